What follows belongs to an exercise in optimizing a design on an open flow for small area; a production flow would make more cautious choices.
RTL that was checked went through simulation tests only; none was proved equivalent to the original.
The runs stand in the order in which they began. Some may have run side by side, so a run need not build on the results above it, and the first need not be the original design.
Some runs may be left out. An edit can pass the tests and still lose a function that they never use.
For runs 2 to 5, only the layout was checked, not whether the RTL still works.
The clock cells of runs 7, 8 and 10 to 12 come from the design's own scripts or RTL, not from TritonCTS.
No driver is modelled on the clock port, so clock power and skew are understated where the tree is cut down; a real chip needs a root buffer or a tree.
Power and IR drop assume default switching activity.

`flow/design.v`:
```
module cycle # (
    parameter                   COUNT_WIDTH = 32,
    parameter                   MAX_COUNT = 25_000_000,
    parameter                   OUTPUT_WIDTH = 4       
)(
    input clk,
    input rst,
    output     [OUTPUT_WIDTH-1:0] out
);
    reg [COUNT_WIDTH-1:0] counter;  
    reg [2:0] cycle_index;  
    reg direction;
    reg [3:0] seq;
    assign out = seq;
    always @(posedge clk) begin
        if (rst) begin
            counter <= 0;
            cycle_index <= 3'b000;
            direction <= 0;
            seq <= 4'b0000;
        end
        else
            if (counter < MAX_COUNT)
                counter <= counter + 1;
            else begin
                counter <= 0;
                if (direction)
                    case (cycle_index)
                        3'b000: seq <= 4'b0000;
                        3'b001: seq <= 4'b0001;
                        3'b010: seq <= 4'b0011;
                        3'b011: seq <= 4'b0111;
                        3'b100: seq <= 4'b1111;
                    endcase
                else
                    case (cycle_index)
                        3'b000: seq <= 4'b1111;
                        3'b001: seq <= 4'b0111;
                        3'b010: seq <= 4'b0011;
                        3'b011: seq <= 4'b0001;
                        3'b100: seq <= 4'b0000;
                    endcase
                if (cycle_index == 3'b100) begin
                    cycle_index <= 3'b000;
                    direction <= ~direction;
                end
                else
                    cycle_index <= cycle_index + 1;     
            end
    end
endmodule
module lfsr # (
    parameter                       COUNT_WIDTH = 32,
    parameter   [COUNT_WIDTH-1:0]   MAX_COUNT = 25_000_000,
    parameter                       OUTPUT_WIDTH = 4
)(
    input                           clk,
    input                           rst,
    output    [OUTPUT_WIDTH-1:0]  out 
);
    wire feedback;
    reg [COUNT_WIDTH-1:0] counter;
    reg [OUTPUT_WIDTH-1:0] shift_register;
    assign feedback = ~(shift_register[3] ^ shift_register[2]);
    assign out = shift_register;
    always @(posedge clk) begin
        if (rst) begin
            counter <= 0;
            shift_register <= 0;
        end
        else
            if (counter < MAX_COUNT)  
                counter <= counter + 1;
            else begin
                counter <= 0;
                shift_register <= {shift_register[2:0], feedback};
            end
    end       
endmodule
module blinker # (
    parameter                       COUNT_WIDTH = 32,
    parameter   [COUNT_WIDTH-1:0]   MAX_COUNT = 25_000_000,
    parameter                       OUTPUT_WIDTH = 4
)(
    input                           clk,
    input                           rst,
    output    [OUTPUT_WIDTH-1:0]    out 
);
    reg [COUNT_WIDTH-1:0] counter;
    reg [OUTPUT_WIDTH-1:0] seed;
    assign out = seed;
    always @(posedge clk) begin
        if (rst) begin
            counter <= 0;
            seed <= 0;
        end
        else
            if (counter < MAX_COUNT)  
                counter <= counter + 1;
            else begin
                counter <= 0;
                seed <= ~seed;
            end
    end       
endmodule
module looper # (
    parameter                       COUNT_WIDTH = 32,
    parameter   [COUNT_WIDTH-1:0]   MAX_COUNT = 25_000_000,
    parameter                       OUTPUT_WIDTH = 4
)(
    input                           clk,
    input                           rst,
    output     [OUTPUT_WIDTH-1:0]  out 
);
    integer i;
    reg[OUTPUT_WIDTH-1:0] seed;
    reg [COUNT_WIDTH-1:0] counter;
    assign out = seed;
    always @(posedge clk) begin
        if (rst) begin
            counter <= 0;
            seed <= 4'b0011;
        end
        else
            if (counter < MAX_COUNT)  
                counter <= counter + 1;
            else begin
                counter <= 0;
                for (i=0; i<OUTPUT_WIDTH; i=i+1) begin
                    seed[i+1] <= seed[i];
                end
                seed[0] <= seed[OUTPUT_WIDTH-1];
            end
    end       
endmodule
module cycle_v2 # (
    parameter COUNT_WIDTH = 32,
    parameter MAX_COUNT = 50_000_000,
    parameter OUTPUT_WIDTH = 4       
) (
    input clk,
    input rst,
    output  [OUTPUT_WIDTH-1:0] out
);
    reg [COUNT_WIDTH-1:0] counter;  
    reg [2:0] cycle_index;  
    reg direction;
    reg [3:0] seq;
    assign out = seq;
    always @(posedge clk) begin
        if (rst) begin
            counter <= 0;
            cycle_index <= 3'b000;
            direction <= 1;
            seq <= 4'b0000;
        end
        else
            if (counter < MAX_COUNT)
                counter <= counter + 1;
            else begin
                counter <= 0;
                if (direction)
                    seq <= (seq << 1) + 1;
                else
                    seq <= seq >> 1;
                if (cycle_index == 2'b11) begin
                    cycle_index <= 2'b00;
                    direction <= ~direction;
                end
                else
                    cycle_index <= cycle_index + 1;     
            end
    end
endmodule
module top (
    input               clk,  
    input               rst,  
    input       [3:0]   sw,
    output      [3:0]   led
);
    wire[3:0]   sequence_0, 
                sequence_1, 
                sequence_2, 
                sequence_3, 
                sequence_4;
    reg [3:0]   seq;
    assign led = seq;
    cycle #(.COUNT_WIDTH(15), .MAX_COUNT(25_000)) mode_0 (
        .clk(clk),
        .rst(rst),
        .out(sequence_0)
    );
    lfsr #(.COUNT_WIDTH(15), .MAX_COUNT(25_000)) mode_1 (
        .clk(clk),
        .rst(rst),
        .out(sequence_1)
    );
    blinker #(.COUNT_WIDTH(15), .MAX_COUNT(25_000)) mode_2 (
        .clk(clk),
        .rst(rst),
        .out(sequence_2)
    );
    looper #(.COUNT_WIDTH(15), .MAX_COUNT(25_000)) mode_3 (
        .clk(clk),
        .rst(rst),
        .out(sequence_3)
    );
    cycle_v2 #(.COUNT_WIDTH(16), .MAX_COUNT(50_000)) mode_4 (
        .clk(clk),
        .rst(rst),
        .out(sequence_4)
    );
    always @(*) begin
        case (sw[2:0])
            3'b000: seq = sequence_0;
            3'b001: seq = sequence_1;
            3'b010: seq = sequence_2;
            3'b011: seq = sequence_3;
            3'b100: seq = sequence_4;
            3'b101: seq = sw;
            3'b110: seq = sw;
            3'b111: seq = sw;
        endcase
    end
endmodule
```
`flow/run.sh`:
```
#!/bin/bash
# synth_recipe.tcl (not shown) runs the flow's synth.tcl, then flattens the netlist and writes it again
# the make line also repeats each setting of config.mk as NAME=value (left out here)
make -C /OpenROAD-flow-scripts/flow DESIGN_CONFIG=/design/flow/config.mk WORK_HOME=/design/flow/orfs CLKGATE_MAP_FILE= SYNTH_SCRIPT=/design/flow/synth_recipe.tcl finish
```
`flow/config.mk`:
```
export PLATFORM = sky130hd
export DESIGN_NAME = top
export DESIGN_NICKNAME = top
export VERILOG_FILES = /design/flow/design.v
export SDC_FILE = /design/flow/constraint.sdc
export NUM_CORES = 4
export LEC_CHECK = 0
export CAP_MARGIN = 20
export CORE_MARGIN = 2
export CORE_UTILIZATION = 40
export SLEW_MARGIN = 20
```
`flow/constraint.sdc`:
```
create_clock -name core_clock -period 10.0 [get_ports {clk}]
set_input_delay 2.0000 -clock core_clock [delete_from_list [all_inputs] [get_ports {clk}]]
set_output_delay 2.0000 -clock core_clock [all_outputs]
set_load 0.01 [all_outputs]
```
==> results of run 1 <==
## cell families after synthesis
| family | share of synthesized area, % |
|---|---|
| flip-flops | 39.9 |
| adder cells (fa/ha/maj) | 2.64 |
| multiplexers | 3.86 |
| buffers and inverters | 3.98 |
| AND/OR/NAND/NOR | 27.5 |
| AO/OA/AOI/OAI | 12.1 |
| XOR/XNOR | 9.91 |
## power by group through the flow
stage / Clock, W / Sequential, W / Combinational, W
floorplan: 0 / 0.000470 / 0.0000577
global placement: 0 / 0.000475 / 0.0000696
detailed placement: 0 / 0.000476 / 0.0000721
CTS: 0.000382 / 0.000467 / 0.0000728
global route: 0.000399 / 0.000472 / 0.0000833
finish: 0.000369 / 0.000467 / 0.0000720
## critical path: cells and delay by family
kind,cells,cell delay [ps]
buf+inv,2,1270
compound gates,3,820
## worst min-delay path by stage
stage                                            start                                  to  slack, ps  depth (start not counted)
floorplan           mode_4.cycle_index[2]$_SDFFE_PP0P_  mode_4.cycle_index[2]$_SDFFE_PP0P_        410                          2
global placement    mode_4.cycle_index[2]$_SDFFE_PP0P_  mode_4.cycle_index[2]$_SDFFE_PP0P_        420                          2
detailed placement  mode_4.cycle_index[2]$_SDFFE_PP0P_  mode_4.cycle_index[2]$_SDFFE_PP0P_        430                          2
CTS                 mode_4.cycle_index[2]$_SDFFE_PP0P_  mode_4.cycle_index[2]$_SDFFE_PP0P_        440                          2
global route        mode_4.cycle_index[2]$_SDFFE_PP0P_  mode_4.cycle_index[2]$_SDFFE_PP0P_        470                          2
finish              mode_4.cycle_index[2]$_SDFFE_PP0P_  mode_4.cycle_index[2]$_SDFFE_PP0P_        440                          2
## per-layer routing
metal | wire length, um | vias up
met5 | 0 | -
met4 | 228 | 0
met3 | 347 | 15
met2 | 4340 | 45
met1 | 5200 | 1927
li1 | - | 2184
## sequential cells by signal, summed over array words and instances, names as in the netlist
name,cells
mode_4.counter,16
mode_2.counter,15
mode_2.seed,4
mode_0.counter,15
mode_1.shift_register,4
mode_4.direction,1
mode_0.seq,4
mode_4.cycle_index,3
mode_1.counter,15
mode_4.seq,4
mode_0.direction,1
mode_0.cycle_index,3
mode_3.seed,4
mode_3.counter,15
## layout by cell type (no fill, tap or decap), types with 3 or more instances in the layout
cell type / Yosys / final
a211oi_1: 6 / 6
a21o_1: 5 / 5
a21oi_1: 17 / 17
a22oi_1: 6 / 6
and3_1: 11 / 11
and4_1: 4 / 4
buf_4: 0 / 4
clkbuf_16: 0 / 9
clkbuf_8: 0 / 4
clkdlybuf4s50_1: 0 / 8
dfxtp_1: 104 / 104
ha_1: 11 / 11
inv_1: 24 / 24
mux2i_1: 19 / 19
nand2_1: 49 / 49
nand2b_1: 4 / 4
nand3_1: 31 / 31
nand4_1: 17 / 17
nor2_1: 63 / 63
nor2b_1: 14 / 14
nor3_1: 48 / 48
nor4_1: 17 / 17
o211ai_1: 4 / 4
o21a_1: 4 / 4
o21ai_0: 14 / 14
o21bai_1: 3 / 3
o22a_1: 3 / 3
or3_1: 3 / 3
or4_1: 5 / 5
xnor2_1: 38 / 38
xor2_1: 21 / 21
## cell usage after synthesis (15+ instances only)
master / number / share of area (%)
a21oi_1: 17 / 1.6
clkbuf_1: 15 / 1.1
dfxtp_1: 104 / 40
inv_1: 24 / 1.7
mux2i_1: 19 / 3.6
nand2_1: 49 / 3.5
nand3_1: 31 / 3.0
nand4_1: 17 / 2.0
nor2_1: 63 / 4.5
nor3_1: 48 / 4.6
nor4_1: 17 / 2.0
xnor2_1: 38 / 6.4
xor2_1: 21 / 3.5
## cell type report
cell class / instances / area [um^2] / area share (%)
clock buffers: 14 / 284 / 4.94
well taps: 172 / 215 / 3.74
diodes: 1 / 2.50 / 0.0435
flip-flops and latches: 104 / 2080 / 36.2
clock inverters: 2 / 35.0 / 0.609
repair buffers: 13 / 115 / 2.00
multi-input cells: 460 / 2930 / 50.9
inverters: 24 / 90.1 / 1.57
## through the flow
| step | setup WS [ps] | cells |
|---|---|---|
| 2_1_floorplan | 5040 | 613 |
| 3_3_place_gp | 3950 | 772 |
| 3_5_place_dp | 3890 | 772 |
| 4_1_cts | 3870 | 788 |
| 5_1_grt | 3750 | 789 |
| 6_report | 3900 | 790 |
==> impl_metrics.env, run 1 <==
export IMPL_use_met2_pct=22.8
export IMPL_wl_per_cell_um=12.8
export IMPL_cts_made_buffers=9
export IMPL_power_density_nw_per_um2=158
export IMPL_comb_power_share_pct=7.9
export IMPL_crit_required_ps=8000
export IMPL_ant_nets=0
export IMPL_reg2reg_to="mode_4.seq[3]$_SDFFE_PP0P_"
export IMPL_drc=0
export IMPL_power_switching_w=0.000214
export IMPL_clkLatencyLatePin_ps=350
export IMPL_worst_pin_slew_ps=868
export IMPL_io_buffer_count=9
export IMPL_cp_max_fo=17
export IMPL_drive_gt1_share_pct=5.67
export IMPL_rsz0062_at_grt="no"
export IMPL_vias=4171
export IMPL_period_needed_ps=6100
export IMPL_p_total_w=0.000908
export IMPL_antenna_found_initial=1
export IMPL_clk_pin_slew_ps=70
export IMPL_dieWidth_um=118
export IMPL_drt_total_wl_mm=10.1
export IMPL_grtUsageMet3_pct=3.33
export IMPL_cpPeakStageDelay_ps=680
export IMPL_synth_edf_count=0
export IMPL_hold_viol=0
export IMPL_synth_ff_type="dfxtp_1"
export IMPL_fin_crit_sh_pct=61.0
export IMPL_hold_path_class="reg2reg"
export IMPL_hold_ws_ps=438
export IMPL_design_area_um2=5750
export IMPL_yosysWarnings=8
export IMPL_nFillCells=1233
export IMPL_htree_levels=3
export IMPL_crit_path_end_kind="primary output"
export IMPL_drt_iter0_markers=278
export IMPL_initial_core_util_pct=41.2
export IMPL_grt_max_degree=59
export IMPL_root_buffer="clkbuf_16"
export IMPL_cp_slowest_cell="clkdlybuf4s50_1"
export IMPL_clkSinkCount=104
export IMPL_top_usage_layer="met2"
export IMPL_synth_cell_types=62
export IMPL_clk_path_buf_depth=2
export IMPL_synth_cells=613
export IMPL_r2r_slack_ps=8090
export IMPL_fin_nets=629
export IMPL_timing_fmax_mhz=164
export IMPL_worstPathCellList="clkdlybuf4s50_1 > a211oi_1 > o22ai_1 > a21oi_1 > clkdlybuf4s50_1"
export IMPL_pin_count=10
export IMPL_cp_startpoint="sw[2]"
export IMPL_grt_usage_pct=15.2
export IMPL_reg2reg_depth=4
export IMPL_post_cts_buffers=0
export IMPL_synth_fp_nets=630
export IMPL_ir_drop_v=0.0000893
export IMPL_setup_tns_ps=0
export IMPL_ys_seq_area_share_pct=39.9
export IMPL_use_met1_pct=20.5
export IMPL_relSlewSlack_pct=41.6
export IMPL_drt_vias_per_instance=5.28
export IMPL_drt_pass1_iter_count=4
export IMPL_sw_frac_of_total_pct=23.5
export IMPL_avgSynthCellArea_um2=8.51
export IMPL_fin_worst_skew_ps=5.55
export IMPL_cp_arrival_ps=4100
export IMPL_grt_pass1_wl_mm=17.6
export IMPL_die_h_um=118
export IMPL_crit_path_frequent_cell="clkdlybuf4s50_1"
export IMPL_die_area_um2=14000
export IMPL_core_um2=12700
export IMPL_place_congestion=0.861
export IMPL_p_seq_share_pct=51.4
export IMPL_synth_seq_cells=104
export IMPL_start_kind="input pin"
export IMPL_grt_pass1_vias=3801
export IMPL_dp_hpwl_mm=7.01
export IMPL_cts_hold_buf=0
export IMPL_synth_async_sr_flop_share_pct=0
export IMPL_drv_cap=0
export IMPL_finalSetupViolations=0
export IMPL_syn2layout_area_growth_pct=10.2
export IMPL_crit_end="led[1]"
export IMPL_crit_type="in2out"
export IMPL_leakagePower_nw=2.11
export IMPL_cts_tree="built"
export IMPL_reg2reg_from="mode_4.counter[4]$_SDFF_PP0_"
export IMPL_placementRows=41
export IMPL_syn_area_um2=5220
export IMPL_cts_resized=0
export IMPL_grt_ovfl_total=0
export IMPL_p_int_w=0.000695
export IMPL_slew_violations=0
export IMPL_placed_cell_area_um2=5420
export IMPL_outcome="finished clean"
export IMPL_clkPwrFrac_pct=40.6
export IMPL_final_util_pct=45.4
==> run 2, diff against run 1 <==
==> flow/design.v (replaced) <==
module top (
    input               clk,  
    input               rst,  
    input       [3:0]   sw,
    output      [3:0]   led
);
    localparam [14:0] A_MASK = 15'h2AAA;    
    localparam [14:0] A_INIT = 15'h7BA4;    
    localparam [14:0] A_K    = 15'h2AFF;    
    localparam [14:0] A_LAST = 15'h0000;    
    reg  [14:0] a_q;
    wire [14:0] a_t = a_q ^ A_MASK;
    wire        a_tc = (a_t & A_K) == A_LAST;
    wire        a_ld = rst | a_tc;
    always @(posedge clk)
        a_q <= (a_ld ? A_INIT : {a_t[13:0], a_t[14] ^ a_t[0]}) ^ A_MASK;
    localparam [15:0] B_MASK = 16'hAAAA;
    localparam [15:0] B_INIT = 16'hB312;
    localparam [15:0] B_K    = 16'h5EBF;
    localparam [15:0] B_LAST = 16'h0000;
    reg  [15:0] b_q;
    wire [15:0] b_t = b_q ^ B_MASK;
    wire        b_tc = (b_t & B_K) == B_LAST;
    wire        b_ld = rst | b_tc;
    always @(posedge clk)
        b_q <= (b_ld ? B_INIT : {b_t[14:0], b_t[15] ^ b_t[6]}) ^ B_MASK;
    reg  [3:0] lf;       
    reg  [1:0] g;        
    reg        fresh;    
    always @(posedge clk) begin
        if (rst) begin
            lf    <= 4'b0000;
            g     <= 2'b00;
            fresh <= 1'b1;
        end else if (a_tc) begin
            lf    <= {lf[2:0], ~(lf[3] ^ lf[2])};
            g     <= {g[0], ~g[1]};
            fresh <= 1'b0;
        end
    end
    reg [3:0] cyc;
    always @(*) begin
        case ({lf, g})
            6'b000101: cyc = 4'b1111;  
            6'b001111: cyc = 4'b0111;  
            6'b011110: cyc = 4'b0011;  
            6'b111000: cyc = 4'b0001;  
            6'b110101: cyc = 4'b0000;  
            6'b101111: cyc = 4'b0000;  
            6'b011010: cyc = 4'b0001;  
            6'b110000: cyc = 4'b0011;  
            6'b100101: cyc = 4'b0111;  
            6'b001011: cyc = 4'b1111;  
            6'b010110: cyc = 4'b1111;  
            6'b101000: cyc = 4'b0111;  
            6'b010001: cyc = 4'b0011;  
            6'b100011: cyc = 4'b0001;  
            6'b000010: cyc = 4'b0000;  
            6'b000100: cyc = 4'b0000;  
            6'b001101: cyc = 4'b0001;  
            6'b011111: cyc = 4'b0011;  
            6'b111010: cyc = 4'b0111;  
            6'b110100: cyc = 4'b1111;  
            6'b101101: cyc = 4'b1111;  
            6'b011011: cyc = 4'b0111;  
            6'b110010: cyc = 4'b0011;  
            6'b100100: cyc = 4'b0001;  
            6'b001001: cyc = 4'b0000;  
            6'b010111: cyc = 4'b0000;  
            6'b101010: cyc = 4'b0001;  
            6'b010000: cyc = 4'b0011;  
            6'b100001: cyc = 4'b0111;  
            6'b000011: cyc = 4'b1111;  
            6'b000110: cyc = 4'b1111;  
            6'b001100: cyc = 4'b0111;  
            6'b011101: cyc = 4'b0011;  
            6'b111011: cyc = 4'b0001;  
            6'b110110: cyc = 4'b0000;  
            6'b101100: cyc = 4'b0000;  
            6'b011001: cyc = 4'b0001;  
            6'b110011: cyc = 4'b0011;  
            6'b100110: cyc = 4'b0111;  
            6'b001000: cyc = 4'b1111;  
            6'b010101: cyc = 4'b1111;  
            6'b101011: cyc = 4'b0111;  
            6'b010010: cyc = 4'b0011;  
            6'b100000: cyc = 4'b0001;  
            6'b000001: cyc = 4'b0000;  
            6'b000111: cyc = 4'b0000;  
            6'b001110: cyc = 4'b0001;  
            6'b011100: cyc = 4'b0011;  
            6'b111001: cyc = 4'b0111;  
            6'b110111: cyc = 4'b1111;  
            6'b101110: cyc = 4'b1111;  
            6'b011000: cyc = 4'b0111;  
            6'b110001: cyc = 4'b0011;  
            6'b100111: cyc = 4'b0001;  
            6'b001010: cyc = 4'b0000;  
            6'b010100: cyc = 4'b0000;  
            6'b101001: cyc = 4'b0001;  
            6'b010011: cyc = 4'b0011;  
            6'b100010: cyc = 4'b0111;  
            6'b000000: cyc = 4'b1111;  
            default: cyc = 4'bxxxx;
        endcase
    end
    wire [3:0] seq0 = fresh ? 4'b0000 : cyc;
    wire [3:0] seq3 = {g[1], g[0], ~g[1], ~g[0]};
    wire       blink = g[1] ^ g[0];
    reg  [3:0] j;
    always @(posedge clk) begin
        if (rst)
            j <= 4'b0000;
        else if (b_tc)
            j <= {j[2:0], ~j[3]};
    end
    wire [3:0] seq4 = {j[3] & j[0], j[2] & j[1], j[2] | j[1], j[3] | j[0]};
    reg [3:0] seq;
    assign led = seq;
    always @(*) begin
        case (sw[2:0])
            3'b000: seq = seq0;
            3'b001: seq = lf;
            3'b010: seq = {4{blink}};
            3'b011: seq = seq3;
            3'b100: seq = seq4;
            default: seq = sw;
        endcase
    end
endmodule
==> run 2 against run 1 <==
Net effect: critical endpoint is now led[2]; via count fell by 63%; synthesized area decreased by 63%; sequential share of layout area increased by 7.2 points; first-iteration DRC count fell by 41%; synthesized cell count decreased by 63%; critical path type unchanged; still clean.
==> impl_metrics.env, run 2 <==
export IMPL_yosysWarnings=1
export IMPL_synth_ff_type="dfxtp_1"
export IMPL_hold_viol=0
export IMPL_synth_cell_types=46
export IMPL_synth_top_area_share_pct=48.3
export IMPL_root_buffer="clkbuf_8"
export IMPL_reg2reg_depth=5
export IMPL_ant_nets=0
export IMPL_setup_tns_ps=0
export IMPL_rsz0062_at_grt="no"
export IMPL_start_kind="input pin"
export IMPL_slew_violations=0
export IMPL_hold_path_class="reg2reg"
export IMPL_worstPathCellList="clkdlybuf4s50_1 > nor2b_1 > xnor2_1 > a21oi_1 > nor2_1 > a31oi_1 > clkdlybuf4s50_1"
export IMPL_avgSynthCellArea_um2=8.40
export IMPL_largest_register_ffs=16
export IMPL_clkSinkCount=46
export IMPL_hold_end="b_q[8]$_SDFF_PP1_"
export IMPL_fin_worst_skew_ps=4.72
export IMPL_clk_path_buf_depth=2
export IMPL_cts_made_buffers=5
export IMPL_drt_vias_per_instance=5.41
export IMPL_cp_startpoint="sw[0]"
export IMPL_antenna_cells=0
export IMPL_synth_fp_nets=233
export IMPL_drc=0
export IMPL_synth_async_sr_flop_share_pct=0
export IMPL_drive_gt1_share_pct=5.19
export IMPL_post_cts_buffers=0
export IMPL_crit_required_ps=8000
export IMPL_die_area_um2=5340
export IMPL_wl_per_cell_um=12.9
export IMPL_die_h_um=73.0
export IMPL_cp_max_fo=14
export IMPL_worst_pin_slew_ps=759
export IMPL_worstHoldPathCells=1
export IMPL_crit_type="in2out"
export IMPL_crit_path_end_kind="primary output"
export IMPL_synth_most_common_cell="dfxtp_1"
export IMPL_outcome="finished clean"
export IMPL_syn_area_um2=1910
export IMPL_synth_seq_cells=46
export IMPL_reg2reg_from="a_q[2]$_SDFF_PP1_"
export IMPL_grt_pass1_wl_mm=6.29
export IMPL_cpPeakStageDelay_ps=710
export IMPL_cts_hold_buf=0
export IMPL_period_needed_ps=5830
export IMPL_antenna_found_initial=0
export IMPL_timing_fmax_mhz=171
export IMPL_placementRows=25
export IMPL_drv_cap=0
export IMPL_initial_core_util_pct=40.9
export IMPL_grt_max_degree=23
export IMPL_ys_seq_area_share_pct=48.3
export IMPL_relSlewSlack_pct=49.1
export IMPL_dp_hpwl_mm=2.52
export IMPL_cp_arrival_ps=3830
export IMPL_fin_crit_sh_pct=58.3
export IMPL_clkLatencyLatePin_ps=300
export IMPL_hold_start="b_q[7]$_DFF_P_"
export IMPL_core_um2=4660
export IMPL_vias=1542
export IMPL_synth_cells=227
export IMPL_synthTopCellsByCount="46 x dfxtp_1, 40 x nor2_1, 35 x nand2_1"
export IMPL_cp_slowest_cell="clkdlybuf4s50_1"
export IMPL_largestRegisters="b_q (16), a_q (15)"
export IMPL_io_buffer_count=9
export IMPL_power_density_nw_per_um2=160
export IMPL_placed_cell_area_um2=2020
export IMPL_grt_pass1_vias=1386
export IMPL_reg2reg_to="cyc[1]$_DFF_P_"
export IMPL_cts_resized=0
export IMPL_drt_pass1_iter_count=5
export IMPL_pin_count=10
export IMPL_final_common_cell="dfxtp_1"
export IMPL_drt_total_wl_mm=3.67
export IMPL_ir_drop_v=0.0000517
export IMPL_cts_tree="built"
export IMPL_grt_ovfl_total=0
export IMPL_regMostFlops="b_q"
export IMPL_r2r_slack_ps=7480
export IMPL_layout_common_cells="46 x dfxtp_1, 40 x nor2_1, 35 x nand2_1"
export IMPL_clk_pin_slew_ps=80
export IMPL_leakagePower_nw=0.831
export IMPL_syn2layout_area_growth_pct=11.3
export IMPL_fin_nets=236
export IMPL_drt_iter0_markers=163
export IMPL_design_area_um2=2120
export IMPL_dieWidth_um=73.0
export IMPL_finalSetupViolations=0
export IMPL_grt_usage_pct=15.3
export IMPL_crit_path_frequent_cell="clkdlybuf4s50_1"
export IMPL_synth_edf_count=0
export IMPL_netlist_top_cells_area="dfxtp_1 48%, nor2_1 7.9%, nand2_1 6.9%"
export IMPL_htree_levels=2
export IMPL_synth_top_area_cell="dfxtp_1"
export IMPL_place_congestion=0.822
run 2: cell types whose count changed after synthesis, moves of 15 or more:
cell     change
inv_1       -20
xnor2_1     -32
dfxtp_1     -58
nand4_1     -17
nand3_1     -25
xor2_1      -20
nor4_1      -15
nor2_1      -23
nor3_1      -46
run 2: worst max-delay path, delay by kind of cell:
kind	cells	cell delay, ps
simple gates	2	160
buf+inv	2	1260
xor+xnor	1	140
compound gates	2	280
run 2: through the flow:
step           setup slack [ps]  hold slack [ps]  total power (W)  cells  utilization [%]
2_1_floorplan              5130              353         0.000211    227                -
3_3_place_gp               4150              361         0.000220    277             43.3
3_5_place_dp               4160              368         0.000220    277             43.3
4_1_cts                    4160              386         0.000343    285             45.5
5_1_grt                    3950              391         0.000353    285             45.5
6_report                   4170              382         0.000339    285             45.5
run 2: power breakdown:
part / internal [W] / leakage [nW] / switching [W]
Combinational: 0.00000938 / 0.397 / 0.0000109
Sequential: 0.000191 / 0.379 / 0.00000403
Clock: 0.0000633 / 0.0544 / 0.0000603
run 2: cell families after synthesis:
group / Yosys count / synth area share, %
AO/OA/AOI/OAI: 43 / 15.3
XOR/XNOR: 7 / 3.22
buffers and inverters: 18 / 3.67
flip-flops: 46 / 48.3
multiplexers: 6 / 3.22
AND/OR/NAND/NOR: 107 / 26.3
run 2: layout make-up:
class / count / area, um^2
Clock buffer: 7 / 96.3
Clock inverter: 1 / 8.76
Fill cell: 463 / 2540
Inverter: 4 / 15.0
Multi-Input combinational cell: 163 / 916
Sequential cell: 46 / 921
Tap cell: 54 / 67.6
Timing Repair Buffer: 10 / 97.6
run 2: per-layer routing:
layer / routed length [um] / track usage (%)
met5: 0 / 0
met4: 46 / 6.17
met3: 134 / 3.73
met2: 1680 / 24.1
met1: 1810 / 19.9
run 2: worst max-delay path by stage:
| stage | end | slack (ps) | cells after the start |
|---|---|---|---|
| global route | led[3] | 3950 | 7 |
| global placement | led[2] | 4150 | 7 |
| floorplan | led[0] | 5130 | 3 |
| detailed placement | led[2] | 4160 | 7 |
| CTS | led[2] | 4160 | 7 |
| finish | led[2] | 4170 | 7 |
==> run 3, diff against run 2 <==
==> flow/design.v (replaced) <==
module top (
    input               clk,  
    input               rst,  
    input       [3:0]   sw,
    output      [3:0]   led
);
    localparam [14:0] A_MASK = 15'h2AAA;    
    localparam [14:0] A_INIT = 15'h7BA4;    
    localparam [14:0] A_K    = 15'h2AFF;    
    localparam [14:0] A_LAST = 15'h0000;    
    reg  [14:0] a_q;
    wire [14:0] a_t = a_q ^ A_MASK;
    wire        a_tc = (a_t & A_K) == A_LAST;
    wire        a_ld = rst | a_tc;
    always @(posedge clk)
        a_q <= (a_ld ? A_INIT : {a_t[13:0], a_t[14] ^ a_t[0]}) ^ A_MASK;
    localparam [15:0] B_MASK = 16'hAAAA;
    localparam [15:0] B_INIT = 16'hB312;
    localparam [15:0] B_K    = 16'h5EBF;
    localparam [15:0] B_LAST = 16'h0000;
    reg  [15:0] b_q;
    wire [15:0] b_t = b_q ^ B_MASK;
    wire        b_tc = (b_t & B_K) == B_LAST;
    wire        b_ld = rst | b_tc;
    always @(posedge clk)
        b_q <= (b_ld ? B_INIT : {b_t[14:0], b_t[15] ^ b_t[6]}) ^ B_MASK;
    reg  [3:0] lf;       
    reg  [1:0] g;        
    reg        fresh;    
    always @(posedge clk) begin
        if (rst) begin
            lf    <= 4'b0000;
            g     <= 2'b00;
            fresh <= 1'b1;
        end else if (a_tc) begin
            lf    <= {lf[2:0], ~(lf[3] ^ lf[2])};
            g     <= {g[0], ~g[1]};
            fresh <= 1'b0;
        end
    end
    reg [4:0] j0;
    always @(posedge clk) begin
        if (rst)
            j0 <= 5'b01111;
        else if (a_tc)
            j0 <= {j0[3:0], ~j0[4]};
    end
    wire [3:0] cyc = {j0[3] & j0[0], j0[2] & j0[1], j0[2] | j0[1], j0[3] | j0[0]};
    wire [3:0] seq0 = fresh ? 4'b0000 : cyc;
    wire [3:0] seq3 = {g[1], g[0], ~g[1], ~g[0]};
    wire       blink = g[1] ^ g[0];
    reg  [3:0] j;
    always @(posedge clk) begin
        if (rst)
            j <= 4'b0000;
        else if (b_tc)
            j <= {j[2:0], ~j[3]};
    end
    wire [3:0] seq4 = {j[3] & j[0], j[2] & j[1], j[2] | j[1], j[3] | j[0]};
    reg [3:0] seq;
    assign led = seq;
    always @(*) begin
        case (sw[2:0])
            3'b000: seq = seq0;
            3'b001: seq = lf;
            3'b010: seq = {4{blink}};
            3'b011: seq = seq3;
            3'b100: seq = seq4;
            default: seq = sw;
        endcase
    end
endmodule
--- a/flow/config.mk
+++ b/flow/config.mk
@@ -9,3 +9,5 @@
 export CORE_MARGIN = 2
-export CORE_UTILIZATION = 40
+export CORE_UTILIZATION = 60
+export CTS_CLUSTER_DIAMETER = 500
+export CTS_CLUSTER_SIZE = 60
 export SLEW_MARGIN = 20
==> run 3 against run 2 <==
Net effect: global-route usage grew 4.1 points; first-iteration DRC count shrank 60%; critical path type unchanged; routed wire length shrank 28%; critical endpoint is now led[0]; worst hold slack gained 6.4 ps; total power shrank 11%; highest routed layer unchanged.
==> impl_metrics.env, run 3 <==
export IMPL_dp_hpwl_mm=1.89
export IMPL_timing_fmax_mhz=163
export IMPL_placementRows=19
export IMPL_worst_pin_slew_ps=789
export IMPL_crit_type="in2out"
export IMPL_dieWidth_um=57.1
export IMPL_core_um2=2710
export IMPL_cpPeakStageDelay_ps=530
export IMPL_synth_ff_type="dfxtp_1"
export IMPL_cts_hold_buf=0
export IMPL_fin_nets=185
export IMPL_hold_path_class="reg2reg"
export IMPL_slew_violations=0
export IMPL_crit_path_frequent_cell="clkdlybuf4s50_1"
export IMPL_wl_per_cell_um=12.5
export IMPL_synth_cells=167
export IMPL_grt_max_degree=34
export IMPL_drt_iter0_markers=66
export IMPL_drv_cap=0
export IMPL_clk_path_buf_depth=2
export IMPL_rsz0062_at_grt="no"
export IMPL_fin_worst_skew_ps=5.66
export IMPL_netlist_top_cells_area="dfxtp_1 56%, nor2_1 6.9%, mux2i_1 5.9%"
export IMPL_die_h_um=57.1
export IMPL_period_needed_ps=6130
export IMPL_grt_usage_pct=19.4
export IMPL_post_cts_buffers=0
export IMPL_drive_gt1_share_pct=11.1
export IMPL_clkSinkCount=47
export IMPL_largest_register_ffs=16
export IMPL_synth_seq_cells=47
export IMPL_synth_top_area_cell="dfxtp_1"
export IMPL_cp_slowest_cell="clkdlybuf4s50_1"
export IMPL_clkLatencyLatePin_ps=330
export IMPL_power_density_nw_per_um2=162
export IMPL_clk_pin_slew_ps=120
export IMPL_design_area_um2=1850
export IMPL_fin_crit_sh_pct=61.3
export IMPL_synthTopCellsByCount="47 x dfxtp_1, 31 x nor2_1, 12 x nand2_1"
export IMPL_path_delay_family="buffers and inverters"
export IMPL_placed_cell_area_um2=1800
export IMPL_worstPathCellList="clkdlybuf4s50_1 > nor4_1 > o21ai_0 > o311ai_0 > a22o_1 > clkdlybuf4s50_1"
export IMPL_final_util_pct=68.3
export IMPL_synth_cell_types=36
export IMPL_synth_most_common_cell="dfxtp_1"
export IMPL_cts_made_buffers=5
export IMPL_antenna_cells=0
export IMPL_outcome="finished clean"
export IMPL_synth_top_area_share_pct=55.6
export IMPL_layout_common_cells="47 x dfxtp_1, 31 x nor2_1, 12 x nand2_1"
export IMPL_synth_fp_nets=173
export IMPL_final_common_cell="dfxtp_1"
export IMPL_crit_path_end_kind="primary output"
export IMPL_top_layer_used="met4"
export IMPL_seq_area_um2=941
export IMPL_antenna_found_initial=0
export IMPL_ys_seq_area_share_pct=55.6
export IMPL_cp_arrival_ps=4130
export IMPL_drt_vias_per_instance=5.57
export IMPL_setup_tns_ps=0
export IMPL_yosysWarnings=1
export IMPL_pre_cts_slack_ps=3880
export IMPL_drt_total_wl_mm=2.63
export IMPL_grt_ovfl_total=0
export IMPL_initial_core_util_pct=62.4
export IMPL_relSlewSlack_pct=47.2
export IMPL_hold_viol=0
export IMPL_place_congestion=0.969
export IMPL_avgSynthCellArea_um2=10.1
export IMPL_r2r_slack_ps=7860
export IMPL_ant_nets=0
export IMPL_grt_pass1_wl_mm=4.93
export IMPL_drt_pass1_iter_count=4
export IMPL_start_kind="input pin"
export IMPL_met3_length_um=90
export IMPL_grt_pass1_vias=1136
export IMPL_regMostFlops="b_q"
export IMPL_htree_levels=2
export IMPL_drc=0
export IMPL_leakagePower_nw=0.713
export IMPL_root_buffer="clkbuf_4"
export IMPL_syn2layout_area_growth_pct=9.47
export IMPL_die_area_um2=3260
export IMPL_largestRegisters="b_q (16), a_q (15), j0 (5)"
export IMPL_cp_max_fo=8
export IMPL_synth_edf_count=0
export IMPL_crit_required_ps=8000
export IMPL_ir_drop_v=0.000125
export IMPL_wl_met1_mm=1.32
export IMPL_finalWorstSetupSlack_ps=3870
export IMPL_syn_area_um2=1690
export IMPL_cts_resized=0
export IMPL_io_buffer_count=9
export IMPL_dr_wl_met2_mm=1.19
export IMPL_nFillCells=217
export IMPL_multi_input_area_um2=713
export IMPL_cts_tree="built"
export IMPL_pin_count=10
export IMPL_finalSetupViolations=0
export IMPL_worst_path_buf_inv=2
export IMPL_synth_async_sr_flop_share_pct=0
export IMPL_vias=1175
==> run 3: cell count changes after synthesis, moves of 3 or more <==
cell,delta
nand2b_1,+6
a211o_2,+3
clkbuf_1,-7
o211ai_1,-3
a22oi_1,-3
a31oi_1,-3
nor2_1,-9
xnor2_1,-4
nand2_1,-23
a21oi_1,-8
mux2i_1,+5
and4bb_2,+3
==> run 3: routing by layer <==
| layer | vias to the layer above | global-route usage, % |
|---|---|---|
| met3 | 2 | 7.26 |
| met2 | 22 | 28.7 |
| met1 | 546 | 26.3 |
| met5 | - | 0 |
| li1 | 605 | - |
| met4 | 0 | 6.64 |
==> run 3: cell type report <==
cell class / count / share of cell area (%)
inverters: 2 / 0.405
flip-flops and latches: 47 / 50.8
clock buffers: 6 / 2.23
multi-input cells: 113 / 38.5
repair buffers: 10 / 5.27
well taps: 31 / 2.09
clock inverters: 2 / 0.676
==> run 3: power by group <==
group / leakage [nW] / internal, W / switching (W) / total, W
Combinational: 0.297 / 0.0000106 / 0.00000985 / 0.0000205
Clock: 0.0282 / 0.0000272 / 0.0000537 / 0.0000809
Sequential: 0.387 / 0.000195 / 0.00000375 / 0.000199
==> run 3: path summary, 6_finish.rpt <==
check                                  startpoint  depth (start not counted)                 end
worst max-delay path                        sw[2]                          6              led[0]
worst min-delay path               a_q[1]$_DFF_P_                          1   a_q[2]$_SDFF_PP1_
worst max register to register  a_q[0]$_SDFF_PP0_                          4  j0[0]$_SDFFE_PP1N_
worst min register to register     a_q[1]$_DFF_P_                          1   a_q[2]$_SDFF_PP1_
==> run 3: per-stage QoR <==
step | total power (W) | cells | hold WS [ps]
after floorplan | 0.000215 | 167 | 353
after global placement | 0.000223 | 203 | 359
after detailed placement | 0.000224 | 203 | 362
after CTS | 0.000304 | 211 | 392
after global routing | 0.000315 | 211 | 403
final | 0.000300 | 211 | 389
==> run 3: cell families after synthesis <==
logic type,count (synthesis),synth area share [%]
AO/OA/AOI/OAI,22,10.1
XOR/XNOR,4,2.07
buffers and inverters,7,2.22
flip-flops,47,55.6
multiplexers,10,5.92
AND/OR/NAND/NOR,77,24.0
==> run 4, diff against run 3 <==
--- a/flow/design.v
+++ b/flow/design.v
@@ -26,34 +26,28 @@
         b_q <= (b_ld ? B_INIT : {b_t[14:0], b_t[15] ^ b_t[6]}) ^ B_MASK;
-    reg  [3:0] lf;       
-    reg  [1:0] g;        
-    reg        fresh;    
+    wire adv_a  = ~rst & a_tc;
+    wire hold_a = ~rst & ~a_tc;
+    wire adv_b  = ~rst & b_tc;
+    wire hold_b = ~rst & ~b_tc;
+    reg  [3:0] lf;
+    wire [3:0] lf_n = {lf[2:0], ~(lf[3] ^ lf[2])};
+    reg  [1:0] g;
+    wire [1:0] g_n = {g[0], ~g[1]};
+    reg  [4:0] jc;
+    wire [4:0] j0 = jc ^ 5'b01111;
+    wire [4:0] j0_n = {j0[3:0], ~j0[4]};
+    wire [4:0] jc_n = j0_n ^ 5'b01111;
+    reg        nfresh;
+    reg  [3:0] j;
+    wire [3:0] j_n = {j[2:0], ~j[3]};
     always @(posedge clk) begin
-        if (rst) begin
-            lf    <= 4'b0000;
-            g     <= 2'b00;
-            fresh <= 1'b1;
-        end else if (a_tc) begin
-            lf    <= {lf[2:0], ~(lf[3] ^ lf[2])};
-            g     <= {g[0], ~g[1]};
-            fresh <= 1'b0;
-        end
+        lf     <= ({4{adv_a}} & lf_n) | ({4{hold_a}} & lf);
+        g      <= ({2{adv_a}} & g_n)  | ({2{hold_a}} & g);
+        jc     <= ({5{adv_a}} & jc_n) | ({5{hold_a}} & jc);
+        nfresh <= adv_a | (hold_a & nfresh);
+        j      <= ({4{adv_b}} & j_n)  | ({4{hold_b}} & j);
     end
-    reg [4:0] j0;
-    always @(posedge clk) begin
-        if (rst)
-            j0 <= 5'b01111;
-        else if (a_tc)
-            j0 <= {j0[3:0], ~j0[4]};
-    end
-    wire [3:0] cyc = {j0[3] & j0[0], j0[2] & j0[1], j0[2] | j0[1], j0[3] | j0[0]};
-    wire [3:0] seq0 = fresh ? 4'b0000 : cyc;
+    wire [3:0] cyc  = {j0[3] & j0[0], j0[2] & j0[1], j0[2] | j0[1], j0[3] | j0[0]};
+    wire [3:0] seq0 = nfresh ? cyc : 4'b0000;
     wire [3:0] seq3 = {g[1], g[0], ~g[1], ~g[0]};
     wire       blink = g[1] ^ g[0];
-    reg  [3:0] j;
-    always @(posedge clk) begin
-        if (rst)
-            j <= 4'b0000;
-        else if (b_tc)
-            j <= {j[2:0], ~j[3]};
-    end
     wire [3:0] seq4 = {j[3] & j[0], j[2] & j[1], j[2] | j[1], j[3] | j[0]};
==> flow/flow/run.sh (new file) <==
#!/bin/bash
# Own layout flow: the standard synthesis, then the combinational logic
# re-mapped by ABC for area (registers untouched), then the standard ORFS
# layout with small port buffers and a one-level clock tree.
set -euo pipefail
W=$PWD
F=$W/flow
R=$W/orfs/results/$FLOW_PLATFORM/top/base
LIB=$FLOW_HOME/platforms/$FLOW_PLATFORM/lib/sky130_fd_sc_hd__tt_025C_1v80.lib
YOSYS=$(command -v yosys || echo $FLOW_HOME/../tools/install/yosys/bin/yosys)

# 1. standard synthesis
bash standard.sh synth > $W/synth.log 2>&1

# 2. re-map the combinational logic for area
cp $R/1_2_yosys.v $W/1_2_yosys_standard.v
DU=$(grep -o -- '-dont_use [^ ]*' $W/orfs/logs/$FLOW_PLATFORM/top/base/1_2_yosys.log | sort -u | tr '\n' ' ')
sed -e "s|@LIB@|$LIB|g" -e "s|@IN@|$W/1_2_yosys_standard.v|" -e "s|@OUT@|$R/1_2_yosys.v|" \
    -e "s|@SCRIPT@|$F/remap.abc|" -e "s|@DU@|$DU|" $F/remap.ys > $W/remap.ys
$YOSYS -s $W/remap.ys > $W/remap.log 2>&1

# 3. layout
bash standard.sh finish \
  "BUFFER_PORTS_ARGS=-buffer_cell sky130_fd_sc_hd__buf_1" \
  "CTS_ARGS=$(cat $F/cts_args)" > $W/layout.log 2>&1
==> flow/flow/cts_args (new file) <==
-sink_clustering_enable -repair_clock_nets -sink_clustering_size 60 -sink_clustering_max_diameter 500 -dont_use_dummy_load -buf_list sky130_fd_sc_hd__clkbuf_8 -root_buf sky130_fd_sc_hd__clkbuf_8
==> flow/flow/remap.abc (new file) <==
strash
dc2
dch -f
amap
strash
dc2
dch -f
amap
==> flow/flow/remap.ys (new file) <==
read_liberty -ignore_miss_func -ignore_miss_dir -ignore_miss_data_latch @LIB@
read_verilog @IN@
hierarchy -top top
blackbox sky130_fd_sc_hd__df* sky130_fd_sc_hd__edf* sky130_fd_sc_hd__sdf* sky130_fd_sc_hd__sedf* sky130_fd_sc_hd__dl* sky130_fd_sc_hd__conb_1
flatten
opt_clean -purge
abc -script @SCRIPT@ -liberty @LIB@ @DU@
opt_clean -purge
splitnets
opt_clean -purge
hilomap -singleton -hicell sky130_fd_sc_hd__conb_1 HI -locell sky130_fd_sc_hd__conb_1 LO
insbuf -buf sky130_fd_sc_hd__buf_4 A X
hierarchy -top top
stat -liberty @LIB@
write_verilog -noattr -nohex -nodec @OUT@
==> flow/standard.sh (new file) <==
#!/bin/bash
# synth_recipe.tcl (not shown) runs the flow's synth.tcl, then flattens the netlist and writes it again
# the make line also repeats each setting of config.mk as NAME=value (left out here)
make -C /OpenROAD-flow-scripts/flow DESIGN_CONFIG=/design/flow/config.mk WORK_HOME=/design/flow/orfs CLKGATE_MAP_FILE= SYNTH_SCRIPT=/design/flow/synth_recipe.tcl "${@:-finish}"
--- a/flow/config.mk
+++ b/flow/config.mk
@@ -9,5 +9,3 @@
 export CORE_MARGIN = 2
-export CORE_UTILIZATION = 60
-export CTS_CLUSTER_DIAMETER = 500
-export CTS_CLUSTER_SIZE = 60
+export CORE_UTILIZATION = 40
 export SLEW_MARGIN = 20
removed: flow/run.sh
==> run 4 against run 3 <==
Net effect: cell count is 8.5% higher; critical endpoint is now led[1]; critical path depth grew 2; combinational power down 24%.
==> impl_metrics.env, run 4 <==
export IMPL_clkLatencyLatePin_ps=290
export IMPL_dieWidth_um=66.0
export IMPL_htree_levels=2
export IMPL_drc=0
export IMPL_io_buffer_count=9
export IMPL_cts_made_buffers=5
export IMPL_fin_nets=189
export IMPL_crit_end="led[1]"
export IMPL_start_kind="input pin"
export IMPL_cp_arrival_ps=3440
export IMPL_timing_fmax_mhz=184
export IMPL_drt_vias_per_instance=5.12
export IMPL_grt_max_degree=17
export IMPL_synth_fp_nets=173
export IMPL_reg2reg_from="a_q[0]$_SDFF_PP0_"
export IMPL_clk_path_buf_depth=2
export IMPL_hold_ws_ps=366
export IMPL_cp_startpoint="sw[1]"
export IMPL_nFillCells=370
export IMPL_regMostFlops="b_q"
export IMPL_clk_pin_slew_ps=80
export IMPL_synth_cells=167
export IMPL_wl_per_cell_um=12.2
export IMPL_top_layer_used="met4"
export IMPL_syn_area_um2=1540
export IMPL_slew_violations=0
export IMPL_hold_path_class="reg2reg"
export IMPL_post_cts_buffers=0
export IMPL_finalSetupViolations=0
export IMPL_crit_path_end_kind="primary output"
export IMPL_met3_length_um=83
export IMPL_die_h_um=66.0
export IMPL_pin_count=10
export IMPL_initial_core_util_pct=41.6
export IMPL_drt_total_wl_mm=2.79
export IMPL_avgSynthCellArea_um2=9.19
export IMPL_reg2reg_to="lf[3]$_DFF_P_"
export IMPL_seq_area_um2=941
export IMPL_layout_common_cells="47 x dfxtp_1, 30 x nor2_1, 22 x clkinv_1"
export IMPL_relSlewSlack_pct=60.5
export IMPL_root_buffer="clkbuf_8"
export IMPL_cts_tree="built"
export IMPL_outcome="finished clean"
export IMPL_period_needed_ps=5440
export IMPL_ir_drop_v=0.000114
export IMPL_final_cells=229
export IMPL_finalWorstSetupSlack_ps=4560
export IMPL_crit_type="in2out"
export IMPL_antenna_cells=0
export IMPL_largestRegisters="b_q (16), a_q (15), jc (5)"
export IMPL_drt_iter0_markers=38
export IMPL_cts_hold_buf=0
export IMPL_syn2layout_area_growth_pct=10.6
export IMPL_ant_nets=0
export IMPL_grt_pass1_vias=1136
export IMPL_grt_ovfl_total=0
export IMPL_dr_wl_met2_mm=1.36
export IMPL_core_um2=3690
export IMPL_hold_viol=0
export IMPL_grt_pass1_wl_mm=4.87
export IMPL_placementRows=22
export IMPL_final_common_cell="dfxtp_1"
export IMPL_r2r_slack_ps=8210
export IMPL_vias=1172
export IMPL_wl_met1_mm=1.30
export IMPL_die_area_um2=4350
export IMPL_grt_usage_pct=15.1
export IMPL_antenna_found_initial=0
export IMPL_p_total_w=0.000312
export IMPL_crit_required_ps=8000
export IMPL_reg2reg_depth=6
export IMPL_fin_crit_sh_pct=54.4
export IMPL_place_congestion=0.844
export IMPL_dp_cells=224
export IMPL_rsz0062_at_grt="no"
export IMPL_leakagePower_nw=0.609
export IMPL_cts_resized=0
export IMPL_largest_register_ffs=16
export IMPL_drive_gt1_share_pct=2.76
export IMPL_cp_max_fo=8
export IMPL_power_density_nw_per_um2=184
export IMPL_fin_worst_skew_ps=14.5
export IMPL_clkSinkCount=47
export IMPL_multi_input_area_um2=512
export IMPL_drv_cap=0
export IMPL_drt_pass1_iter_count=4
export IMPL_pre_cts_slack_ps=4610
export IMPL_worst_pin_slew_ps=592
export IMPL_setup_tns_ps=0
export IMPL_yosysWarnings=1
export IMPL_dp_hpwl_mm=2.04
run 4: changes by cell type in the layout (fill, tap and decap cells not counted), sizes merged, moves of 3 or more:
cell	previous run	this run
a211o	4	0
buf	1	9
nor3	3	8
clkdlybuf4s50	9	0
mux2i	10	0
o22ai	0	15
clkinv	1	22
nor2b	4	0
and4bb	3	0
nand2b	9	6
run 4: how the worst min path moves through the flow:
stage	to	cells past startpoint	slack [ps]	from
2_1_floorplan	b_q[12]$_SDFF_PP1_	1	350	b_q[11]$_DFF_P_
3_3_place_gp	a_q[2]$_SDFF_PP1_	1	370	a_q[1]$_DFF_P_
3_5_place_dp	b_q[4]$_SDFF_PP1_	1	370	b_q[3]$_DFF_P_
4_1_cts	a_q[11]$_DFF_P_	1	370	a_q[10]$_SDFF_PP0_
5_1_grt	a_q[11]$_DFF_P_	1	380	a_q[10]$_SDFF_PP0_
6_report	a_q[11]$_DFF_P_	1	370	a_q[10]$_SDFF_PP0_
run 4: critical path: stages:
cell and delay [ps]:
buf_1 260, clkinv_1 240, nor2_1 140, o221ai_1 140, o21ai_0 150, clkinv_1 130, a31oi_1 200, buf_1 170
run 4: final cells by class:
cell class / count / area share, %
inverter: 22 / 4.86
clock buffer: 5 / 4.05
multi-input combinational: 98 / 30.1
timing repair buffer: 9 / 1.99
sequential: 47 / 55.4
tap: 48 / 3.54
run 4: where the power goes:
part            total, W  switching (W)  leakage [nW]  internal (W)
registers       0.000198     0.00000359         0.387      0.000195
clock network  0.0000982      0.0000532        0.0359     0.0000451
logic          0.0000156     0.00000995         0.186    0.00000561
total           0.000312      0.0000667         0.609      0.000245
run 4: through the flow:
| step | util, % | cell area, um^2 |
|---|---|---|
| floorplan | - | 1540 |
| detailed placement | 44.2 | 1630 |
| global placement | 44.2 | 1630 |
| finish | 46.0 | 1700 |
| CTS | 46.0 | 1700 |
| global route | 46.0 | 1700 |
run 4: metal layers:
| metal | vias to the layer above | GRT usage [%] |
|---|---|---|
| li1 | 609 | - |
| met1 | 536 | 17.5 |
| met2 | 20 | 25.3 |
| met3 | 7 | 5.11 |
| met4 | 0 | 6.89 |
| met5 | - | 0 |
==> run 5, diff against run 4 <==
==> flow/flow/cts_args (replaced) <==
-sink_clustering_enable -repair_clock_nets -dont_use_dummy_load -buf_list sky130_fd_sc_hd__clkbuf_4 -root_buf sky130_fd_sc_hd__clkbuf_4
--- a/flow/config.mk
+++ b/flow/config.mk
@@ -9,3 +9,3 @@
 export CORE_MARGIN = 2
-export CORE_UTILIZATION = 40
+export CORE_UTILIZATION = 70
 export SLEW_MARGIN = 20
==> run 5 against run 4 <==
Net effect: register-to-register slack got worse by 40 ps; flip-flop and latch count stayed put; sequential power about the same; utilization grew 35 points; synthesized area stayed put; still clean on timing, DRC and antenna; global-route usage increased by 9.8 points; maximum frequency fell by 0.47%; critical endpoint unchanged; highest routed layer unchanged; clock skew decreased by 2.7 ps; non-clock buffer count stayed put.
==> impl_metrics.env, run 5 <==
export IMPL_grt_pass1_wl_mm=4.64
export IMPL_syn2layout_area_growth_pct=6.85
export IMPL_root_buffer="clkbuf_4"
export IMPL_io_buffer_count=9
export IMPL_nFillCells=142
export IMPL_synth_fp_nets=173
export IMPL_fin_nets=189
export IMPL_syn_area_um2=1540
export IMPL_core_um2=2020
export IMPL_cp_max_fo=8
export IMPL_vias=1182
export IMPL_worst_pin_slew_ps=574
export IMPL_drt_iter0_markers=20
export IMPL_cts_made_buffers=5
export IMPL_cts_hold_buf=0
export IMPL_yosysWarnings=1
export IMPL_die_area_um2=2580
export IMPL_hold_path_class="reg2reg"
export IMPL_antenna_found_initial=0
export IMPL_clkSinkCount=47
export IMPL_antenna_cells=0
export IMPL_clk_pin_slew_ps=110
export IMPL_clk_path_buf_depth=2
export IMPL_placed_cell_area_um2=1600
export IMPL_design_area_um2=1640
export IMPL_place_congestion=0.876
export IMPL_relSlewSlack_pct=61.8
export IMPL_grt_usage_pct=24.9
export IMPL_crit_required_ps=8000
export IMPL_power_density_nw_per_um2=176
export IMPL_hold_viol=0
export IMPL_period_needed_ps=5460
export IMPL_final_common_cell="dfxtp_1"
export IMPL_die_h_um=50.8
export IMPL_largestRegisters="b_q (16), a_q (15), jc (5)"
export IMPL_drt_pass1_iter_count=4
export IMPL_crit_path_end_kind="primary output"
export IMPL_cts_tree="built"
export IMPL_drc=0
export IMPL_initial_core_util_pct=75.9
export IMPL_grt_ovfl_total=0
export IMPL_ant_nets=0
export IMPL_drive_gt1_share_pct=2.76
export IMPL_leakagePower_nw=0.596
export IMPL_drt_total_wl_mm=2.74
export IMPL_fin_crit_sh_pct=54.6
export IMPL_regMostFlops="b_q"
export IMPL_setup_tns_ps=0
export IMPL_p_total_w=0.000288
export IMPL_dieWidth_um=50.8
export IMPL_grt_max_degree=17
export IMPL_outcome="finished clean"
export IMPL_wl_per_cell_um=13.2
export IMPL_drv_cap=0
export IMPL_grt_pass1_vias=1106
export IMPL_pin_count=10
export IMPL_placementRows=16
export IMPL_cp_arrival_ps=3460
export IMPL_ir_drop_v=0.000158
export IMPL_rsz0062_at_grt="no"
export IMPL_finalSetupViolations=0
export IMPL_drt_vias_per_instance=5.68
export IMPL_htree_levels=2
export IMPL_avgSynthCellArea_um2=9.19
export IMPL_layout_common_cells="47 x dfxtp_1, 30 x nor2_1, 22 x clkinv_1"
export IMPL_post_cts_buffers=0
export IMPL_largest_register_ffs=16
export IMPL_fin_worst_skew_ps=11.8
export IMPL_slew_violations=0
export IMPL_timing_fmax_mhz=183
export IMPL_cts_resized=0
export IMPL_synth_cells=167
export IMPL_start_kind="input pin"
export IMPL_clkLatencyLatePin_ps=350
export IMPL_dp_hpwl_mm=1.97
export IMPL_crit_type="in2out"
==> run 5: layout make-up <==
cell class	instances	area [um^2]	share of cell area, %
repair buffers	9	33.8	2.06
flip-flops and latches	47	941	57.4
clock buffers	5	37.5	2.29
inverters	22	82.6	5.03
multi-input cells	98	512	31.2
well taps	27	33.8	2.06
==> run 5: path summary, 6_finish.rpt <==
check                           cells past startpoint         startpoint  slack, ps             end
worst max-delay path                                8              sw[1]       4540          led[1]
worst min-delay path                                1  a_q[8]$_SDFF_PP1_        390  a_q[9]$_DFF_P_
worst max register to register                      6  a_q[0]$_SDFF_PP0_       8170    g[0]$_DFF_P_
worst min register to register                      1  a_q[8]$_SDFF_PP1_        390  a_q[9]$_DFF_P_
==> run 5: critical path, stage by stage <==
cell and delay, ps:
buf_1 280, clkinv_1 250, nor2_1 150, o221ai_1 140
o21ai_0 130, clkinv_1 130, a31oi_1 210, buf_1 170
==> run 5: stage by stage <==
stage	worst slack [ps]	std cells	hold slack (ps)	util [%]
finish	4540	208	394	81.1
global route	4370	208	401	81.1
CTS	4610	208	398	81.1
detailed placement	4620	203	373	79.3
global placement	4710	203	365	79.3
floorplan	5060	167	353	-
==> run 5: per-layer routing <==
metal	wire, um	track usage (%)	vias up	part of all wire, %
met5	0	0	-	0
met4	74	12.2	0	2.7
met3	96	8.19	8	3.5
met2	1260	41.2	26	46
met1	1310	29.1	542	48
li1	-	-	606	-
==> run 5: power breakdown <==
part	switching [W]	leakage (nW)	total [W]	internal, W
registers	0.00000374	0.387	0.000198	0.000195
clock network	0.0000501	0.0230	0.0000737	0.0000236
logic	0.0000102	0.186	0.0000158	0.00000561
==> run 6, diff against run 5 <==
--- a/flow/design.v
+++ b/flow/design.v
@@ -34,9 +34,7 @@
     wire [1:0] g_n = {g[0], ~g[1]};
-    reg  [4:0] jc;
-    wire [4:0] j0 = jc ^ 5'b01111;
-    wire [4:0] j0_n = {j0[3:0], ~j0[4]};
-    wire [4:0] jc_n = j0_n ^ 5'b01111;
+    wire       blink = g[1] ^ g[0];
     reg        nfresh;
-    reg  [3:0] j;
-    wire [3:0] j_n = {j[2:0], ~j[3]};
+    reg  [2:0] c;
+    wire       c_f = (~c[2] & (~c[1] | c[0])) | (c[2] & c[1] & ~c[0]);
+    wire [2:0] c_n = {c[1:0], c_f};
     always @(posedge clk) begin
@@ -44,11 +42,14 @@
         g      <= ({2{adv_a}} & g_n)  | ({2{hold_a}} & g);
-        jc     <= ({5{adv_a}} & jc_n) | ({5{hold_a}} & jc);
         nfresh <= adv_a | (hold_a & nfresh);
-        j      <= ({4{adv_b}} & j_n)  | ({4{hold_b}} & j);
+        c      <= ({3{adv_b}} & c_n)  | ({3{hold_b}} & c);
     end
-    wire [3:0] cyc  = {j0[3] & j0[0], j0[2] & j0[1], j0[2] | j0[1], j0[3] | j0[0]};
+    wire l3 = lf[3], l2 = lf[2], l1 = lf[1], l0 = lf[0], p = blink;
+    wire [3:0] cyc;
+    assign cyc[0] = ~(l3&l1&l0&~p | l3&l2&l0&p | ~l3&~l2&~l0&p | ~l3&~l1&l0&~p);
+    assign cyc[1] = ~l3&l1&~p | ~l2&l1&~l0&~p | ~l3&~l1&l0&p | l3&~l2&l0&p | l2&~l1&~l0 | l2&l1&l0 | l3&l2&l0&~p | ~l3&~l0&~p | l3&~l2&~l1&p | l3&l2&l1&p;
+    assign cyc[2] = ~l2&l1&~l0&~p | ~l3&~l1&l0&p | ~l3&~l2&~l0&~p | l3&~l2&l0&p | l3&l2&l0&~p | ~l3&~l2&l1&~p | l3&~l2&~l1&p | ~l3&l1&~l0&~p | l3&l2&l1&p;
+    assign cyc[3] = ~l3&~l1&l0&p | ~l3&~l2&~l0&~p | l3&l2&l0&~p | l3&l1&l0&p;
     wire [3:0] seq0 = nfresh ? cyc : 4'b0000;
     wire [3:0] seq3 = {g[1], g[0], ~g[1], ~g[0]};
-    wire       blink = g[1] ^ g[0];
-    wire [3:0] seq4 = {j[3] & j[0], j[2] & j[1], j[2] | j[1], j[3] | j[0]};
+    wire [3:0] seq4 = {c[2] & c[1] & ~c[0], c[2] & (c[1] | c[0]), c[1] | (c[2] & c[0]), |c};
     reg [3:0] seq;
==> flow/flow/remap.abc (replaced) <==
strash
&get -n
&deepsyn -T 15
&put
dch -f
amap
mfs3 -a
--- a/flow/config.mk
+++ b/flow/config.mk
@@ -9,3 +9,3 @@
 export CORE_MARGIN = 2
-export CORE_UTILIZATION = 70
+export CORE_UTILIZATION = 40
 export SLEW_MARGIN = 20
==> run 6 against run 5 <==
Net effect: sequential power down 12%; clock power down about 10%; synthesized cell count down 5.4%; die area up 55%; via count down 6.7%; flip-flop and latch count down 6; sequential share of layout area down 3.9 points; global-route usage down 12 points; critical path type unchanged; largest cell class unchanged; largest power group unchanged.
==> impl_metrics.env, run 6 <==
export IMPL_outcome="finished clean"
export IMPL_ant_nets=0
export IMPL_synth_fp_nets=164
export IMPL_clkSinkCount=41
export IMPL_wl_per_cell_um=10.7
export IMPL_grt_ovfl_total=0
export IMPL_core_um2=3360
export IMPL_layout_common_cells="41 x dfxtp_1, 34 x nor2_1, 15 x nand2_1, 15 x clkinv_1, 11 x o22ai_1"
export IMPL_die_area_um2=4010
export IMPL_crit_required_ps=8000
export IMPL_finalSetupViolations=0
export IMPL_avgSynthCellArea_um2=8.90
export IMPL_cts_made_buffers=5
export IMPL_hold_viol=0
export IMPL_cp_arrival_ps=3310
export IMPL_crit_path_end_kind="primary output"
export IMPL_placementRows=21
export IMPL_vias=1103
export IMPL_syn2layout_area_growth_pct=9.16
export IMPL_io_buffer_count=9
export IMPL_grt_max_degree=17
export IMPL_drive_gt1_share_pct=2.91
export IMPL_timing_fmax_mhz=188
export IMPL_drv_cap=0
export IMPL_crit_type="in2out"
export IMPL_finalWorstSetupSlack_ps=4690
export IMPL_clk_path_buf_depth=2
export IMPL_dieWidth_um=63.3
export IMPL_yosysWarnings=1
export IMPL_drt_total_wl_mm=2.34
export IMPL_htree_levels=2
export IMPL_largestRegisters="b_q (16), a_q (15), lf (4)"
export IMPL_cp_max_fo=5
export IMPL_initial_core_util_pct=41.8
export IMPL_relSlewSlack_pct=62.9
export IMPL_grt_pass1_wl_mm=4.15
export IMPL_setup_tns_ps=0
export IMPL_regMostFlops="b_q"
export IMPL_drc=0
export IMPL_reg2reg_depth=6
export IMPL_die_h_um=63.3
export IMPL_ir_drop_v=0.0000925
export IMPL_period_needed_ps=5310
export IMPL_pre_cts_slack_ps=4730
export IMPL_fin_crit_sh_pct=53.1
export IMPL_drt_vias_per_instance=5.06
export IMPL_antenna_found_initial=0
export IMPL_start_kind="input pin"
export IMPL_fin_worst_skew_ps=11.1
export IMPL_dp_hpwl_mm=1.74
export IMPL_worstHoldPathCells=1
export IMPL_pin_count=10
export IMPL_grt_pass1_vias=1022
export IMPL_power_density_nw_per_um2=166
export IMPL_drt_pass1_iter_count=5
export IMPL_cts_tree="built"
export IMPL_hold_ws_ps=387
export IMPL_grt_usage_pct=13.4
export IMPL_root_buffer="clkbuf_4"
export IMPL_post_cts_buffers=0
export IMPL_clk_pin_slew_ps=100
export IMPL_syn_area_um2=1410
export IMPL_cts_hold_buf=0
export IMPL_antenna_cells=0
export IMPL_fin_nets=180
export IMPL_largest_register_ffs=16
export IMPL_clkLatencyLatePin_ps=330
export IMPL_rsz0062_at_grt="no"
export IMPL_final_common_cell="dfxtp_1"
export IMPL_slew_violations=0
export IMPL_drt_iter0_markers=120
export IMPL_worst_pin_slew_ps=556
export IMPL_hold_path_class="reg2reg"
export IMPL_cts_resized=0
export IMPL_place_congestion=0.800
export IMPL_leakagePower_nw=0.569
export IMPL_synth_cells=158
==> run 6: layout make-up <==
cell class | count | area, um^2
Fill cell | 354 | 1830
Sequential cell | 41 | 821
Multi-Input combinational cell | 102 | 529
Tap cell | 46 | 57.6
Inverter | 15 | 56.3
Clock buffer | 5 | 37.5
Timing Repair Buffer | 9 | 33.8
==> run 6: final timing paths <==
check / startpoint / end / slack [ps]
worst min register to register: a_q[11]$_DFF_P_ / a_q[12]$_SDFF_PP1_ / 390
worst max-delay path: sw[0] / led[1] / 4690
worst max register to register: a_q[0]$_SDFF_PP0_ / lf[2]$_DFF_P_ / 8470
worst min-delay path: a_q[11]$_DFF_P_ / a_q[12]$_SDFF_PP1_ / 390
==> run 6: worst max-delay path, cell delays in order <==
cell and delay (ps):
buf_1 140, clkinv_1 120, nor2_1 270, a22oi_1 140, a221oi_1 330, a31oi_1 70
nand2_1 80, buf_1 150
==> run 6: per-layer routing <==
metal	wire length (um)	GRT usage [%]	part of all wire [%]
met3	103	3.39	4.4
met4	63	9.51	2.7
met2	1050	21.7	45
met5	0	0	0
met1	1120	15.3	48
==> run 6: through the flow <==
stage / cell area, um^2 / power (W) / instances / util [%]
3_3_place_gp: 1500 / 0.000193 / 213 / 44.5
6_report: 1540 / 0.000255 / 218 / 45.6
4_1_cts: 1540 / 0.000260 / 218 / 45.6
3_5_place_dp: 1500 / 0.000193 / 213 / 44.5
2_1_floorplan: 1410 / 0.000187 / 158 / -
5_1_grt: 1540 / 0.000269 / 218 / 45.6
==> run 6: power breakdown <==
part | internal [W] | switching, W
Combinational | 0.00000581 | 0.00000879
Sequential | 0.000171 | 0.00000383
Clock | 0.0000235 | 0.0000425
==> run 7, diff against run 6 <==
==> flow/flow/run.sh (replaced) <==
#!/bin/bash
# Own layout flow:
#  1. the standard synthesis (standard.sh synth), unchanged;
#  2. the combinational logic between the registers re-mapped by ABC for
#     area (registers, their names and cells untouched): several ABC runs
#     with different random seeds, in two rounds, keeping the smallest;
#  3. the standard ORFS layout, with buf_1 port buffers and, after CTS, the
#     clock tree replaced by a few leaf buffers driven by the clock port
#     (flow/clock_tree.tcl).
# Each tool's output goes to its own log file in the work folder.
set -euo pipefail
W=$PWD
F=$W/flow
R=$W/orfs/results/$FLOW_PLATFORM/top/base
LIB=$FLOW_HOME/platforms/$FLOW_PLATFORM/lib/sky130_fd_sc_hd__tt_025C_1v80.lib
YOSYS=$(command -v yosys || echo $FLOW_HOME/../tools/install/yosys/bin/yosys)

# 1. standard synthesis
bash standard.sh synth > $W/synth.log 2>&1

# 2. area re-mapping
mkdir -p $W/remap
cp $R/1_2_yosys.v $W/remap/standard.v
DU=$(grep -o -- '-dont_use [^ ]*' $W/orfs/logs/$FLOW_PLATFORM/top/base/1_2_yosys.log | sort -u | tr '\n' ' ')
remap_one() {  # in.v seed tag
  local tag=$3
  sed -e "s|@SEED@|$2|" $F/remap.abc > $W/remap/$tag.abc
  sed -e "s|@LIB@|$LIB|g" -e "s|@IN@|$1|" -e "s|@OUT@|$W/remap/$tag.v|" \
      -e "s|@SCRIPT@|$W/remap/$tag.abc|" -e "s|@DU@|$DU|" $F/remap.ys > $W/remap/$tag.ys
  if timeout 600 $YOSYS -s $W/remap/$tag.ys > $W/remap/$tag.log 2>&1; then
    grep "Chip area for module" $W/remap/$tag.log | tail -1 | awk -v t=$tag '{print $NF, t}' >> $W/remap/areas.txt
  fi
}
: > $W/remap/areas.txt
for s in 1 2 3 4; do remap_one $W/remap/standard.v $s r1s$s & done; wait
for s in 5 6 7 8; do remap_one $W/remap/standard.v $s r1s$s & done; wait
if [[ -s $W/remap/areas.txt ]]; then
  best=$(sort -g $W/remap/areas.txt | head -1 | awk '{print $2}')
  for s in 11 12 13 14; do remap_one $W/remap/$best.v $s r2s$s & done; wait
  best=$(sort -g $W/remap/areas.txt | head -1 | awk '{print $2}')
  echo "using $best: $(sort -g $W/remap/areas.txt | head -1)" > $W/remap/chosen.txt
  cp $W/remap/$best.v $R/1_2_yosys.v
fi

# 3. layout
bash standard.sh finish \
  "BUFFER_PORTS_ARGS=-buffer_cell sky130_fd_sc_hd__buf_1" \
  "CTS_ARGS=-sink_clustering_enable -repair_clock_nets -dont_use_dummy_load -buf_list sky130_fd_sc_hd__clkbuf_4 -root_buf sky130_fd_sc_hd__clkbuf_4" \
  "POST_CTS_TCL=$F/clock_tree.tcl" > $W/layout.log 2>&1
==> flow/flow/clock_tree.tcl (new file) <==
# Runs after clock_tree_synthesis (POST_CTS_TCL). Replaces the tree it built
# with NLEAF leaf buffers driven straight from the clock port, each driving
# the register clock pins of one cluster (k-means on pin position, equal
# weights). Every register still gets the clock through exactly one buffer.
set leaf_cell sky130_fd_sc_hd__clkbuf_8
set nleaf 2
set block [ord::get_db_block]
set clknet [$block findNet clk]
set sinks {}
foreach inst [$block getInsts] {
  if { [[$inst getMaster] isSequential] } {
    set loc [$inst getLocation]
    lappend sinks [list [$inst findITerm CLK] [lindex $loc 0] [lindex $loc 1]]
  }
}
foreach inst [$block getInsts] {
  set name [$inst getName]
  if { [string match clkbuf_* $name] || [string match clkload* $name] } {
    puts "clock_tree.tcl: removing [$inst getName] ([[$inst getMaster] getName])"
    odb::dbInst_destroy $inst
  }
}
foreach net [$block getNets] {
  if { [string match clknet_* [$net getName]] } { odb::dbNet_destroy $net }
}
foreach s $sinks {
  set it [lindex $s 0]
  if { [$it getNet] ne "NULL" } { $it disconnect }
}
# k-means, seeded with sinks spread along x
set sorted [lsort -integer -index 1 $sinks]
set n [llength $sorted]
set cx {}; set cy {}
for { set g 0 } { $g < $nleaf } { incr g } {
  set s [lindex $sorted [expr {($g * $n + $n / 2) / $nleaf}]]
  lappend cx [lindex $s 1]; lappend cy [lindex $s 2]
}
for { set iter 0 } { $iter < 20 } { incr iter } {
  set assign {}
  foreach s $sinks {
    set bg 0; set bd -1
    for { set g 0 } { $g < $nleaf } { incr g } {
      set dx [expr {[lindex $s 1] - [lindex $cx $g]}]
      set dy [expr {[lindex $s 2] - [lindex $cy $g]}]
      set d [expr {double($dx) * $dx + double($dy) * $dy}]
      if { $bd < 0 || $d < $bd } { set bd $d; set bg $g }
    }
    lappend assign $bg
  }
  set ncx {}; set ncy {}
  for { set g 0 } { $g < $nleaf } { incr g } {
    set sx 0; set sy 0; set k 0
    foreach s $sinks a $assign {
      if { $a == $g } { set sx [expr {$sx + [lindex $s 1]}]; set sy [expr {$sy + [lindex $s 2]}]; incr k }
    }
    if { $k > 0 } { lappend ncx [expr {$sx / $k}]; lappend ncy [expr {$sy / $k}] } else { lappend ncx [lindex $cx $g]; lappend ncy [lindex $cy $g] }
  }
  set cx $ncx; set cy $ncy
}
set master [[ord::get_db] findMaster $leaf_cell]
for { set g 0 } { $g < $nleaf } { incr g } {
  set leaf [odb::dbInst_create $block $master clkbuf_leaf_$g]
  set lnet [odb::dbNet_create $block clknet_leaf_$g]
  $lnet setSigType CLOCK
  [$leaf findITerm A] connect $clknet
  [$leaf findITerm X] connect $lnet
  set k 0
  foreach s $sinks a $assign {
    if { $a == $g } { [lindex $s 0] connect $lnet; incr k }
  }
  $leaf setLocation [lindex $cx $g] [lindex $cy $g]
  $leaf setPlacementStatus PLACED
  puts "clock_tree.tcl: $leaf_cell clkbuf_leaf_$g drives $k clock pins"
}
detailed_placement
estimate_parasitics -placement
==> flow/flow/remap.abc (replaced) <==
strash
&get -n
&deepsyn -T 15 -S @SEED@
&put
dch -f
amap
mfs3 -a
removed: flow/flow/cts_args
==> run 7 against run 6 <==
Net effect: cell count up 0.92%; synthesized area down 0.36%; cell area is 0.98% lower; critical endpoint is now led[3]; largest power group unchanged; highest routed layer unchanged.
==> impl_metrics.env, run 7 <==
export IMPL_outcome="finished clean"
export IMPL_ir_drop_v=0.000102
export IMPL_drt_vias_per_instance=4.90
export IMPL_hold_path_class="reg2reg"
export IMPL_timing_fmax_mhz=173
export IMPL_slew_violations=0
export IMPL_power_density_nw_per_um2=161
export IMPL_sw_frac_of_total_pct=20.5
export IMPL_reg2reg_from="a_q[0]$_SDFF_PP0_"
export IMPL_fin_nets=182
export IMPL_clkPwrFrac_pct=22.9
export IMPL_grt_pass1_vias=1017
export IMPL_crit_required_ps=8000
export IMPL_syn2layout_area_growth_pct=8.48
export IMPL_cp_max_fo=8
export IMPL_initial_core_util_pct=41.7
export IMPL_layout_common_cells="41 x dfxtp_1, 36 x nor2_1, 16 x o22ai_1, 16 x nand2_1, 16 x clkinv_1"
export IMPL_grt_max_degree=23
export IMPL_die_area_um2=3990
export IMPL_synth_cells=163
export IMPL_dp_hpwl_mm=1.80
export IMPL_yosysWarnings=1
export IMPL_avgSynthCellArea_um2=8.60
export IMPL_hold_viol=0
export IMPL_relSlewSlack_pct=62.1
export IMPL_io_buffer_count=9
export IMPL_largest_register_ffs=16
export IMPL_die_h_um=63.2
export IMPL_drc=0
export IMPL_syn_area_um2=1400
export IMPL_synth_fp_nets=169
export IMPL_cp_startpoint="sw[1]"
export IMPL_drt_total_wl_mm=2.36
export IMPL_cp_arrival_ps=3790
export IMPL_dieWidth_um=63.2
export IMPL_dp_cells=218
export IMPL_antenna_found_initial=0
export IMPL_leakagePower_nw=0.552
export IMPL_vias=1077
export IMPL_placementRows=21
export IMPL_regMostFlops="b_q"
export IMPL_hold_start="a_q[12]$_SDFF_PP1_"
export IMPL_p_seq_share_pct=71.2
export IMPL_grt_pass1_wl_mm=4.20
export IMPL_drv_cap=0
export IMPL_drt_pass1_iter_count=4
export IMPL_grt_usage_pct=12.7
export IMPL_antenna_cells=0
export IMPL_p_int_w=0.000195
export IMPL_period_needed_ps=5790
export IMPL_crit_type="in2out"
export IMPL_drive_gt1_share_pct=1.15
export IMPL_crit_path_end_kind="primary output"
export IMPL_grt_ovfl_total=0
export IMPL_setup_tns_ps=0
export IMPL_final_cells=220
export IMPL_final_common_cell="dfxtp_1"
export IMPL_fin_worst_skew_ps=7.59
export IMPL_worst_pin_slew_ps=555
export IMPL_ant_nets=0
export IMPL_place_congestion=0.872
export IMPL_finalWorstSetupSlack_ps=4210
export IMPL_rsz0062_at_grt="no"
export IMPL_clk_pin_slew_ps=110
export IMPL_comb_power_share_pct=5.9
export IMPL_clkSinkCount=41
export IMPL_clkLatencyLatePin_ps=170
export IMPL_start_kind="input pin"
export IMPL_power_switching_w=0.0000502
export IMPL_fin_crit_sh_pct=57.9
export IMPL_pin_count=10
export IMPL_core_um2=3360
export IMPL_finalSetupViolations=0
export IMPL_largestRegisters="b_q (16), a_q (15), lf (4)"
export IMPL_drt_iter0_markers=79
export IMPL_wl_per_cell_um=10.7
export IMPL_pre_cts_slack_ps=4220
export IMPL_p_total_w=0.000245
[run 7: power groups by stage]
stage	sequential (W)	combinational [W]	clock [W]
final	0.000175	0.0000144	0.0000563
after detailed placement	0.000178	0.0000145	0
after floorplan	0.000177	0.00000968	0
after global routing	0.000176	0.0000166	0.0000653
after global placement	0.000178	0.0000140	0
[run 7: stage by stage]
stage	hold WS (ps)	cell area (um^2)	util, %
finish	392	1520	45.2
global placement	368	1490	44.4
detailed placement	368	1490	44.4
floorplan	358	1400	-
global route	402	1520	45.2
[run 7: routing by layer]
| metal | vias to the layer above | wire, um | track usage (%) |
|---|---|---|---|
| met3 | 3 | 83 | 2.32 |
| met5 | - | 0 | 0 |
| met4 | 0 | 25 | 2.45 |
| li1 | 576 | - | - |
| met1 | 485 | 1110 | 15.4 |
| met2 | 13 | 1140 | 23.4 |
[run 7: worst paths after layout]
path / end / slack (ps) / cells after the start
min reg2reg: a_q[13]$_DFF_P_ / 390 / 1
max reg2reg: lf[0]$_DFF_P_ / 8350 / 6
min: a_q[13]$_DFF_P_ / 390 / 1
max: led[3] / 4210 / 10
[run 7: cell type report]
type / instances / area, um^2
plain buffers: 2 / 27.5
flip-flops and latches: 41 / 821
inverters: 16 / 60.1
multi-input cells: 106 / 520
repair buffers: 9 / 33.8
well taps: 46 / 57.6
fillers: 369 / 1840
[run 7: worst max-delay path: stages]
cell and delay, ps:
buf_1 150, nor2_1 130, nand2_1 80, a2111oi_0 440, nor2_1 130, nor2_1 120, a21oi_1 40, or3_1 350
o21ai_0 170, buf_1 160
==> run 8, diff against run 7 <==
--- a/flow/flow/run.sh
+++ b/flow/flow/run.sh
@@ -37,6 +37,6 @@
 if [[ -s $W/remap/areas.txt ]]; then
-  best=$(sort -g $W/remap/areas.txt | head -1 | awk '{print $2}')
+  best=$(sort -g $W/remap/areas.txt | awk 'NR==1 {print $2}')
   for s in 11 12 13 14; do remap_one $W/remap/$best.v $s r2s$s & done; wait
-  best=$(sort -g $W/remap/areas.txt | head -1 | awk '{print $2}')
-  echo "using $best: $(sort -g $W/remap/areas.txt | head -1)" > $W/remap/chosen.txt
+  best=$(sort -g $W/remap/areas.txt | awk 'NR==1 {print $2}')
+  sort -g $W/remap/areas.txt > $W/remap/chosen.txt
   cp $W/remap/$best.v $R/1_2_yosys.v
==> run 8 against run 7 <==
Net effect: flip-flop and latch count is the same; clock power about the same; cell area did not move; synthesized area unchanged; largest cell class unchanged; largest power group unchanged.
==> impl_metrics.env, run 8 <==
export IMPL_clkLatencyLatePin_ps=170
export IMPL_cp_arrival_ps=3790
export IMPL_place_congestion=0.872
export IMPL_design_area_um2=1520
export IMPL_slew_violations=0
export IMPL_pre_cts_slack_ps=4220
export IMPL_wl_per_cell_um=10.7
export IMPL_hold_path_class="reg2reg"
export IMPL_grt_pass1_wl_mm=4.20
export IMPL_outcome="finished clean"
export IMPL_drc=0
export IMPL_final_common_cell="dfxtp_1"
export IMPL_avgSynthCellArea_um2=8.60
export IMPL_ant_nets=0
export IMPL_drt_pass1_iter_count=4
export IMPL_die_h_um=63.2
export IMPL_synth_cells=163
export IMPL_worstHoldPathCells=1
export IMPL_reg2reg_depth=6
export IMPL_largest_register_ffs=16
export IMPL_pin_count=10
export IMPL_start_kind="input pin"
export IMPL_placed_cell_area_um2=1490
export IMPL_grt_max_degree=23
export IMPL_initial_core_util_pct=41.7
export IMPL_hold_viol=0
export IMPL_rsz0062_at_grt="no"
export IMPL_relSlewSlack_pct=62.1
export IMPL_fin_crit_sh_pct=57.9
export IMPL_syn2layout_area_growth_pct=8.48
export IMPL_grt_usage_pct=12.7
export IMPL_clkSinkCount=41
export IMPL_drive_gt1_share_pct=1.15
export IMPL_fin_worst_skew_ps=7.59
export IMPL_drt_total_wl_mm=2.36
export IMPL_reg2reg_to="lf[0]$_DFF_P_"
export IMPL_regMostFlops="b_q"
export IMPL_grt_pass1_vias=1017
export IMPL_core_um2=3360
export IMPL_vias=1077
export IMPL_largestRegisters="b_q (16), a_q (15), lf (4)"
export IMPL_placementRows=21
export IMPL_antenna_cells=0
export IMPL_crit_end="led[3]"
export IMPL_setup_tns_ps=0
export IMPL_io_buffer_count=9
export IMPL_crit_required_ps=8000
export IMPL_nFillCells=369
export IMPL_hold_ws_ps=392
export IMPL_yosysWarnings=1
export IMPL_crit_type="in2out"
export IMPL_finalWorstSetupSlack_ps=4210
export IMPL_cp_max_fo=8
export IMPL_syn_area_um2=1400
export IMPL_crit_path_end_kind="primary output"
export IMPL_layout_common_cells="41 x dfxtp_1, 36 x nor2_1, 16 x o22ai_1, 16 x nand2_1, 16 x clkinv_1"
export IMPL_drt_vias_per_instance=4.90
export IMPL_worst_pin_slew_ps=555
export IMPL_reg2reg_from="a_q[0]$_SDFF_PP0_"
export IMPL_dp_hpwl_mm=1.80
export IMPL_die_area_um2=3990
export IMPL_r2r_slack_ps=8350
export IMPL_finalSetupViolations=0
export IMPL_grt_ovfl_total=0
export IMPL_dieWidth_um=63.2
export IMPL_clk_pin_slew_ps=110
export IMPL_synth_fp_nets=169
export IMPL_power_density_nw_per_um2=161
export IMPL_timing_fmax_mhz=173
export IMPL_leakagePower_nw=0.552
export IMPL_period_needed_ps=5790
export IMPL_antenna_found_initial=0
export IMPL_drv_cap=0
export IMPL_cp_startpoint="sw[1]"
export IMPL_drt_iter0_markers=79
export IMPL_fin_nets=182
export IMPL_ir_drop_v=0.000102
## run 8: worst min-delay path by stage
| stage | startpoint | end | slack [ps] |
|---|---|---|---|
| finish | a_q[12]$_SDFF_PP1_ | a_q[13]$_DFF_P_ | 390 |
| floorplan | a_q[7]$_DFF_P_ | a_q[8]$_SDFF_PP1_ | 360 |
| global route | a_q[10]$_SDFF_PP0_ | a_q[11]$_DFF_P_ | 400 |
| detailed placement | a_q[11]$_DFF_P_ | a_q[12]$_SDFF_PP1_ | 370 |
| global placement | a_q[13]$_DFF_P_ | a_q[14]$_SDFF_PP1_ | 370 |
## run 8: area by class of cell
type	count	area, um^2	share of cell area (%)
inverters	16	60.1	3.95
multi-input cells	106	520	34.2
well taps	46	57.6	3.79
flip-flops and latches	41	821	54.0
repair buffers	9	33.8	2.22
plain buffers	2	27.5	1.81
## run 8: report_power, final
part / internal (W) / total, W / switching [W]
Sequential: 0.000171 / 0.000175 / 0.00000374
Combinational: 0.00000542 / 0.0000144 / 0.00000895
Clock: 0.0000187 / 0.0000563 / 0.0000376
Total: 0.000195 / 0.000245 / 0.0000502
## run 8: stage by stage
step,util [%],total power (W),instances
after detailed placement,44.4,0.000193,218
final,45.2,0.000245,220
after global routing,45.2,0.000258,220
after floorplan,-,0.000187,163
after global placement,44.4,0.000192,218
## run 8: layer usage
metal / vias to the layer above / wire (um) / track usage (%)
li1: 576 / - / -
met1: 485 / 1110 / 15.4
met2: 13 / 1140 / 23.4
met3: 3 / 83 / 2.32
met4: 0 / 25 / 2.45
met5: - / 0 / 0
## run 8: critical path: stages
cell and delay (ps):
buf_1 150, nor2_1 130, nand2_1 80, a2111oi_0 440, nor2_1 130, nor2_1 120
a21oi_1 40, or3_1 350, o21ai_0 170, buf_1 160
==> run 9, diff against run 8 <==
--- a/flow/flow/run.sh
+++ b/flow/flow/run.sh
@@ -6,5 +6,4 @@
 #     with different random seeds, in two rounds, keeping the smallest;
-#  3. the standard ORFS layout, with buf_1 port buffers and, after CTS, the
-#     clock tree replaced by a few leaf buffers driven by the clock port
-#     (flow/clock_tree.tcl).
+#  3. the standard ORFS layout, with buf_1 port buffers and a clock tree of
+#     clkbuf_4 cells without dummy loads.
 # Each tool's output goes to its own log file in the work folder.
@@ -24,5 +23,5 @@
 DU=$(grep -o -- '-dont_use [^ ]*' $W/orfs/logs/$FLOW_PLATFORM/top/base/1_2_yosys.log | sort -u | tr '\n' ' ')
-remap_one() {  # in.v seed tag
+remap_one() {  # in.v seed tag eps
   local tag=$3
-  sed -e "s|@SEED@|$2|" $F/remap.abc > $W/remap/$tag.abc
+  sed -e "s|@SEED@|$2|" -e "s|@EPS@|$4|" $F/remap.abc > $W/remap/$tag.abc
   sed -e "s|@LIB@|$LIB|g" -e "s|@IN@|$1|" -e "s|@OUT@|$W/remap/$tag.v|" \
@@ -34,7 +33,8 @@
 : > $W/remap/areas.txt
-for s in 1 2 3 4; do remap_one $W/remap/standard.v $s r1s$s & done; wait
-for s in 5 6 7 8; do remap_one $W/remap/standard.v $s r1s$s & done; wait
+for s in 1 2 3 4; do remap_one $W/remap/standard.v $s r1s$s 0.01 & done; wait
+for s in 5 6 7 8; do remap_one $W/remap/standard.v $s r1s$s 0.01 & done; wait
+for s in 1 2 3 4; do remap_one $W/remap/standard.v $s r1e$s 0.001 & done; wait
 if [[ -s $W/remap/areas.txt ]]; then
   best=$(sort -g $W/remap/areas.txt | awk 'NR==1 {print $2}')
-  for s in 11 12 13 14; do remap_one $W/remap/$best.v $s r2s$s & done; wait
+  for s in 11 12 13 14; do remap_one $W/remap/$best.v $s r2s$s 0.01 & done; wait
   best=$(sort -g $W/remap/areas.txt | awk 'NR==1 {print $2}')
@@ -47,3 +47,2 @@
   "BUFFER_PORTS_ARGS=-buffer_cell sky130_fd_sc_hd__buf_1" \
-  "CTS_ARGS=-sink_clustering_enable -repair_clock_nets -dont_use_dummy_load -buf_list sky130_fd_sc_hd__clkbuf_4 -root_buf sky130_fd_sc_hd__clkbuf_4" \
-  "POST_CTS_TCL=$F/clock_tree.tcl" > $W/layout.log 2>&1
+  "CTS_ARGS=-sink_clustering_enable -repair_clock_nets -dont_use_dummy_load -buf_list sky130_fd_sc_hd__clkbuf_4 -root_buf sky130_fd_sc_hd__clkbuf_4" > $W/layout.log 2>&1
==> flow/flow/remap.abc (replaced) <==
strash
&get -n
&deepsyn -T 15 -S @SEED@
&put
dch -f
amap -F 8 -A 16 -E @EPS@
--- a/flow/config.mk
+++ b/flow/config.mk
@@ -10,2 +10,3 @@
 export CORE_UTILIZATION = 40
+export PLACE_DENSITY = 0.85
 export SLEW_MARGIN = 20
removed: flow/flow/clock_tree.tcl
==> run 9 against run 8 <==
Net effect: via count is 2.1% higher; routed wire length rose by 0.47%; still clean on timing, DRC and antenna; largest cell class unchanged; global-route usage up 1.3 points; flip-flop and latch count unchanged; largest power group unchanged.
==> impl_metrics.env, run 9 <==
export IMPL_pre_cts_slack_ps=4830
export IMPL_antenna_found_initial=0
export IMPL_pin_count=10
export IMPL_htree_levels=2
export IMPL_ir_drop_v=0.0000730
export IMPL_drt_vias_per_instance=5.21
export IMPL_largest_register_ffs=16
export IMPL_worst_pin_slew_ps=449
export IMPL_start_kind="input pin"
export IMPL_grt_max_degree=13
export IMPL_rsz0062_at_grt="no"
export IMPL_drt_total_wl_mm=2.38
export IMPL_regMostFlops="b_q"
export IMPL_die_h_um=62.8
export IMPL_post_cts_buffers=0
export IMPL_initial_core_util_pct=41.4
export IMPL_drv_cap=0
export IMPL_multi_input_area_um2=502
export IMPL_syn2layout_area_growth_pct=9.32
export IMPL_grt_usage_pct=14.0
export IMPL_finalSetupViolations=0
export IMPL_largestRegisters="b_q (16), a_q (15), lf (4)"
export IMPL_drc=0
export IMPL_crit_path_frequent_cell="buf_1"
export IMPL_die_area_um2=3940
export IMPL_antenna_cells=0
export IMPL_grt_pass1_vias=1028
export IMPL_cpPeakStageDelay_ps=310
export IMPL_nFillCells=325
export IMPL_path_delay_family="compound AO/OA/AOI/OAI gates"
export IMPL_clkLatencyLatePin_ps=340
export IMPL_grt_pass1_wl_mm=4.26
export IMPL_fin_worst_skew_ps=22.3
export IMPL_cts_resized=0
export IMPL_hold_path_class="reg2reg"
export IMPL_worst_path_buf_inv=3
export IMPL_synth_fp_nets=157
export IMPL_place_congestion=0.877
export IMPL_crit_type="in2out"
export IMPL_seq_area_um2=821
export IMPL_crit_required_ps=8000
export IMPL_cts_hold_buf=0
export IMPL_clk_pin_slew_ps=120
export IMPL_synth_cells=151
export IMPL_drt_iter0_markers=58
export IMPL_syn_area_um2=1380
export IMPL_avgSynthCellArea_um2=9.16
export IMPL_dp_hpwl_mm=1.77
export IMPL_power_density_nw_per_um2=170
export IMPL_worstPathCellList="buf_1 > clkinv_1 > or2_0 > o22ai_1 > o221ai_1 > o211ai_1 > buf_1"
export IMPL_fin_crit_sh_pct=51.8
export IMPL_period_needed_ps=5180
export IMPL_cp_slowest_cell="or2_0"
export IMPL_clkSinkCount=41
export IMPL_grt_ovfl_total=0
export IMPL_outcome="finished clean"
export IMPL_root_buffer="clkbuf_4"
export IMPL_slew_violations=0
export IMPL_drt_pass1_iter_count=4
export IMPL_drive_gt1_share_pct=3.03
export IMPL_setup_tns_ps=0
export IMPL_final_common_cell="dfxtp_1"
export IMPL_ant_nets=0
export IMPL_layout_common_cells="41 x dfxtp_1, 27 x nor2_1, 18 x nand2_1"
export IMPL_io_buffer_count=9
export IMPL_timing_fmax_mhz=193
export IMPL_finalWorstSetupSlack_ps=4820
export IMPL_core_um2=3340
export IMPL_clk_path_buf_depth=2
export IMPL_cts_made_buffers=5
export IMPL_cp_max_fo=5
export IMPL_cp_arrival_ps=3180
export IMPL_placementRows=21
export IMPL_yosysWarnings=1
export IMPL_wl_per_cell_um=11.3
export IMPL_hold_viol=0
export IMPL_relSlewSlack_pct=70.1
export IMPL_cts_tree="built"
export IMPL_dieWidth_um=62.8
export IMPL_crit_path_end_kind="primary output"
export IMPL_fin_nets=173
export IMPL_leakagePower_nw=0.545
export IMPL_vias=1100
## run 9: cell types whose count changed in the layout (fill, tap and decap cells not counted), moves of 3 or more
cell,before,now
nand2b_1,9,1
nor2_1,36,27
clkbuf_4,0,5
nand3_1,5,2
## run 9: layout make-up
| cell class | count | area share (%) |
|---|---|---|
| repair buffers | 9 | 2.24 |
| well taps | 46 | 3.81 |
| flip-flops and latches | 41 | 54.3 |
| clock buffers | 5 | 2.48 |
| inverters | 16 | 3.97 |
| multi-input cells | 94 | 33.2 |
## run 9: worst reg2reg max path: cells and delay by family (launching register included)
kind	cells	cell delay, ps
buffers and inverters	1	240
AO/OA/AOI/OAI	1	110
flip-flops	1	360
AND/OR/NAND/NOR	4	970
## run 9: report_power, final
group	internal, W	switching (W)	total (W)
clock network	0.0000235	0.0000453	0.0000689
logic	0.00000539	0.00000881	0.0000142
registers	0.000171	0.00000372	0.000175
total	0.000200	0.0000579	0.000258
## run 9: stage by stage
| step | area (um^2) | hold slack, ps | util [%] | power (W) | std cells |
|---|---|---|---|---|---|
| 6_report | 1510 | 386 | 45.3 | 0.000258 | 211 |
| 3_3_place_gp | 1470 | 361 | 44.2 | 0.000192 | 206 |
| 3_5_place_dp | 1470 | 366 | 44.2 | 0.000193 | 206 |
| 2_1_floorplan | 1380 | 354 | - | 0.000187 | 151 |
| 5_1_grt | 1510 | 404 | 45.3 | 0.000269 | 211 |
| 4_1_cts | 1510 | 389 | 45.3 | 0.000260 | 211 |
## run 9: final timing paths
| kind | end | cells past startpoint | startpoint | slack (ps) |
|---|---|---|---|---|
| hold reg to reg | a_q[14]$_SDFF_PP1_ | 1 | a_q[13]$_DFF_P_ | 390 |
| hold / removal | a_q[14]$_SDFF_PP1_ | 1 | a_q[13]$_DFF_P_ | 390 |
| setup reg to reg | lf[2]$_DFF_P_ | 6 | a_q[3]$_DFF_P_ | 8220 |
| setup / recovery | led[1] | 7 | sw[0] | 4820 |
## run 9: metal layers
layer | vias up | wire length, um | track usage [%] | share of wire [%]
met5 | - | 0 | 0 | 0
met4 | 0 | 43 | 6.94 | 1.8
met3 | 6 | 148 | 6.49 | 6.2
met2 | 27 | 1070 | 21.6 | 45
met1 | 505 | 1120 | 16.3 | 47
li1 | 562 | - | - | -
==> run 10, diff against run 9 <==
--- a/flow/flow/run.sh
+++ b/flow/flow/run.sh
@@ -6,4 +6,5 @@
 #     with different random seeds, in two rounds, keeping the smallest;
-#  3. the standard ORFS layout, with buf_1 port buffers and a clock tree of
-#     clkbuf_4 cells without dummy loads.
+#  3. the standard ORFS layout, with buf_1 port buffers and, after CTS, the
+#     clock tree replaced by a few leaf buffers driven by the clock port
+#     (flow/clock_tree.tcl).
 # Each tool's output goes to its own log file in the work folder.
@@ -47,2 +48,3 @@
   "BUFFER_PORTS_ARGS=-buffer_cell sky130_fd_sc_hd__buf_1" \
-  "CTS_ARGS=-sink_clustering_enable -repair_clock_nets -dont_use_dummy_load -buf_list sky130_fd_sc_hd__clkbuf_4 -root_buf sky130_fd_sc_hd__clkbuf_4" > $W/layout.log 2>&1
+  "CTS_ARGS=-sink_clustering_enable -repair_clock_nets -dont_use_dummy_load -buf_list sky130_fd_sc_hd__clkbuf_4 -root_buf sky130_fd_sc_hd__clkbuf_4" \
+  "POST_CTS_TCL=$F/clock_tree.tcl" > $W/layout.log 2>&1
==> flow/flow/clock_tree.tcl: back to that of run 7 <==
==> run 10 against run 9 <==
Net effect: register-to-register slack worse by 30 ps; clock power down 18%; first-iteration DRC count down 19%; sequential share of layout area up 0.36 points; global-route usage down 1.3 points; cell count down 1.4%; still clean; sequential power about the same; synthesized cell count unchanged; critical path depth unchanged.
==> impl_metrics.env, run 10 <==
export IMPL_outcome="finished clean"
export IMPL_syn_area_um2=1380
export IMPL_place_congestion=0.877
export IMPL_use_met1_pct=16.1
export IMPL_die_area_um2=3940
export IMPL_clkPwrFrac_pct=23.1
export IMPL_reg2reg_from="a_q[4]$_SDFF_PP0_"
export IMPL_hold_path_class="reg2reg"
export IMPL_power_density_nw_per_um2=163
export IMPL_antenna_cells=0
export IMPL_largest_register_ffs=16
export IMPL_final_common_cell="dfxtp_1"
export IMPL_worstPathCellList="buf_1 > clkinv_1 > or2_0 > o22ai_1 > o221ai_1 > o211ai_1 > buf_1"
export IMPL_synth_fp_nets=157
export IMPL_antenna_found_initial=0
export IMPL_leakagePower_nw=0.536
export IMPL_drt_total_wl_mm=2.31
export IMPL_dp_hpwl_mm=1.77
export IMPL_clk_pin_slew_ps=110
export IMPL_crit_type="in2out"
export IMPL_drc=0
export IMPL_dieWidth_um=62.8
export IMPL_largestRegisters="b_q (16), a_q (15), lf (4)"
export IMPL_grt_pass1_wl_mm=4.13
export IMPL_ant_nets=0
export IMPL_grt_max_degree=22
export IMPL_hold_viol=0
export IMPL_drt_iter0_markers=47
export IMPL_grt_usage_pct=12.7
export IMPL_final_cells=208
export IMPL_dp_cells=206
export IMPL_regMostFlops="b_q"
export IMPL_p_int_w=0.000195
export IMPL_syn2layout_area_growth_pct=8.60
export IMPL_core_um2=3340
export IMPL_die_h_um=62.8
export IMPL_start_kind="input pin"
export IMPL_power_switching_w=0.0000503
export IMPL_grt_pass1_vias=1010
export IMPL_io_buffer_count=9
export IMPL_crit_path_frequent_cell="buf_1"
export IMPL_placementRows=21
export IMPL_fin_worst_skew_ps=1.58
export IMPL_cpPeakStageDelay_ps=310
export IMPL_slew_violations=0
export IMPL_finalSetupViolations=0
export IMPL_yosysWarnings=1
export IMPL_nFillCells=327
export IMPL_fin_crit_sh_pct=51.8
export IMPL_top_usage_layer="met2"
export IMPL_hold_ws_ps=388
export IMPL_period_needed_ps=5180
export IMPL_cp_slowest_cell="or2_0"
export IMPL_wl_per_cell_um=11.1
export IMPL_drv_cap=0
export IMPL_grtUsageMet3_pct=3.24
export IMPL_cp_arrival_ps=3180
export IMPL_initial_core_util_pct=41.4
export IMPL_hold_start="a_q[12]$_SDFF_PP1_"
export IMPL_rsz0062_at_grt="no"
export IMPL_relSlewSlack_pct=70.7
export IMPL_cp_max_fo=5
export IMPL_clkLatencyLatePin_ps=160
export IMPL_drt_vias_per_instance=5.25
export IMPL_worst_pin_slew_ps=440
export IMPL_p_seq_share_pct=71.2
export IMPL_drt_pass1_iter_count=4
export IMPL_cp_startpoint="sw[0]"
export IMPL_crit_path_end_kind="primary output"
export IMPL_timing_fmax_mhz=193
export IMPL_ir_drop_v=0.000136
export IMPL_crit_required_ps=8000
export IMPL_grt_ovfl_total=0
export IMPL_pin_count=10
export IMPL_avgSynthCellArea_um2=9.16
export IMPL_clkSinkCount=41
export IMPL_comb_power_share_pct=5.8
export IMPL_fin_nets=170
export IMPL_setup_tns_ps=0
export IMPL_sw_frac_of_total_pct=20.5
export IMPL_drive_gt1_share_pct=1.23
export IMPL_use_met2_pct=21.8
export IMPL_synth_cells=151
export IMPL_vias=1092
export IMPL_layout_common_cells="41 x dfxtp_1, 27 x nor2_1, 18 x nand2_1"
==> run 10: power groups by stage <==
stage	Sequential [W]	Combinational [W]	Clock (W)
6_report	0.000175	0.0000142	0.0000565
3_5_place_dp	0.000178	0.0000143	0
5_1_grt	0.000176	0.0000162	0.0000628
3_3_place_gp	0.000178	0.0000139	0
2_1_floorplan	0.000177	0.00000985	0
==> run 10: final timing paths <==
check / endpoint / slack, ps / cells past startpoint
worst min-delay path: a_q[13]$_DFF_P_ / 390 / 1
worst max register to register: g[0]$_DFF_P_ / 8190 / 6
worst max-delay path: led[1] / 4820 / 7
worst min register to register: a_q[13]$_DFF_P_ / 390 / 1
==> run 10: stage by stage <==
step | util, % | setup slack, ps | power (W) | cell area (um^2)
after floorplan | - | 5150 | 0.000187 | 1380
after global placement | 44.2 | 4830 | 0.000192 | 1470
after detailed placement | 44.2 | 4830 | 0.000193 | 1470
after global routing | 45.0 | 4630 | 0.000254 | 1500
final | 45.0 | 4820 | 0.000245 | 1500
==> run 10: layout make-up <==
class / count / area [um^2] / share of cell area (%)
inverters: 16 / 60.1 / 4.00
well taps: 46 / 57.6 / 3.83
plain buffers: 2 / 27.5 / 1.83
multi-input cells: 94 / 502 / 33.4
repair buffers: 9 / 33.8 / 2.25
flip-flops and latches: 41 / 821 / 54.7
==> run 10: layer usage <==
layer | share of wire [%] | vias to the layer above
met4 | 1.2 | 0
met3 | 4.7 | 5
li1 | - | 559
met2 | 46 | 26
met5 | 0 | -
met1 | 48 | 502
==> run 10: worst max-delay path: cells and delay by family <==
kind | cells | cell delay (ps)
compound gates | 3 | 440
buf+inv | 3 | 430
simple gates | 1 | 310
==> run 11, diff against run 10 <==
==> flow/flow/run.sh (replaced) <==
#!/bin/bash
# Own layout flow:
#  1. the standard synthesis (standard.sh synth), unchanged;
#  3. the standard ORFS layout, with buf_1 port buffers and, after CTS, the
#     clock tree replaced by two leaf buffers driven by the clock port
#     (flow/clock_tree.tcl).
# Each tool's output goes to its own log file in the work folder.
set -euo pipefail
W=$PWD
F=$W/flow
R=$W/orfs/results/$FLOW_PLATFORM/top/base
export LIB=$FLOW_HOME/platforms/$FLOW_PLATFORM/lib/sky130_fd_sc_hd__tt_025C_1v80.lib
export YOSYS=$(command -v yosys || echo $FLOW_HOME/../tools/install/yosys/bin/yosys)
NP=${NUM_CORES:-4}

# 1. standard synthesis
bash standard.sh synth > $W/synth.log 2>&1

# 2. area re-mapping
mkdir -p $W/remap
cp $R/1_2_yosys.v $W/remap/standard.v
export DU=$(grep -o -- '-dont_use [^ ]*' $W/orfs/logs/$FLOW_PLATFORM/top/base/1_2_yosys.log | sort -u | tr '\n' ' ')
: > $W/remap/areas.txt
for s in $(seq 1 32); do echo "$W/remap/standard.v $s r1s$s"; done | xargs -P $NP -L 1 bash $F/remap_one.sh
if [[ -s $W/remap/areas.txt ]]; then
  best=$(sort -g $W/remap/areas.txt | awk 'NR==1 {print $2}')
  for s in $(seq 33 48); do echo "$W/remap/$best.v $s r2s$s"; done | xargs -P $NP -L 1 bash $F/remap_one.sh
  best=$(sort -g $W/remap/areas.txt | awk 'NR==1 {print $2}')
  sort -g $W/remap/areas.txt > $W/remap/chosen.txt
  cp $W/remap/$best.v $R/1_2_yosys.v
fi

# 3. layout
bash standard.sh finish \
  "BUFFER_PORTS_ARGS=-buffer_cell sky130_fd_sc_hd__buf_1" \
  "CTS_ARGS=-sink_clustering_enable -repair_clock_nets -dont_use_dummy_load -buf_list sky130_fd_sc_hd__clkbuf_4 -root_buf sky130_fd_sc_hd__clkbuf_4" \
  "POST_CTS_TCL=$F/clock_tree.tcl" > $W/layout.log 2>&1
==> flow/flow/clock_tree.tcl (replaced) <==
# Runs after clock_tree_synthesis (POST_CTS_TCL). Replaces the tree it built
# with two leaf buffers driven straight from the clock port. The register
# clock pins are split into two halves of equal size along the longer side
# of their bounding box; each leaf sits at its half's centre and drives it.
# Every register still gets the clock through exactly one buffer.
set leaf_cell sky130_fd_sc_hd__clkbuf_8
set block [ord::get_db_block]
set clknet [$block findNet clk]
set sinks {}
foreach inst [$block getInsts] {
  if { [[$inst getMaster] isSequential] } {
    set loc [$inst getLocation]
    lappend sinks [list [$inst findITerm CLK] [lindex $loc 0] [lindex $loc 1]]
  }
}
foreach inst [$block getInsts] {
  set name [$inst getName]
  if { [string match clkbuf_* $name] || [string match clkload* $name] } {
    puts "clock_tree.tcl: removing $name ([[$inst getMaster] getName])"
    odb::dbInst_destroy $inst
  }
}
foreach net [$block getNets] {
  if { [string match clknet_* [$net getName]] } { odb::dbNet_destroy $net }
}
foreach s $sinks {
  set it [lindex $s 0]
  if { [$it getNet] ne "NULL" } { $it disconnect }
}
set xs [lsort -integer [lmap s $sinks {lindex $s 1}]]
set ys [lsort -integer [lmap s $sinks {lindex $s 2}]]
set axis [expr {([lindex $xs end] - [lindex $xs 0]) >= ([lindex $ys end] - [lindex $ys 0]) ? 1 : 2}]
set sorted [lsort -integer -index $axis $sinks]
set n [llength $sorted]
set half [expr {($n + 1) / 2}]
set groups [list [lrange $sorted 0 [expr {$half - 1}]] [lrange $sorted $half end]]
set master [[ord::get_db] findMaster $leaf_cell]
set g 0
foreach grp $groups {
  set leaf [odb::dbInst_create $block $master clkbuf_leaf_$g]
  set lnet [odb::dbNet_create $block clknet_leaf_$g]
  $lnet setSigType CLOCK
  [$leaf findITerm A] connect $clknet
  [$leaf findITerm X] connect $lnet
  set sx 0; set sy 0
  foreach s $grp {
    [lindex $s 0] connect $lnet
    set sx [expr {$sx + [lindex $s 1]}]; set sy [expr {$sy + [lindex $s 2]}]
  }
  $leaf setLocation [expr {$sx / [llength $grp]}] [expr {$sy / [llength $grp]}]
  $leaf setPlacementStatus PLACED
  puts "clock_tree.tcl: $leaf_cell clkbuf_leaf_$g drives [llength $grp] clock pins"
  incr g
}
detailed_placement
estimate_parasitics -placement
==> flow/flow/remap.abc (replaced) <==
strash
&get -n
&deepsyn -J 200 -T 60 -S @SEED@
&put
dch -f
amap -F 8 -A 16 -E 0.01
==> flow/flow/remap_one.sh (new file) <==
#!/bin/bash
# remap_one.sh IN.v SEED TAG: one ABC area re-mapping run of IN.v (flow/remap.ys
# with flow/remap.abc, deepsyn seed SEED) into remap/TAG.v; on success
# appends "area TAG" to remap/areas.txt.
set -u
W=$PWD; F=$W/flow; in=$1; seed=$2; tag=$3
sed -e "s|@SEED@|$seed|" $F/remap.abc > $W/remap/$tag.abc
sed -e "s|@LIB@|$LIB|g" -e "s|@IN@|$in|" -e "s|@OUT@|$W/remap/$tag.v|" \
    -e "s|@SCRIPT@|$W/remap/$tag.abc|" -e "s|@DU@|$DU|" $F/remap.ys > $W/remap/$tag.ys
if timeout 600 $YOSYS -s $W/remap/$tag.ys > $W/remap/$tag.log 2>&1; then
  a=$(grep "Chip area for module" $W/remap/$tag.log | tail -1 | awk '{print $NF}')
  [[ -n "$a" ]] && echo "$a $tag" >> $W/remap/areas.txt
fi
exit 0
==> run 11 against run 10 <==
Net effect: highest routed layer unchanged; worst setup slack worse by 1.2 ps; first-iteration DRC count decreased by 11%; largest power group unchanged; via count fell by 2.0%; synthesized cell count is the same; clock skew increased by 3.3 ps; total power is 0.23% lower; flip-flop and latch count stayed put; critical path depth is the same; register-to-register slack is essentially flat.
==> impl_metrics.env, run 11 <==
export IMPL_outcome="finished clean"
export IMPL_drive_gt1_share_pct=1.23
export IMPL_antenna_found_initial=0
export IMPL_sw_frac_of_total_pct=20.3
export IMPL_placementRows=21
export IMPL_grt_max_degree=22
export IMPL_grtUsageMet3_pct=2.16
export IMPL_avgSynthCellArea_um2=9.16
export IMPL_layout_common_cells="41 x dfxtp_1, 27 x nor2_1, 18 x nand2_1"
export IMPL_fin_nets=170
export IMPL_multi_input_area_um2=502
export IMPL_slew_violations=0
export IMPL_synth_fp_nets=157
export IMPL_leakagePower_nw=0.536
export IMPL_top_usage_layer="met2"
export IMPL_final_util_pct=45.0
export IMPL_antenna_cells=0
export IMPL_cp_max_fo=5
export IMPL_seq_area_um2=821
export IMPL_crit_path_end_kind="primary output"
export IMPL_regMostFlops="b_q"
export IMPL_die_area_um2=3940
export IMPL_setup_tns_ps=0
export IMPL_period_needed_ps=5180
export IMPL_dieWidth_um=62.8
export IMPL_ir_drop_v=0.0000836
export IMPL_crit_required_ps=8000
export IMPL_power_switching_w=0.0000498
export IMPL_clk_pin_slew_ps=110
export IMPL_dp_hpwl_mm=1.77
export IMPL_grt_pass1_vias=1011
export IMPL_core_um2=3340
export IMPL_ant_nets=0
export IMPL_hold_viol=0
export IMPL_vias=1070
export IMPL_cp_arrival_ps=3180
export IMPL_nFillCells=327
export IMPL_timing_fmax_mhz=193
export IMPL_p_seq_share_pct=71.3
export IMPL_clkPwrFrac_pct=22.8
export IMPL_fin_crit_sh_pct=51.8
export IMPL_drt_total_wl_mm=2.33
export IMPL_p_total_w=0.000245
export IMPL_clkSinkCount=41
export IMPL_grt_usage_pct=13.0
export IMPL_largestRegisters="b_q (16), a_q (15), lf (4)"
export IMPL_syn_area_um2=1380
export IMPL_yosysWarnings=1
export IMPL_synth_cells=151
export IMPL_worst_pin_slew_ps=455
export IMPL_drv_cap=0
export IMPL_drt_iter0_markers=42
export IMPL_use_met2_pct=21.9
export IMPL_relSlewSlack_pct=69.6
export IMPL_initial_core_util_pct=41.4
export IMPL_power_density_nw_per_um2=163
export IMPL_io_buffer_count=9
export IMPL_pre_cts_slack_ps=4830
export IMPL_drt_pass1_iter_count=4
export IMPL_finalSetupViolations=0
export IMPL_hold_path_class="reg2reg"
export IMPL_drc=0
export IMPL_pin_count=10
export IMPL_drt_vias_per_instance=5.14
export IMPL_largest_register_ffs=16
export IMPL_grt_ovfl_total=0
export IMPL_grt_pass1_wl_mm=4.24
export IMPL_die_h_um=62.8
export IMPL_syn2layout_area_growth_pct=8.60
export IMPL_p_int_w=0.000195
export IMPL_place_congestion=0.877
export IMPL_rsz0062_at_grt="no"
export IMPL_wl_per_cell_um=11.2
export IMPL_clkLatencyLatePin_ps=170
export IMPL_crit_type="in2out"
export IMPL_start_kind="input pin"
export IMPL_final_common_cell="dfxtp_1"
export IMPL_comb_power_share_pct=5.8
export IMPL_fin_worst_skew_ps=4.92
export IMPL_use_met1_pct=17.2
export IMPL_finalWorstSetupSlack_ps=4820
run 11: cell counts in the layout (fill, tap and decap cells not counted):
Identical to the previous run, type by type.
run 11: stage by stage:
step                      cells  area, um^2  hold slack [ps]
after detailed placement    206        1470              366
after global routing        208        1500              404
after global placement      206        1470              361
after floorplan             151        1380              354
final                       208        1500              388
run 11: power by group through the flow:
stage	combinational, W	clock, W	sequential (W)
global placement	0.0000139	0	0.000178
floorplan	0.00000985	0	0.000177
detailed placement	0.0000143	0	0.000178
global route	0.0000163	0.0000648	0.000176
finish	0.0000142	0.0000559	0.000175
run 11: path summary, 6_finish.rpt:
path	start	end	slack (ps)	cells after the start
hold / removal	a_q[12]$_SDFF_PP1_	a_q[13]$_DFF_P_	390	1
hold reg to reg	a_q[12]$_SDFF_PP1_	a_q[13]$_DFF_P_	390	1
setup / recovery	sw[0]	led[1]	4820	7
setup reg to reg	a_q[3]$_DFF_P_	g[0]$_DFF_P_	8180	6
run 11: metal layers:
layer  part of all wire (%)  vias up  routed length [um]
li1                       -      556                   -
met1                     49      492                1130
met2                     46       17                1080
met3                    3.6        5                  84
met4                    1.5        0                  34
met5                      0        -                   0
run 11: layout make-up:
class,count,area share [%]
buffer,2,1.83
inverter,16,4.00
multi-input combinational,94,33.4
sequential,41,54.7
tap,46,3.83
timing repair buffer,9,2.25
run 11: worst max-delay path, cell delays in order:
cell	delay, ps
buf_1	150
clkinv_1	110
or2_0	310
o22ai_1	200
o221ai_1	120
o211ai_1	120
buf_1	170
==> run 12, diff against run 11 <==
--- a/flow/design.v
+++ b/flow/design.v
@@ -7,4 +7,4 @@
     localparam [14:0] A_MASK = 15'h2AAA;    
-    localparam [14:0] A_INIT = 15'h7BA4;    
-    localparam [14:0] A_K    = 15'h2AFF;    
+    localparam [14:0] A_INIT = 15'h37BA;    
+    localparam [14:0] A_K    = 15'h7AAF;    
     localparam [14:0] A_LAST = 15'h0000;    
==> run 12 against run 11 <==
Net effect: cell area down 0.83%; global-route usage down 0.87 points; synthesized area down 0.90%; clock skew down 1.8 ps; critical endpoint unchanged.
==> impl_metrics.env, run 12 <==
export IMPL_outcome="finished clean"
export IMPL_die_h_um=62.5
export IMPL_sw_frac_of_total_pct=20.1
export IMPL_clkLatencyLatePin_ps=160
export IMPL_nFillCells=342
export IMPL_grt_max_degree=22
export IMPL_cp_max_fo=5
export IMPL_power_switching_w=0.0000490
export IMPL_multi_input_area_um2=489
export IMPL_final_cells=209
export IMPL_yosysWarnings=1
export IMPL_syn_area_um2=1370
export IMPL_p_seq_share_pct=71.6
export IMPL_crit_path_end_kind="primary output"
export IMPL_design_area_um2=1490
export IMPL_clk_pin_slew_ps=110
export IMPL_place_congestion=0.827
export IMPL_die_area_um2=3910
export IMPL_drc=0
export IMPL_drive_gt1_share_pct=1.23
export IMPL_clkSinkCount=41
export IMPL_ir_drop_v=0.0000660
export IMPL_worst_pin_slew_ps=473
export IMPL_fin_worst_skew_ps=3.15
export IMPL_drt_vias_per_instance=4.93
export IMPL_hold_path_class="reg2reg"
export IMPL_antenna_cells=0
export IMPL_ant_nets=0
export IMPL_cp_slowest_cell="nor2_1"
export IMPL_grt_usage_pct=12.1
export IMPL_path_delay_family="simple AND/OR/NAND/NOR gates"
export IMPL_syn2layout_area_growth_pct=8.68
export IMPL_synth_cells=152
export IMPL_worst_path_buf_inv=2
export IMPL_largestRegisters="b_q (16), a_q (15), lf (4)"
export IMPL_core_um2=3310
export IMPL_drt_total_wl_mm=2.18
export IMPL_drv_cap=0
export IMPL_r2r_slack_ps=8270
export IMPL_dieWidth_um=62.5
export IMPL_regMostFlops="b_q"
export IMPL_cp_arrival_ps=3520
export IMPL_leakagePower_nw=0.539
export IMPL_top_usage_layer="met2"
export IMPL_drt_iter0_markers=71
export IMPL_final_common_cell="dfxtp_1"
export IMPL_comb_power_share_pct=5.7
export IMPL_use_met2_pct=19.1
export IMPL_fin_nets=171
export IMPL_cpPeakStageDelay_ps=200
export IMPL_use_met1_pct=16.3
export IMPL_start_kind="input pin"
export IMPL_crit_path_frequent_cell="nor2_1"
export IMPL_setup_tns_ps=0
export IMPL_power_density_nw_per_um2=164
export IMPL_fin_crit_sh_pct=55.2
export IMPL_largest_register_ffs=16
export IMPL_layout_common_cells="41 x dfxtp_1, 34 x nor2_1, 16 x clkinv_1, 16 x nand2_1, 13 x o22ai_1"
export IMPL_vias=1030
export IMPL_hold_viol=0
export IMPL_dp_cells=207
export IMPL_seq_area_um2=821
export IMPL_clkPwrFrac_pct=22.8
export IMPL_grt_pass1_vias=895
export IMPL_pin_count=10
export IMPL_period_needed_ps=5520
export IMPL_avgSynthCellArea_um2=9.01
export IMPL_worstPathCellList="buf_1 > nor2_1 > nand3_1 > o21bai_1 > nor2_1 > a22oi_1 > nor2_1 > nor2_1 > o21ai_0 > a21oi_1 > o22ai_1 > buf_1"
export IMPL_dp_hpwl_mm=1.66
export IMPL_placementRows=21
export IMPL_slew_violations=0
export IMPL_p_int_w=0.000195
export IMPL_timing_fmax_mhz=181
export IMPL_grt_pass1_wl_mm=3.87
export IMPL_relSlewSlack_pct=68.2
export IMPL_antenna_found_initial=0
export IMPL_synth_fp_nets=158
export IMPL_finalSetupViolations=0
export IMPL_crit_required_ps=8000
export IMPL_crit_type="in2out"
export IMPL_drt_pass1_iter_count=4
export IMPL_initial_core_util_pct=41.4
export IMPL_grtUsageMet3_pct=2.34
export IMPL_io_buffer_count=9
export IMPL_p_total_w=0.000244
export IMPL_rsz0062_at_grt="no"
export IMPL_placed_cell_area_um2=1460
export IMPL_grt_ovfl_total=0
export IMPL_wl_per_cell_um=10.4
==> run 12: path summary, 6_finish.rpt <==
| check | startpoint | end | depth (start not counted) |
|---|---|---|---|
| worst max-delay path | sw[1] | led[1] | 12 |
| worst min-delay path | a_q[10]$_SDFF_PP1_ | a_q[11]$_DFF_P_ | 1 |
| worst max register to register | b_q[0]$_SDFF_PP0_ | c[0]$_DFF_P_ | 5 |
| worst min register to register | a_q[10]$_SDFF_PP1_ | a_q[11]$_DFF_P_ | 1 |
==> run 12: per-stage QoR <==
stage | hold WS, ps | worst slack (ps) | util [%]
3_3_place_gp | 345 | 4550 | 44.1
6_report | 383 | 4480 | 45.0
2_1_floorplan | 343 | 4830 | -
5_1_grt | 402 | 4340 | 45.0
3_5_place_dp | 352 | 4490 | 44.1
==> run 12: routing by layer <==
metal  wire length [um]  part of all wire (%)  vias up
met1               1120                    51      465
met5                  0                     0        -
met2                938                    43       14
met3                 80                   3.7        3
met4                 39                   1.8        0
li1                   -                     -      548
==> run 12: layout make-up <==
class | count | share of cell area, %
multi-input cells | 95 | 32.9
plain buffers | 2 | 1.85
inverters | 16 | 4.03
well taps | 46 | 3.87
flip-flops and latches | 41 | 55.1
repair buffers | 9 | 2.27
==> run 12: worst reg2reg max path, delay by kind of cell, from the launching register on <==
| kind | cells | cell delay, ps |
|---|---|---|
| simple gates | 3 | 1000 |
| flops | 1 | 330 |
| buf+inv | 1 | 190 |
| compound gates | 1 | 100 |
==> run 12: power by group through the flow <==
| stage | registers, W | clock network (W) | logic, W |
|---|---|---|---|
| 2_1_floorplan | 0.000177 | 0 | 0.00000965 |
| 3_3_place_gp | 0.000178 | 0 | 0.0000137 |
| 6_report | 0.000174 | 0.0000555 | 0.0000139 |
| 5_1_grt | 0.000176 | 0.0000650 | 0.0000161 |
| 3_5_place_dp | 0.000178 | 0 | 0.0000140 |

==> afterwards: timing with drivers on the ports <==
The results above use ideal ports. As a check the final layouts listed here were re-extracted and re-timed, cells and wires unchanged.
Step 1 (the two cells are an assumption about what drives the block):
set clk [get_ports {clk}]
set_driving_cell -lib_cell sky130_fd_sc_hd__clkbuf_16 $clk
set_driving_cell -lib_cell sky130_fd_sc_hd__buf_2 [delete_from_list [all_inputs] $clk]
Step 2 moves the port delays by t, midway between the first and last clock arrival at a register: inputs arrive t later, outputs are due t later. That takes back most of the time a late clock gives input paths.
Three values: ideal, step 1, step 2; two values: the first two.
| run | t (ns) | slack for setup (ns) | worst register clock-pin slew, ns |
|---|---|---|---|
| run 1 | 0.384 | 3.905 / 3.876 / 3.876 | 0.07 / 0.07 |
| run 2 | 0.319 | 4.166 / 4.139 / 4.139 | 0.08 / 0.08 |
| run 3 | 0.354 | 3.875 / 3.855 / 3.855 | 0.12 / 0.12 |
| run 4 | 0.305 | 4.563 / 4.537 / 4.537 | 0.08 / 0.08 |
| run 5 | 0.361 | 4.538 / 4.514 / 4.514 | 0.12 / 0.12 |
| run 6 | 0.342 | 4.694 / 4.670 / 4.670 | 0.10 / 0.10 |
| run 7 | 0.196 | 4.211 / 4.190 / 4.190 | 0.11 / 0.11 |
| run 8 | 0.196 | 4.211 / 4.190 / 4.190 | 0.11 / 0.11 |
| run 9 | 0.354 | 4.819 / 4.794 / 4.794 | 0.12 / 0.12 |
| run 10 | 0.194 | 4.821 / 4.796 / 4.796 | 0.11 / 0.11 |
| run 11 | 0.193 | 4.820 / 4.795 / 4.795 | 0.11 / 0.11 |
| run 12 | 0.198 | 4.483 / 4.461 / 4.461 | 0.11 / 0.11 |
After both steps setup and hold are still met in every run listed. The setup slack of run 1, which loses most, moves by -0.029 ns with the drivers and by -0.029 ns with both steps.
